This is an optimization exercise on Yosys and OpenROAD, whose aim is small area, not a production implementation.
Only simulation tests tie the RTL to the original design; equivalence was not proved.
Runs are listed by start time; runs that overlapped did not see each other's results, and the first one shown may already differ from the original design.
Not every run is shown, and edits may drop behaviour that the tests do not exercise.
Power is estimated from default activity; no workload was simulated.

==> flow/design.v <==
`default_nettype none
module uart_down_counter(
        input clk,
        input rst,
        input effective,
        output ready
);
localparam bauds_per_clock = 104;
reg [$clog2(bauds_per_clock)-1:0] downcounter;
always @(posedge clk) begin
        if (rst) begin
                downcounter <= 0;
        end else if (effective) begin
                downcounter <= bauds_per_clock - 1;
        end else if (downcounter != 0) begin
                downcounter <= downcounter - 1;
        end
end
assign ready = (downcounter == 0);
endmodule
module uart_put(
        input clk,
        input rst,
        input [7:0] x,
        input effective,
        output uart,
        output ready
);
reg [3:0] state;
reg [7:0] chr;
assign ready = (state == 0);
wire [10:0] choice;
assign choice = {1'b1, chr, 2'b01};
wire counter_finish;
reg transit;
uart_down_counter counter(
        .clk(clk),
        .rst(rst),
        .effective(transit),
        .ready(counter_finish)
);
reg r_uart;
always @(posedge clk) begin
        if (rst) begin
                state <= 0;
                chr <= 0;
                transit <= 0;
                r_uart <= 1;
        end else if (effective & (state == 0)) begin
                state <= 1;
                chr <= x;
                transit <= 1;
                r_uart <= 1;
        end else if ((state != 0) & counter_finish & ~transit) begin
                if(state != 4'd11) begin
                        state <= state + 1;
                        transit <= 1;
                        r_uart <= choice[state];
                end else begin
                        state <= 0;
                        r_uart <= 1;
                end
        end else begin
                transit <= 0;
        end
end
assign uart = r_uart;
endmodule
module ffmul(
        input clk,
        input rst,
        input [63:0] x,
        input [63:0] y,
        input [63:0] pol,
        input effective,
        output [63:0] result,
        output ready
);
reg [63:0] rx;
reg [63:0] ry;
reg [63:0] rpol;
assign ready = (rx == 0);
reg [63:0] rresult;
assign result = rresult;
always @(posedge clk) begin
        if (rst) begin
                rx <= 0;
                ry <= 0;
                rpol <= 0;
                rresult <= 0;
        end else if (effective) begin
                rx <= x;
                ry <= y;
                rpol <= pol;
                rresult <= 0;
        end else if (rx != 0) begin
                if (rx[0]) begin
                        rresult <= rresult ^ ry;
                end
                rx <= rx[63:1];
                if (ry[63]) begin
                        ry <= {ry[62:0],1'b0} ^ rpol;
                end else begin
                        ry <= {ry[62:0],1'b0};
                end
        end
end
endmodule
module top(
        input uart,
        input clk_12,
        input rst,
        output uart2
);
reg [7:0] my_memory [0:95];
initial begin
        $readmemb("memory.mem", my_memory);
end
wire [63:0] target1;
wire [63:0] target2;
assign target1 = {my_memory[87],my_memory[86],my_memory[85],my_memory[84],my_memory[83],my_memory[82],my_memory[81],my_memory[80]};
assign target2 = {my_memory[95],my_memory[94],my_memory[93],my_memory[92],my_memory[91],my_memory[90],my_memory[89],my_memory[88]};
wire ready1;
wire [63:0] result1;
wire ready2;
wire [63:0] result2;
wire ready3;
wire [63:0] result3;
localparam bauds_per_clock = 104;
reg [31:0] state;
wire downcounter_start;
reg [$clog2(bauds_per_clock)-1:0] downcounter;
reg [3:0] bitn;
always @(posedge clk_12) begin
        if (rst) begin
                bitn <= 0;
                state <= 32'd0;
        end else begin
                case (state)
                        32'd0: begin
                                if (uart == 0) begin
                                        state <= 32'd1;
                                end
                        end
                        32'd1: begin
                                if (downcounter == 0) begin
                                        state <= 32'd2;
                                        bitn <= 7;
                                end
                        end
                        32'd2: begin
                                if (downcounter == 0) begin
                                        if (bitn == 0) begin
                                                state <= 32'd3;
                                        end else begin
                                                bitn <= bitn - 1;
                                        end
                                end
                        end
                        32'd3: begin
                                if (downcounter == 0) begin
                                        state <= 32'd0;
                                end
                        end
                endcase
        end
end
assign downcounter_start =      (state == 32'd0 && uart == 0) ? 1 : 
                                (state == 32'd1 && downcounter == 0) ? 1 :
                                (state == 32'd2 && downcounter == 0) ? 1 : 0;
always @(posedge clk_12) begin
        if (rst) begin
                downcounter <= 0;
        end else begin
                if (downcounter_start) begin
                        downcounter <= bauds_per_clock - 1;
                end else begin
                        if (downcounter != 0) begin
                                downcounter <= downcounter - 1;
                        end
                end
        end
end
wire sample_bit = (state == 32'd2 && downcounter == bauds_per_clock / 2);
reg [7:0] cur_byte;
always @(posedge clk_12) begin
        if (sample_bit) begin
                cur_byte[7-bitn] <= uart;
        end
end
wire byte_strobe = (state == 32'd3 && downcounter == bauds_per_clock / 2);
reg unlock_flag;
reg locked;
reg [3:0] char_counter;
reg [127:0] char_buf;
integer i;
always @(posedge clk_12) begin
        if (rst) begin
                char_counter <= 0;
                locked <= 0;
                char_buf <= 0;
        end else begin
                if (byte_strobe & ~locked) begin
                        if(char_counter == 4'd15) begin
                                locked <= 1;
                        end
                        char_counter <= char_counter + 1;
                        char_buf[char_counter*8 +: 8] <= cur_byte ^ 8'd42;
                end else if (locked & unlock_flag) begin
                        locked <= 0;
                end
        end
end
reg [3:0] stage;
always @(posedge clk_12) begin
        if (rst) begin
                stage <= 0;
        end else if (stage == 0) begin
                if (locked) begin
                        stage <= 1;
                end
        end else if (stage == 1) begin
                stage <= 2;
        end else if (stage == 2) begin
                if(ready1 & ready2)
                        stage <= 3;
        end else if (stage == 3) begin
                stage <= 4;
        end else if (stage == 4) begin
                if(ready1 & ready2 & ready3) begin
                        stage <= 5;
                end
        end else if (stage == 5) begin
                if((result1 == target1)
                &  (result2 == target2)) begin
                        stage <= 6;
                end else begin
                        stage <= 7;
                end
        end else if ((stage == 6)|(stage == 7)) begin
                stage <= 8;
        end else if (stage == 8) begin
                if(unlock_flag)
                        stage <= 0;
        end
end
reg [7:0] start_off;
reg [7:0] end_off;
reg sending;
reg [7:0] chr;
reg send_signal;
wire send_finish;
reg [63:0] enc_key;
reg enc_key_gen;
reg align_bound;
always @(posedge clk_12) begin
        if (rst) begin
                start_off <= 0;
                end_off <= 0;
                sending <= 0;
                chr <= 0;
                send_signal <= 0;
                unlock_flag <= 0;
                align_bound <= 0;
        end else if (~sending&((stage == 6)|(stage == 7))) begin
                sending <= 1;
                send_signal <= 0;
                if (stage == 6) begin
                        start_off <= 0;
                        end_off <= 8'h40;
                end else if (stage == 7) begin
                        start_off <= 8'h40;
                        end_off <= 8'h50;
                end
                align_bound <= 0;
        end else if (sending & send_finish) begin
                if (start_off == end_off) begin
                        send_signal <= 0;
                        sending <= 0;
                        unlock_flag <= 1;
                        start_off <= 0;
                        end_off <= 0;
                        chr <= 0;
                        align_bound <= 0;
                end else if (send_signal == 0) begin
                        send_signal <= 1;
                        chr <= enc_key[(start_off&7)*8 +: 8]^my_memory[start_off];
                        start_off <= start_off + 1;
                        if ((start_off&7) == 7) begin
                                align_bound <= 1;
                        end else begin
                                align_bound <= 0;
                        end
                end else begin
                        align_bound <= 0;
                end
        end else if (unlock_flag) begin
                unlock_flag <= 0;
        end else begin
                send_signal <= 0;
        end
end
reg last_ready3;
always @(posedge clk_12) begin
        if (rst) begin
                enc_key <= 0;
                enc_key_gen <= 0;
        end else if(stage == 1) begin
                enc_key_gen <= 1;
                enc_key <= char_buf[127:64]+char_buf[63:0];
        end else if(stage == 7) begin
                enc_key <= 64'hc456a1adda0b49cf;
        end else if(align_bound) begin
                enc_key_gen <= 1;
        end else begin
                enc_key_gen <= 0;
                if (ready3 & ~last_ready3) begin
                        enc_key <= result3;
                end
        end
        last_ready3 <= ready3;
end
ffmul ff1(
        .clk(clk_12),
        .rst(rst),
        .x((char_buf[63:0]&{64{stage==1}})|
                (result2&{64{stage==3}})),
        .y(64'h12345678deadc32f),
        .pol(64'h30410c084000aa3),
        .effective((stage==1)|(stage==3)),
        .result(result1),
        .ready(ready1)
);
ffmul ff2(
        .clk(clk_12),
        .rst(rst),
        .x((char_buf[127:64]&{64{stage==1}})|
                (result1&{64{stage==3}})),
        .y(64'h113355770044baef),
        .pol(64'h283),
        .effective((stage==1)|(stage==3)),
        .result(result2),
        .ready(ready2)
);
ffmul ff3(
        .clk(clk_12),
        .rst(rst),
        .x(enc_key),
        .y(64'hceba1234deaf2019),
        .pol(64'h80000000001005),
        .effective(enc_key_gen),
        .result(result3),
        .ready(ready3)
);
uart_put putter(
        .clk(clk_12),
        .rst(rst),
        .x(chr),
        .effective(send_signal),
        .uart(uart2),
        .ready(send_finish)
);
endmodule
==> flow/memory.mem <==
00101001
01101101
01111101
11111010
11010110
11100011
10110000
10100000
01110111
11010111
01011000
11101110
00101110
01000001
01011110
11010100
01101101
10101010
00110010
00011010
01111000
11101111
01010101
00110011
00101000
11110100
10100101
11010010
11101010
01000110
10100100
10000010
01000011
10001111
00001000
10111011
00010000
00100100
00010101
10001000
10110100
00110010
01101011
00010000
10100100
00111000
00110101
11000101
11000110
00010110
00010011
11110101
00111001
00101000
00101111
00101001
00001010
11111010
11110010
00111100
10001000
01101111
00101101
10011000
10011011
00111011
01110010
11111010
11001100
11000110
00110111
10101101
11101000
01011100
01100100
01111001
10010011
10011011
00000111
00101110
01001110
01011000
00000110
10000001
10011110
11101100
01011011
11001011
11111011
11011001
00010101
10111000
01110011
00101000
10111010
00100110
==> flow/run.sh <==
#!/bin/bash
# synth_recipe.tcl (not shown) runs the flow's synth.tcl, then flattens the netlist and writes it again
# the make line also repeats each setting of config.mk as NAME=value (left out here)
make -C /OpenROAD-flow-scripts/flow DESIGN_CONFIG=/design/flow/config.mk WORK_HOME=/design/flow/orfs CLKGATE_MAP_FILE= SYNTH_SCRIPT=/design/flow/synth_recipe.tcl finish
==> flow/config.mk <==
export PLATFORM = sky130hd
export DESIGN_NAME = top
export DESIGN_NICKNAME = top
export VERILOG_FILES = /design/flow/design.v
export SDC_FILE = /design/flow/constraint.sdc
export NUM_CORES = 4
export LEC_CHECK = 0
export CAP_MARGIN = 20
export CORE_MARGIN = 2
export CORE_UTILIZATION = 40
export SLEW_MARGIN = 20
==> flow/constraint.sdc <==
create_clock -name core_clock -period 10.0 [get_ports {clk_12}]
set_input_delay 2.0000 -clock core_clock [delete_from_list [all_inputs] [get_ports {clk_12}]]
set_output_delay 2.0000 -clock core_clock [all_outputs]
set_load 0.01 [all_outputs]
==> reports/qor.txt, run 1 <==
crit-path max FO - 129
PD cells - 207 nW/µm²
via count - 31841
Distinct cells, synth - 90
met2 Use GR - 34.8%
Mean Syn Cell Area - 8.76 µm²
CP required - 10500 ps
final net count - 4435
Residual DRC - 0
Slew HR - 17.6%
Area Overhead vs Synth - 9.66%
top-count cell post-synth - nor2_1
row cnt - 115
Clock Skew - 28.7 ps
fmax - 212 MHz
Design Area, Final - 43500 µm²
Synth async-reset ratio - 0%
post-synth top area share - 42.6%
vias in the first global route - 29314
CTS tree - yes
CP Launch Type - primary input
max-slew violations - 0
clk latency of the worst-skew pair - 670 ps
max reg flops - 128
total I/O pin count - 4
Core Region - 98400 µm²
Die Width - 319 µm
crit path time final - 4720 ps
die area - 102000 µm²
Root Driver - clkbuf_16
unrepaired setup endpoints after global routing - no
placed instance area - 40400 µm²
global-route usage over all layers - 22.3%
Final period util - 47.2%
status - no timing/DRC/antenna violations
H-tree depth - 3
CTS buffer count - 92
1st-iter DRT viols - 2691
Initial Utilization - 40.3%
Worst Hold Class - flip-flop to flip-flop
most common cell type on the critical path - o21ai_0
Top reg by flops - char_buf
main flop type after synthesis - dfxtp_1
Seq/Total Area, Yosys - 43.2%
M1 GR Usage - 31.9%
Post-Syn Nets - 4629
final core utilization - 44.2%
gr ovfl total - 0
synthesized flop and latch total - 853
top cells by count, synth - 862 x nor2_1, 845 x dfxtp_1, 417 x mux2i_1, 388 x nand2_1, 265 x a21oi_1
antenna-violating nets left - 0
yosys warns - 4
Fillers - 9744
Worst EP arrival - 5220 ps
IO Port Bufs - 3
CP max stage cell - mux2_2
Mapped Cells - 4532
final setup violation count - 0
antenna violations before repair - 0
CP Class - primary input to flip-flop
layout cell share with drive strength beyond 1 - 5.81%
leading area contributor after synthesis - dfxtp_1
die height - 319 µm
post-CTS setup buffers - 0
Pleak - 15.6 nW
Post-CTS Hold Fix Bufs - 0
Placer Congestion - 0.877
first-pass GRT wire length - 180 mm
Post-Syn Area - 39700 µm²
Avg WL per Cell - 20.5 µm
number of synthesized flops with an enable pin - 8
met3 Track Usage GR - 2.50%
GR peak layer - met2
MaxCap Viol Count - 0
CP endpoint kind - flip-flop
Via-to-Cell Ratio - 5.59
crit path cell chain - buf_8 -> nor3_1 -> o21ai_0 -> mux2_2 -> inv_2 -> nor2_2 -> o21ai_0 -> a311oi_1 -> a211oi_1
largest net degree at the start of global routing - 243
crit-path max cell delay - 600 ps
final HPWL from detailed placement - 81.1 mm
main area contributors after synthesis - dfxtp_1 43%, mux2i_1 11%, nor2_1 8.1%
Hold Fails Final Rpt - 0
clock sinks - 853
Fin Setup TNS - 0 ps
Pre-antenna DRT Iters - 6
peak supply drop - 0.148 mV
clk slew on worst S/H paths - 60 ps
CTS resizes - 0
maximum clock path buffer count - 3
Slew @ Worst Pin - 1240 ps
wirelength, routed - 117 mm
==> worst max-delay path, delay by kind of cell <==
kind,cells,cell delay [ps]
AOI/OAI and AO/OA,4,860
muxes,1,600
and+or+nand+nor,2,520
buffers and inverters,2,1090
==> stage by stage <==
step           cells  power [mW]  setup WS (ps)  hold slack [ps]
6_report        5697        9.00           5280              455
5_1_grt         5696        9.37           4990              467
4_1_cts         5696        9.05           5340              453
3_5_place_dp    5531        5.58           4670              445
3_3_place_gp    5531        5.56           4620              437
2_1_floorplan   4532        5.14           5760              432
==> layer usage <==
metal  wire length (µm)  up-vias
met1              55300    15349
met2              52100      793
met5                  0        -
met4               3660        0
met3               5720      182
li1                   -    15517
==> power by group <==
part / switching [mW] / internal (mW)
logic: 1.01 / 0.588
clock network: 1.46 / 2.03
registers: 0.233 / 3.68
==> final timing paths <==
kind / startpoint / endpoint / slack [ps] / depth (start not counted)
worst max-delay path: rst / flip-flop / 5280 / 9
worst min-delay path: putter.chr[4] / putter.chr[4] / 460 / 2
worst min register to register: putter.chr[4] / putter.chr[4] / 460 / 2
worst max register to register: start_off[2] / flip-flop / 5500 / 13
==> cells by family after synthesis <==
group                    share of synthesized area, %
AND/OR/NAND/NOR                                  17.9
buffers and inverters                            3.77
AO/OA/AOI/OAI                                    14.1
adder cells (fa/ha/maj)                          2.98
multiplexers                                     11.8
XOR/XNOR                                         6.31
flip-flops                                       43.2
==> area by class of cell <==
type | instances | area, µm² | share of cell area (%)
multi-input cells | 3296 | 21100 | 48.5
flip-flops and latches | 853 | 17200 | 39.4
repair buffers | 40 | 342 | 0.785
clock buffers | 132 | 2640 | 6.07
clock inverters | 33 | 450 | 1.03
diodes | 1 | 2.50 | 0.00575
inverters | 55 | 206 | 0.474
well taps | 1287 | 1610 | 3.70
==> layout by cell type (no fill, tap or decap), types with 11 or more instances in the layout <==
cell type,netlist,final
nand2b_1,12,12
a21o_1,42,42
a221oi_1,22,22
mux4_2,17,17
clkbuf_16,0,92
inv_1,52,52
buf_4,2,34
o21ai_0,96,96
nor2_1,862,861
ha_1,93,93
nor2b_1,33,33
xor2_1,221,221
and3_1,15,15
a311oi_1,15,15
nor4b_1,11,11
dfxtp_1,845,840
nor4_1,72,69
o221ai_1,13,13
nand3_1,44,44
a31oi_1,17,17
o211ai_1,15,15
nor3_1,72,71
a211oi_1,207,207
nand4_1,48,48
mux2i_1,417,417
clkbuf_8,0,19
a22oi_1,36,36
nand2_1,388,383
xnor2_1,65,65
a21oi_1,265,264
clkbuf_1,248,21
and2_1,11,11
o21bai_1,14,14
==> inputs of run 2 (changes only) <==
==> flow/design.v (replaced) <==
`default_nettype none
module top(
        input uart,
        input clk_12,
        input rst,
        output uart2
);
localparam [127:0] RXCHARS = 128'h148425168ea60d941b5f0a9c8751cb73;
localparam [511:0] FLAG = 512'h7133355f337630315f5f5f34616563643534653539643830666237363864393463346165653662356665617b67616c660a7d5f63693930315f316169376e3375;
localparam [127:0] TRY = 128'h0a2e2e7a6c70206e6961676120797254;
reg [6:0] cnt;           
reg [3:0] bitn;
reg [5:0] idx;
reg ok;                  
reg tx;                  
wire tick = (cnt == 7'd0);
wire idle = ~tx & (bitn == 4'd1);
wire start = idle & ~uart;
wire wrap = tick & (bitn == 4'd0) & (idx[3:0] == 4'd0);
wire to_tx = ~tx & wrap;
wire done = tx & wrap & (ok ? (idx[5:4] == 2'b01) : (idx[5:4] == 2'b10));
wire [7:0] rxchr = RXCHARS[idx[3:0]*8 +: 8];
wire [7:0] txchr = ok ? FLAG[idx*8 +: 8] : TRY[idx[3:0]*8 +: 8];
always @(posedge clk_12) begin
        if (start)
                cnt <= 7'd51;
        else if (tick)
                cnt <= tx ? 7'd104 : 7'd103;
        else
                cnt <= cnt - 7'd1;
end
always @(posedge clk_12) begin
        if (rst | done) begin
                bitn <= 4'd1;
                idx <= 6'd0;
                ok <= 1'b1;
                tx <= 1'b0;
        end else begin
                if (start | (tx & tick & (bitn == 4'd0)))
                        bitn <= 4'd7;
                else if (tick & ~idle) begin
                        bitn <= bitn + 4'd1;
                        if (bitn == 4'd15)
                                idx <= idx + 6'd1;
                end
                if (to_tx)
                        tx <= 1'b1;
                if (~tx & tick & bitn[3] & (uart != rxchr[bitn[2:0]]))
                        ok <= 1'b0;
        end
end
assign uart2 = ~tx | (bitn[3] ? txchr[bitn[2:0]] : (bitn != 4'd7));
endmodule
removed: flow/memory.mem
==> reports/qor.txt, run 2 <==
status - no timing/DRC/antenna violations
Placer Congestion - 0.910 (+3.8%)
CP Class - flip-flop to output pin
crit-path max cell delay - 730 ps (+130 ps)
fin worst setup slack - 4400 ps (-881 ps)
max-slew violations - 0 (unchanged)
reg2reg start - idx[1]
clk slew on worst S/H paths - 70 ps (about the same)
DP Cell Count - 334 (-94%)
Post-Syn Nets - 301 (-93%)
CP required - 8000 ps (-2500 ps)
hold path cells - 1 (-1)
Final period util - 56.0% (+8.8 points)
Mean Syn Cell Area - 7.47 µm² (-15%)
hold endpoint - cnt[6]
fmax - 179 MHz (-16%)
Distinct cells, synth - 61 (-32%)
MaxCap Viol Count - 0 (unchanged)
Seq/Total Area, Yosys - 17.9% (-25 points)
row cnt - 26 (-77%)
HP Start - cnt[6]
CTS tree - yes
largest net degree at the start of global routing - 58 (-76%)
gr ovfl total - 0 (unchanged)
final setup violation count - 0 (unchanged)
total I/O pin count - 4 (unchanged)
IO Port Bufs - 3 (unchanged)
most frequent cells in the layout - 28 x nor2_1, 21 x nand2_1, 19 x o21ai_0, 19 x dfxtp_1, 16 x a21oi_1
CP endpoint kind - output pin
Fillers - 533 (-95%)
peak supply drop - 0.0619 mV (-58%)
number of synthesized flops with an enable pin - 0 (-8)
die height - 76.9 µm (-76%)
Post-Syn Area - 2130 µm² (-95%)
Design Area, Final - 2160 µm² (-95%)
final HPWL from detailed placement - 3.72 mm (-95%)
post-CTS setup buffers - 0 (unchanged)
non-filler cells, final - 338 (-94%)
maximum clock path buffer count - 2 (-1)
Slew @ Worst Pin - 676 ps (-560 ps)
main area contributors after synthesis - dfxtp_1 18%, ha_1 7.6%, nor2_1 4.9%
H-tree depth - 1 (-2)
synthesized flop and latch total - 19 (-98%)
Ant. Diodes - 0 (-1)
crit path time final - 5600 ps (+881 ps)
Synth async-reset ratio - 0% (unchanged)
leading area contributor after synthesis - dfxtp_1
Seq. cell area - 380 µm² (-98%)
CTS buffer count - 3 (-97%)
Worst Hold Class - flip-flop to flip-flop
Reg2Reg Depth - 8 (-5)
commonest non-fill, non-tap cell in the layout - nor2_1
layout cell share with drive strength beyond 1 - 7.46% (+1.7 points)
die area - 5920 µm² (-94%)
top cells by count, synth - 28 x nor2_1, 21 x nand2_1, 19 x dfxtp_1, 19 x o21ai_0, 16 x a21oi_1
antenna violations before repair - 0 (unchanged)
Pleak - 0.715 nW (-95%)
Root Driver - clkbuf_8
post-synth top area share - 17.9% (-25 points)
max reg flops - 7 (-95%)
Core Region - 5110 µm² (-95%)
worst reg-to-reg setup slack - 7030 ps (+1530 ps)
crit path cell chain - inv_1 -> ha_1 -> nand2_1 -> o21ai_0 -> o211ai_1 -> a311o_1 -> a2111oi_0 -> o311ai_1 -> clkdlybuf4s50_1
Worst EP arrival - 3600 ps (-1620 ps)
wirelength, routed - 5.39 mm (-95%)
Via-to-Cell Ratio - 6.04 (+8.0%)
antenna-violating nets left - 0 (unchanged)
Fin Setup TNS - 0 ps (unchanged)
first-pass GRT wire length - 9.14 mm (-95%)
Largest regs - cnt: 7 flops, idx: 6 flops, bitn: 4 flops
main flop type after synthesis - dfxtp_1
CP Launch Type - flip-flop
global-route usage over all layers - 18.8% (-3.5 points)
unrepaired setup endpoints after global routing - no
crit-path max FO - 18 (-86%)
yosys warns - 1 (-3)
Place WS - 4730 ps (+61.4 ps)
vias in the first global route - 1867 (-94%)
Mapped Cells - 285 (-94%)
placed instance area - 2120 µm² (-95%)
Avg WL per Cell - 15.9 µm (-22%)
Slew HR - 54.9% (+37 points)
Die Width - 76.9 µm (-76%)
Pre-antenna DRT Iters - 4 (-2)
CP max stage cell - dfxtp_1
Area Overhead vs Synth - 1.71%
clk latency of the worst-skew pair - 250 ps (-420 ps)
reg-to-reg endpoint - ok
Initial Utilization - 41.7% (+1.3 points)
PD cells - 87.5 nW/µm² (-58%)
Residual DRC - 0 (unchanged)
Clock Skew - 2.62 ps (-26.0 ps)
Top reg by flops - cnt
Post-CTS Hold Fix Bufs - 0 (unchanged)
final net count - 285 (-94%)
1st-iter DRT viols - 132 (-95%)
CTS resizes - 0 (unchanged)
clock sinks - 19 (-98%)
top-count cell post-synth - nor2_1
Multi-input gate area - 1560 µm² (-93%)
via count - 2040 (-94%)
Hold Fails Final Rpt - 0 (unchanged)
==> run 2: cell type report <==
| cell class | instances | share of cell area, % |
|---|---|---|
| Clock buffer | 4 | 2.08 |
| Inverter | 12 | 2.20 |
| Multi-Input combinational cell | 228 | 72.0 |
| Sequential cell | 19 | 17.6 |
| Tap cell | 70 | 4.05 |
| Timing Repair Buffer | 5 | 2.08 |
==> run 2: worst max-delay path by stage <==
stage	startpoint	endpoint	slack (ps)
floorplan	idx[1]	uart2	5570
CTS	idx[1]	uart2	4450
global placement	idx[1]	uart2	4850
global route	idx[1]	uart2	4150
finish	idx[1]	uart2	4400
detailed placement	idx[1]	uart2	4730
==> run 2: stage by stage <==
step                util, %  power, mW  hold slack (ps)
global route           42.4      0.202              520
CTS                    42.4      0.192              502
finish                 42.4      0.189              500
floorplan                 -      0.131              459
detailed placement     41.5      0.139              488
global placement       41.5      0.138              483
==> run 2: power by group <==
part	leakage (nW)	internal (mW)	total (mW)	switching (mW)
logic	0.537	0.0206	0.0384	0.0177
clock network	0.0228	0.0283	0.0526	0.0243
registers	0.155	0.0858	0.0984	0.0127
==> run 2: cells by family (layout without fill, tap and decap cells) <==
group / count (synthesis) / in the layout / synth area share (%)
compound gates: 80 / 80 / 25.2
xor+xnor: 12 / 12 / 4.94
fa+ha+maj: 13 / 13 / 7.64
buf+inv: 38 / 21 / 8.88
flops: 19 / 19 / 17.9
mux: 9 / 9 / 6.35
simple gates: 114 / 114 / 29.1
==> run 2: worst max-delay path, delay by kind of cell (launching register included) <==
kind,cells,cell delay [ps]
adder cells (fa/ha/maj),1,480
AO/OA/AOI/OAI,5,1290
buffers and inverters,2,700
AND/OR/NAND/NOR,1,140
flip-flops,1,730
==> run 2: metal layers <==
metal	vias up	global-route usage, %	part of all wire, %
met5	-	0	0
met4	0	6.36	2.1
met3	10	3.53	7.5
met2	84	29.7	47
met1	939	25.7	44
li1	1007	-	-
==> inputs of run 3 (changes only) <==
==> flow/flow/run.sh (new file) <==
#!/bin/bash
# Own layout flow: the standard layout, except that synthesis maps the logic with an
# area-oriented ABC script (flow/abc_area.script) and without the adder extraction step.
# Registers come out of the same Yosys passes as the standard synthesis, so they keep
# their names and cell types.
set -euo pipefail
W=$(pwd)
# ORFS's synth.tcl, with the ABC script replaced by ours
sed -e "/^source .*synth_preamble.tcl/a set abc_args [lreplace \$abc_args 1 1 {$W/flow/abc_area.script}]" \
  "$FLOW_HOME/scripts/synth.tcl" > "$W/my_synth_core.tcl"
grep -q lreplace "$W/my_synth_core.tcl"
# synth_recipe.tcl, sourcing that copy
sed -e "s#^source .*synth.tcl#source {$W/my_synth_core.tcl}#" "$W/synth_recipe.tcl" > "$W/my_synth.tcl"
grep -q my_synth_core "$W/my_synth.tcl"
# standard.sh, using that synthesis script and no adder map
sed -E "s#'?SYNTH_SCRIPT=[^ ']*'?#SYNTH_SCRIPT=$W/my_synth.tcl ADDER_MAP_FILE=#" "$W/standard.sh" > "$W/my_standard.sh"
grep -q my_synth.tcl "$W/my_standard.sh"
bash "$W/my_standard.sh" synth > "$W/synth.log" 2>&1
bash "$W/my_standard.sh" finish > "$W/layout.log" 2>&1
test -f "$W/out/final.def"
==> flow/flow/abc_area.script (new file) <==
strash
balance; rewrite; refactor; balance; rewrite; rewrite -z; balance; refactor -z; rewrite -z; balance
balance; rewrite; refactor; balance; rewrite; rewrite -z; balance; refactor -z; rewrite -z; balance
dch -f
map -a
topo
==> flow/standard.sh (new file) <==
#!/bin/bash
# synth_recipe.tcl (not shown) runs the flow's synth.tcl, then flattens the netlist and writes it again
# the make line also repeats each setting of config.mk as NAME=value (left out here)
make -C /OpenROAD-flow-scripts/flow DESIGN_CONFIG=/design/flow/config.mk WORK_HOME=/design/flow/orfs CLKGATE_MAP_FILE= SYNTH_SCRIPT=/design/flow/synth_recipe.tcl "${@:-finish}"
removed: flow/run.sh
==> reports/qor.txt, run 3 <==
status - no timing/DRC/antenna violations
row cnt - 22 (-15%)
leading area contributor after synthesis - dfxtp_1
top cells by count, synth - 53 x nor2_1, 41 x clkinv_1, 29 x a21oi_1, 28 x o21ai_0, 27 x nand2_1
largest net degree at the start of global routing - 22 (-62%)
Pre-antenna DRT Iters - 5 (+1)
final hold slack - 466 ps (-33.3 ps)
layout cell share with drive strength beyond 1 - 1.89% (-5.6 points)
Via-to-Cell Ratio - 6.06 (+0.47%)
Mean Syn Cell Area - 5.97 µm² (-20%)
Ant. Diodes - 0 (unchanged)
CP endpoint kind - output pin
Placer Congestion - 1.02 (+12%)
placed instance area - 1630 µm² (-23%)
crit-path max FO - 21 (+3)
global-route usage over all layers - 25.5% (+6.7 points)
crit path time final - 5980 ps (+373 ps)
Reg2Reg Depth - 17 (+9)
CP Class - flip-flop to output pin
hold endpoint - cnt[6]
unrepaired setup endpoints after global routing - no
Core Region - 3690 µm² (-28%)
Avg WL per Cell - 16.4 µm (+2.6%)
Slew HR - 55.9% (+1.1 points)
total power draw - 0.163 mW (-14%)
Distinct cells, synth - 27 (-56%)
CP max stage cell - dfxtp_1
Synth async-reset ratio - 0% (unchanged)
final setup violation count - 0 (unchanged)
H-tree depth - 1 (unchanged)
Post-CTS Hold Fix Bufs - 0 (unchanged)
non-filler cells, final - 313 (-7.4%)
crit-path max cell delay - 730 ps (about the same)
wirelength, routed - 5.12 mm (-5.0%)
Place WS - 4480 ps (-250 ps)
part of the power in registers - 55.5% (+3.5 points)
hold path cells - 2 (+1)
first-pass GRT wire length - 8.63 mm (-5.6%)
clk latency of the worst-skew pair - 250 ps (about the same)
fmax - 167 MHz (-6.2%)
maximum clock path buffer count - 2 (unchanged)
HP Start - cnt[6]
MaxCap Viol Count - 0 (unchanged)
CP Launch Type - flip-flop
antenna violations before repair - 0 (unchanged)
max-slew violations - 0 (unchanged)
commonest non-fill, non-tap cell in the layout - nor2_1
Fin Setup TNS - 0 ps (unchanged)
Seq/Total Area, Yosys - 24.7% (+6.8 points)
Pleak - 0.527 nW (-26%)
peak supply drop - 0.116 mV (+87%)
P_sw - 0.0414 mW (-24%)
Largest regs - cnt: 7 flops, idx: 6 flops, bitn: 4 flops
die area - 4370 µm² (-26%)
Worst EP arrival - 3980 ps (+380 ps)
worst reg-to-reg setup slack - 6730 ps (-300 ps)
P_int - 0.122 mW (-9.4%)
most frequent cells in the layout - 53 x nor2_1, 41 x clkinv_1, 29 x a21oi_1, 28 x o21ai_0, 27 x nand2_1
PD cells - 97.4 nW/µm² (+11%)
crit path cell chain - clkinv_1 -> nor2_1 -> o22ai_1 -> a21oi_1 -> o21ai_0 -> a21oi_1 -> o21ai_0 -> a221o_2 -> o211ai_1 -> clkdlybuf4s50_1
DP Cell Count - 309 (-7.5%)
post-synth top area share - 24.7% (+6.8 points)
clk slew on worst S/H paths - 70 ps (about the same)
via count - 1898 (-7.0%)
CP required - 8000 ps (about the same)
switch share - 25.3% (-3.6 points)
final HPWL from detailed placement - 3.98 mm (+7.0%)
clock share of power - 31.5% (+3.7 points)
yosys warns - 1 (unchanged)
reg-to-reg endpoint - idx[5]
die height - 66.1 µm (-14%)
main flop type after synthesis - dfxtp_1
reg2reg start - cnt[1]
Slew @ Worst Pin - 658 ps (-17.4 ps)
vias in the first global route - 1832 (-1.9%)
max reg flops - 7 (unchanged)
final net count - 269 (-5.6%)
number of synthesized flops with an enable pin - 0 (unchanged)
synthesized flop and latch total - 19 (unchanged)
final core utilization - 45.5% (+3.1 points)
Post-Syn Nets - 261 (-13%)
IO Port Bufs - 3 (unchanged)
top-count cell post-synth - nor2_1
main area contributors after synthesis - dfxtp_1 25%, nor2_1 13%, clkinv_1 10%
Post-Syn Area - 1540 µm² (-28%)
Initial Utilization - 41.8% (+0.12 points)
fin worst setup slack - 4020 ps (-373 ps)
post-CTS setup buffers - 0 (unchanged)
CTS buffer count - 3 (unchanged)
Root Driver - clkbuf_8
Area Overhead vs Synth - 8.77%
gr ovfl total - 0 (unchanged)
combinational power share - 12.9% (-7.4 points)
Mapped Cells - 258 (-9.5%)
Worst Hold Class - flip-flop to flip-flop
1st-iter DRT viols - 278 (+110%)
total I/O pin count - 4 (unchanged)
Final period util - 59.8% (+3.7 points)
CTS resizes - 0 (unchanged)
Hold Fails Final Rpt - 0 (unchanged)
Design Area, Final - 1680 µm² (-23%)
antenna-violating nets left - 0 (unchanged)
clock sinks - 19 (unchanged)
CTS tree - yes
Residual DRC - 0 (unchanged)
Die Width - 66.1 µm (-14%)
Clock Skew - 4.23 ps (+1.62 ps)
Top reg by flops - cnt
-- run 3: layout make-up --
class | count | area [µm²]
fill | 422 | 2010
multi-input combinational | 198 | 1010
sequential | 19 | 380
inverter | 41 | 154
tap | 48 | 60.1
clock buffer | 4 | 45.0
timing repair buffer | 3 | 30.0
-- run 3: logic make-up (layout without fill, tap and decap cells) --
| kind of cell | Yosys count | after routing | synth area share (%) |
|---|---|---|---|
| buf+inv | 41 | 48 | 9.98 |
| compound gates | 93 | 93 | 37.2 |
| simple gates | 103 | 103 | 27.0 |
| xor+xnor | 2 | 2 | 1.14 |
| flops | 19 | 19 | 24.7 |
-- run 3: how the worst max path moves through the flow --
| stage | end | startpoint |
|---|---|---|
| CTS | uart2 | idx[3] |
| detailed placement | uart2 | idx[3] |
| global route | uart2 | idx[3] |
| finish | uart2 | idx[3] |
| global placement | uart2 | idx[3] |
| floorplan | uart2 | idx[3] |
-- run 3: layer usage --
layer | GRT usage [%] | vias to the layer above | share of wire, %
li1 | - | 935 | -
met1 | 31.2 | 846 | 41
met2 | 43.0 | 91 | 48
met3 | 4.09 | 26 | 6.9
met4 | 12.8 | 0 | 4.8
met5 | 0 | - | 0
-- run 3: worst max-delay path, delay by kind of cell, from the launching register on --
kind	cells	cell delay, ps
buffers and inverters	2	1220
DFF	1	730
and+or+nand+nor	1	500
AOI/OAI and AO/OA	7	1280
-- run 3: power by group through the flow --
stage,Combinational [mW],Clock (mW),Sequential (mW)
6_report,0.0211,0.0515,0.0907
3_5_place_dp,0.0211,0,0.0924
4_1_cts,0.0215,0.0530,0.0907
5_1_grt,0.0251,0.0560,0.0917
2_1_floorplan,0.0171,0,0.0908
3_3_place_gp,0.0211,0,0.0921
==> inputs of run 4 (changes only) <==
==> flow/design.v (replaced) <==
`default_nettype none
module top(
        input uart,
        input clk_12,
        input rst,
        output uart2
);
localparam [127:0] RXCHARS = 128'h148425168ea60d941b5f0a9c8751cb73;
localparam [511:0] FLAG = 512'h7133355f337630315f5f5f34616563643534653539643830666237363864393463346165653662356665617b67616c660a7d5f63693930315f316169376e3375;
localparam [127:0] TRY = 128'h0a2e2e7a6c70206e6961676120797254;
localparam [6:0] CNT_START = 7'd37;    
localparam [6:0] CNT_BIT = 7'd107;      
reg [6:0] cnt;
reg [3:0] bitn;
reg [5:0] idx;
reg ok;                  
reg tx;                  
wire tick = (cnt == 7'd0);
wire idle = ~tx & (bitn == 4'd1);
wire wrap = tick & (bitn == 4'd0) & (idx[3:0] == 4'd0);
wire to_tx = ~tx & wrap;
wire done = tx & wrap & (ok ? (idx[5:4] == 2'b01) : (idx[5:4] == 2'b10));
wire [7:0] rxchr = RXCHARS[idx[3:0]*8 +: 8];
wire [7:0] txchr = ok ? FLAG[idx*8 +: 8] : TRY[idx[3:0]*8 +: 8];
wire tab = tx ? txchr[bitn[2:0]] : rxchr[bitn[2:0]];    
always @(posedge clk_12) begin
        if (idle)
                cnt <= CNT_START;
        else if (tick)
                cnt <= CNT_BIT;
        else
                cnt <= {cnt[5:0], ~(cnt[6] ^ cnt[5])};
end
always @(posedge clk_12) begin
        if (rst | done) begin
                bitn <= 4'd1;
                idx <= 6'd0;
                ok <= 1'b1;
                tx <= 1'b0;
        end else begin
                if ((idle & ~uart) | (tx & tick & (bitn == 4'd0)))
                        bitn <= 4'd7;
                else if (tick) begin     
                        bitn <= bitn + 4'd1;
                        if (bitn == 4'd15)
                                idx <= idx + 6'd1;
                end
                if (to_tx)
                        tx <= 1'b1;
                if (~tx & tick & bitn[3] & (uart != tab))
                        ok <= 1'b0;
        end
end
assign uart2 = ~tx | (bitn[3] ? tab : (bitn != 4'd7));
endmodule
==> flow/flow/run.sh (replaced) <==
#!/bin/bash
# Own layout flow: the standard layout (standard.sh), except that
#  - synthesis maps the logic with an area-oriented ABC script (flow/abc_area.script) and
#    without the adder extraction step; registers come out of the same Yosys passes as
#    the standard synthesis, so they keep their names and cell types;
#  - the port buffers are the smallest buffer, sky130_fd_sc_hd__buf_1;
#  - clock tree synthesis uses sky130_fd_sc_hd__clkbuf_4 and adds no dummy loads.
# Each step's full output goes to a log file here (synth.log, layout.log) and ORFS's own
# logs under orfs/logs.
set -euo pipefail
W=$(pwd)
# ORFS's synth.tcl, with the ABC script replaced by ours
sed -e "/^source .*synth_preamble.tcl/a set abc_args [lreplace \$abc_args 1 1 {$W/flow/abc_area.script}]" \
  "$FLOW_HOME/scripts/synth.tcl" > "$W/my_synth_core.tcl"
grep -q lreplace "$W/my_synth_core.tcl"
# synth_recipe.tcl, sourcing that copy
sed -e "s#^source .*synth.tcl#source {$W/my_synth_core.tcl}#" "$W/synth_recipe.tcl" > "$W/my_synth.tcl"
grep -q my_synth_core "$W/my_synth.tcl"
# standard.sh with that synthesis script, no adder map and buf_1 port buffers
sed -E "s#'?SYNTH_SCRIPT=[^ ']*'?#SYNTH_SCRIPT=$W/my_synth.tcl ADDER_MAP_FILE= \"BUFFER_PORTS_ARGS=-buffer_cell sky130_fd_sc_hd__buf_1\" \"CTS_ARGS=-sink_clustering_enable -repair_clock_nets -buf_list sky130_fd_sc_hd__clkbuf_4 -dont_use_dummy_load\"#" \
  "$W/standard.sh" > "$W/my_standard.sh"
grep -q my_synth.tcl "$W/my_standard.sh"
bash "$W/my_standard.sh" synth > "$W/synth.log" 2>&1
bash "$W/my_standard.sh" finish > "$W/layout.log" 2>&1
test -f "$W/out/final.def"
==> flow/flow/abc_area.script (replaced) <==
strash
&get -n
&deepsyn -S 5 -J 1000
&put
dch -f
amap
topo
--- a/flow/config.mk
+++ b/flow/config.mk
@@ -8,4 +8,5 @@
 export CAP_MARGIN = 20
 export CORE_MARGIN = 2
 export CORE_UTILIZATION = 40
+export GPL_TIMING_DRIVEN = 0
 export SLEW_MARGIN = 20
==> reports/qor.txt, run 4 <==
Fin Setup TNS - 0 ps (unchanged)
Pre-antenna DRT Iters - 6 (+1)
main area contributors after synthesis - dfxtp_1 28%, nor2_1 15%, nor3_1 7.0%
Pleak - 0.479 nW (-9.0%)
PD cells - 100 nW/µm² (+2.8%)
part of the power in registers - 61.2% (+5.7 points)
Mean Syn Cell Area - 6.34 µm² (+6.2%)
Post-CTS Hold Fix Bufs - 0 (unchanged)
first-pass GRT wire length - 6.88 mm (-20%)
Worst EP arrival - 4700 ps (+720 ps)
maximum clock path buffer count - 2 (unchanged)
peak supply drop - 0.0925 mV (-20%)
CP max stage cell - dfxtp_1
max-slew violations - 0 (unchanged)
CTS buffer count - 3 (unchanged)
status - no timing/DRC/antenna violations
delay-heaviest family, CP - simple AND/OR/NAND/NOR gates
Slew @ Worst Pin - 527 ps (-131 ps)
number of synthesized flops with an enable pin - 0 (unchanged)
Mapped Cells - 214 (-17%)
MaxCap Viol Count - 0 (unchanged)
Crit. Startpoint - tx
crit path cell chain - clkinv_1 -> nor2_1 -> clkinv_1 -> nor3_1 -> a31oi_1 -> o21ai_0 -> clkinv_1 -> a31oi_1 -> o221ai_1 -> a31oi_1 -> a31oi_1 -> nor3_1 -> nor2_1 -> nor2_1 -> nor2b_1 -> or4_1 -> buf_1
Hold Fails Final Rpt - 0 (unchanged)
most frequent cells in the layout - 56 x nor2_1, 25 x clkinv_1, 19 x nor3_1, 19 x dfxtp_1, 18 x nand2_1
gr ovfl total - 0 (unchanged)
switch share - 27.1% (+1.7 points)
fmax - 149 MHz (-11%)
Via-to-Cell Ratio - 6.14 (+1.3%)
crit path time final - 6700 ps (+720 ps)
antenna violations before repair - 0 (unchanged)
clk slew on worst S/H paths - 100 ps (+30 ps)
main flop type after synthesis - dfxtp_1
Area Overhead vs Synth - 6.73%
P_int - 0.106 mW (-13%)
CP Launch Type - flip-flop
Post-Syn Nets - 217 (-17%)
layout cell share with drive strength beyond 1 - 1.36% (-0.52 points)
CP endpoint kind - output pin
row cnt - 21 (-4.5%)
CP bufs+invs - 4 (+2)
clock share of power - 24.8% (-6.7 points)
Placer Congestion - 0.988 (-3.1%)
clk latency of the worst-skew pair - 290 ps (+40 ps)
total I/O pin count - 4 (unchanged)
synthesized flop and latch total - 19 (unchanged)
unrepaired setup endpoints after global routing - no
IO Port Bufs - 3 (unchanged)
P_sw - 0.0393 mW (-5.1%)
Largest regs - cnt: 7 flops, idx: 6 flops, bitn: 4 flops
CP required - 8000 ps (about the same)
Core Region - 3280 µm² (-11%)
largest net degree at the start of global routing - 15 (-32%)
clock sinks - 19 (unchanged)
Synth async-reset ratio - 0% (unchanged)
top-count cell post-synth - nor2_1
1st-iter DRT viols - 240 (-14%)
most common cell type on the critical path - a31oi_1
final hold slack - 468 ps (+1.51 ps)
combinational power share - 13.9% (+1.0 points)
CTS resizes - 0 (unchanged)
Root Driver - clkbuf_4
Die Width - 62.3 µm (-5.8%)
crit-path max cell delay - 550 ps (-180 ps)
top cells by count, synth - 56 x nor2_1, 25 x clkinv_1, 19 x dfxtp_1, 19 x nor3_1, 18 x nand2_1
post-CTS setup buffers - 0 (unchanged)
Slew HR - 64.8% (+8.9 points)
wirelength, routed - 4.09 mm (-20%)
leading area contributor after synthesis - dfxtp_1
Distinct cells, synth - 27 (unchanged)
non-filler cells, final - 266 (-15%)
yosys warns - 1 (unchanged)
reg2reg start - tx
Seq/Total Area, Yosys - 28.0% (+3.3 points)
post-synth top area share - 28.0% (+3.3 points)
Avg WL per Cell - 15.4 µm (-5.9%)
final HPWL from detailed placement - 3.13 mm (-21%)
Ant. Diodes - 0 (unchanged)
crit-path max FO - 10 (-52%)
final core utilization - 44.1% (-1.3 points)
Top reg by flops - cnt
Initial Utilization - 41.3% (-0.46 points)
final setup violation count - 0 (unchanged)
Clock Skew - 0.539 ps (-3.70 ps)
die height - 62.3 µm (-5.8%)
commonest non-fill, non-tap cell in the layout - nor2_1
Residual DRC - 0 (unchanged)
die area - 3880 µm² (-11%)
via count - 1634 (-14%)
H-tree depth - 1 (unchanged)
Final period util - 67.0% (+7.2 points)
CTS tree - yes
Worst Hold Class - flip-flop to flip-flop
vias in the first global route - 1558 (-15%)
DP Cell Count - 263 (-15%)
CP Class - flip-flop to output pin
max reg flops - 7 (unchanged)
final net count - 225 (-16%)
Fillers - 347 (-18%)
Post-Syn Area - 1360 µm² (-12%)
global-route usage over all layers - 21.8% (-3.8 points)
HP Start - cnt[1]
antenna-violating nets left - 0 (unchanged)
-- run 4: final timing paths --
check,endpoint,slack (ps),cells after the start
worst min-delay path,cnt[2],470,1
worst min register to register,cnt[2],470,1
worst max register to register,ok,5440,19
worst max-delay path,uart2,3300,17
-- run 4: routing by layer --
layer | vias up | global-route usage [%] | wire length [µm]
met5 | - | 0 | 0
met1 | 721 | 28.5 | 1770
met2 | 104 | 34.4 | 1850
li1 | 796 | - | -
met3 | 13 | 1.81 | 343
met4 | 0 | 14.4 | 128
-- run 4: metrics by stage --
| stage | cell area (µm²) | power [mW] | setup WS, ps |
|---|---|---|---|
| after floorplan | 1360 | 0.105 | 4700 |
| after global placement | 1430 | 0.110 | 3690 |
| after detailed placement | 1430 | 0.111 | 3780 |
| after CTS | 1450 | 0.147 | 3430 |
| after global routing | 1450 | 0.155 | 2810 |
| final | 1450 | 0.145 | 3300 |
-- run 4: area by class of cell --
| type | count | area [µm²] | share of cell area, % |
|---|---|---|---|
| clock buffer | 3 | 22.5 | 1.55 |
| inverter | 25 | 93.8 | 6.48 |
| tap | 46 | 57.6 | 3.97 |
| multi-input combinational | 170 | 883 | 61.0 |
| sequential | 19 | 380 | 26.3 |
| timing repair buffer | 3 | 11.3 | 0.777 |
-- run 4: power groups by stage --
stage | Combinational (mW) | Sequential (mW) | Clock [mW]
5_1_grt | 0.0240 | 0.0900 | 0.0406
6_report | 0.0202 | 0.0889 | 0.0360
2_1_floorplan | 0.0158 | 0.0892 | 0
3_3_place_gp | 0.0198 | 0.0905 | 0
4_1_cts | 0.0202 | 0.0889 | 0.0376
3_5_place_dp | 0.0201 | 0.0905 | 0
-- run 4: cell families after synthesis --
logic type	share of synthesized area [%]
compound gates	30.7
flops	28.0
simple gates	34.4
buf+inv	6.91
==> inputs of run 5 (changes only) <==
--- a/flow/flow/run.sh
+++ b/flow/flow/run.sh
@@ -4,7 +4,7 @@
 #    without the adder extraction step; registers come out of the same Yosys passes as
 #    the standard synthesis, so they keep their names and cell types;
 #  - the port buffers are the smallest buffer, sky130_fd_sc_hd__buf_1;
-#  - clock tree synthesis uses sky130_fd_sc_hd__clkbuf_4 and adds no dummy loads.
+#  - clock tree synthesis uses sky130_fd_sc_hd__clkbuf_8 and adds no dummy loads.
 # Each step's full output goes to a log file here (synth.log, layout.log) and ORFS's own
 # logs under orfs/logs.
 set -euo pipefail
@@ -17,7 +17,7 @@
 sed -e "s#^source .*synth.tcl#source {$W/my_synth_core.tcl}#" "$W/synth_recipe.tcl" > "$W/my_synth.tcl"
 grep -q my_synth_core "$W/my_synth.tcl"
 # standard.sh with that synthesis script, no adder map and buf_1 port buffers
-sed -E "s#'?SYNTH_SCRIPT=[^ ']*'?#SYNTH_SCRIPT=$W/my_synth.tcl ADDER_MAP_FILE= \"BUFFER_PORTS_ARGS=-buffer_cell sky130_fd_sc_hd__buf_1\" \"CTS_ARGS=-sink_clustering_enable -repair_clock_nets -buf_list sky130_fd_sc_hd__clkbuf_4 -dont_use_dummy_load\"#" \
+sed -E "s#'?SYNTH_SCRIPT=[^ ']*'?#SYNTH_SCRIPT=$W/my_synth.tcl ADDER_MAP_FILE= \"BUFFER_PORTS_ARGS=-buffer_cell sky130_fd_sc_hd__buf_1\" \"CTS_ARGS=-sink_clustering_enable -repair_clock_nets -buf_list sky130_fd_sc_hd__clkbuf_8 -dont_use_dummy_load\"#" \
   "$W/standard.sh" > "$W/my_standard.sh"
 grep -q my_synth.tcl "$W/my_standard.sh"
 bash "$W/my_standard.sh" synth > "$W/synth.log" 2>&1
==> reports/qor.txt, run 5 <==
PD cells - 109 nW/µm² (+8.5%)
Avg WL per Cell - 15.4 µm (about the same)
final setup violation count - 0 (unchanged)
layout cell share with drive strength beyond 1 - 1.36% (unchanged)
most frequent cells in the layout - 56 x nor2_1, 25 x clkinv_1, 19 x nor3_1, 19 x dfxtp_1, 18 x nand2_1
Synth async-reset ratio - 0% (unchanged)
fin worst setup slack - 3360 ps (+58.6 ps)
antenna violations before repair - 0 (unchanged)
Placer Congestion - 0.988 (unchanged)
first-pass GRT wire length - 6.89 mm (+0.20%)
Core Region - 3280 µm² (unchanged)
crit-path max FO - 10 (unchanged)
Pre-antenna DRT Iters - 5 (-1)
1st-iter DRT viols - 220 (-8.3%)
mux cell area share after synthesis - 0% (unchanged)
top-count cell post-synth - nor2_1
Die Width - 62.3 µm (unchanged)
CTS tree - yes
Worst EP arrival - 4640 ps (-60 ps)
Clock Skew - 3.01 ps (+2.47 ps)
Synth Area in Simple Gates - 34.4% (unchanged)
top cells by count, synth - 56 x nor2_1, 25 x clkinv_1, 19 x dfxtp_1, 19 x nor3_1, 18 x nand2_1
number of synthesized flops with an enable pin - 0 (unchanged)
Ant. Diodes - 0 (unchanged)
vias in the first global route - 1561 (+0.19%)
CTS buffer count - 3 (unchanged)
compound-gate portion of the synthesized area - 30.7% (unchanged)
largest family of logic cells by synthesized area - simple AND/OR/NAND/NOR gates
Fin Setup TNS - 0 ps (unchanged)
worst reg-to-reg setup slack - 5460 ps (+20 ps)
main area contributors after synthesis - dfxtp_1 28%, nor2_1 15%, nor3_1 7.0%
Initial Utilization - 41.3% (unchanged)
Top reg by flops - cnt
largest net degree at the start of global routing - 15 (unchanged)
via count - 1621 (-0.80%)
die area - 3880 µm² (unchanged)
synthesized flop and latch total - 19 (unchanged)
CP required - 8000 ps (about the same)
post-synth top area share - 28.0% (unchanged)
status - no timing/DRC/antenna violations
Largest regs - cnt: 7 flops, idx: 6 flops, bitn: 4 flops
final HPWL from detailed placement - 3.13 mm (unchanged)
max reg flops - 7 (unchanged)
die height - 62.3 µm (unchanged)
peak supply drop - 0.0996 mV (+7.6%)
max-slew violations - 0 (unchanged)
fmax - 151 MHz (+0.88%)
adder-cell area share of the yosys netlist - 0% (unchanged)
Distinct cells, synth - 27 (unchanged)
Worst Hold Class - flip-flop to flip-flop
total I/O pin count - 4 (unchanged)
H-tree depth - 1 (unchanged)
clk slew on worst S/H paths - 70 ps (-30 ps)
CP Class - flip-flop to output pin
Post-Syn Area - 1360 µm² (unchanged)
Area Overhead vs Synth - 8.11%
Mapped Cells - 214 (unchanged)
post-synthesis xor/xnor area fraction - 0% (unchanged)
crit path time final - 6640 ps (-58.6 ps)
Place WS - 3780 ps (unchanged)
CP Launch Type - flip-flop
clock sinks - 19 (unchanged)
IO Port Bufs - 3 (unchanged)
Post-Syn Nets - 217 (unchanged)
Mean Syn Cell Area - 6.34 µm² (unchanged)
post-CTS setup buffers - 0 (unchanged)
global-route usage over all layers - 21.9% (+0.12 points)
antenna-violating nets left - 0 (unchanged)
yosys warns - 1 (unchanged)
Via-to-Cell Ratio - 6.09 (-0.80%)
Residual DRC - 0 (unchanged)
commonest non-fill, non-tap cell in the layout - nor2_1
gr ovfl total - 0 (unchanged)
Post-CTS Hold Fix Bufs - 0 (unchanged)
Pleak - 0.487 nW (+1.6%)
Root Driver - clkbuf_8
Slew HR - 65.7% (+0.92 points)
Seq/Total Area, Yosys - 28.0% (unchanged)
CTS resizes - 0 (unchanged)
total power draw - 0.160 mW (+9.9%)
clk latency of the worst-skew pair - 260 ps (-30 ps)
leading area contributor after synthesis - dfxtp_1
CP endpoint kind - output pin
Hold Fails Final Rpt - 0 (unchanged)
Slew @ Worst Pin - 513 ps (-13.8 ps)
wirelength, routed - 4.09 mm (about the same)
row cnt - 21 (unchanged)
unrepaired setup endpoints after global routing - no
final net count - 225 (unchanged)
main flop type after synthesis - dfxtp_1
Final period util - 66.4% (-0.59 points)
maximum clock path buffer count - 2 (unchanged)
MaxCap Viol Count - 0 (unchanged)
## run 5: cell types whose count changed in the layout (fill, tap and decap cells not counted)
cell | before | now
clkbuf_4 | 3 | 0
clkbuf_8 | 0 | 3
## run 5: path summary, 6_finish.rpt
path | start | endpoint | cells after the start
setup / recovery | tx | uart2 | 17
hold / removal | cnt[1] | cnt[2] | 1
setup reg to reg | tx | ok | 19
hold reg to reg | cnt[1] | cnt[2] | 1
## run 5: layout make-up
cell class | instances | area [µm²]
clock buffers | 3 | 41.3
fillers | 344 | 1820
inverters | 25 | 93.8
multi-input cells | 170 | 883
flip-flops and latches | 19 | 380
well taps | 46 | 57.6
repair buffers | 3 | 11.3
## run 5: worst max-delay path, stage by stage, from the launching register on
cell and delay [ps]:
dfxtp_1 540, clkinv_1 280, nor2_1 370, clkinv_1 310, nor3_1 490, a31oi_1 240
o21ai_0 330, clkinv_1 100, a31oi_1 180, o221ai_1 160, a31oi_1 290, a31oi_1 140
nor3_1 200, nor2_1 70, nor2_1 90, nor2b_1 70, or4_1 400, buf_1 140
## run 5: where the power goes
part | total, mW | switching [mW] | internal [mW]
Combinational | 0.0202 | 0.0120 | 0.00819
Sequential | 0.0890 | 0.00525 | 0.0837
Clock | 0.0504 | 0.0236 | 0.0268
Total | 0.160 | 0.0409 | 0.119
## run 5: kinds of logic after synthesis
group	count (synthesis)
AND/OR/NAND/NOR	109
buffers and inverters	25
AO/OA/AOI/OAI	61
flip-flops	19
## run 5: layer usage
layer	global-route usage, %	vias to the layer above	wire length [µm]
met1	28.5	709	1820
met4	14.4	0	170
met5	0	-	0
li1	-	799	-
met3	2.36	20	298
met2	34.4	93	1800
## run 5: per-stage QoR
step / cell area, µm² / hold WS (ps) / utilization, % / instances
after global placement: 1430 / 440 / 43.4 / 263
final: 1470 / 460 / 44.7 / 266
after CTS: 1470 / 461 / 44.7 / 266
after floorplan: 1360 / 417 / - / 214
after global routing: 1470 / 473 / 44.7 / 266
after detailed placement: 1430 / 442 / 43.4 / 263
==> inputs of run 6 (changes only) <==
==> flow/flow/run.sh (replaced) <==
#!/bin/bash
# Own layout flow: the standard layout (standard.sh), except that
#  - synthesis maps the logic with an area-oriented ABC script and without the adder
#    extraction step. The script restructures the logic with ABC's &deepsyn, whose result
#    depends on its random seed: the flow tries seeds 1..8 on the logic Yosys hands to ABC
#    and synthesises with the one whose mapping is smallest. Registers come out of the
#    same Yosys passes as the standard synthesis, so they keep their names and cell types;
#  - the port buffers are the smallest buffer, sky130_fd_sc_hd__buf_1;
#  - clock tree synthesis uses sky130_fd_sc_hd__clkbuf_4 and adds no dummy loads.
# Each step's full output goes to a log file here (synth_probe.log, seed_N.log, synth.log,
# layout.log) and ORFS's own logs under orfs/logs.
set -euo pipefail
W=$(pwd)
LIB="$FLOW_HOME/platforms/sky130hd/lib/sky130_fd_sc_hd__tt_025C_1v80.lib"
DONT=$(grep -oE 'sky130_fd_sc_hd__(probe|lpflow)[a-z0-9_]+' "$FLOW_HOME/platforms/sky130hd/config.mk" | sort -u | sed 's/^/-X /' | tr '\n' ' ')
MAP="dch -f; amap; topo"
YABC="$FLOW_HOME/../tools/install/yosys/bin/yosys-abc"
[ -x "$YABC" ] || YABC=$(command -v yosys-abc)

# synthesis with ABC script $1: ORFS's synth.tcl with the ABC script replaced, sourced by
# a copy of synth_recipe.tcl, run by a copy of standard.sh without the adder map
synth_with() {
  sed -e "/^source .*synth_preamble.tcl/a set abc_args [lreplace \$abc_args 1 1 {$1}]" \
    "$FLOW_HOME/scripts/synth.tcl" > "$W/my_synth_core.tcl"
  grep -q lreplace "$W/my_synth_core.tcl"
  sed -e "s#^source .*synth.tcl#source {$W/my_synth_core.tcl}#" "$W/synth_recipe.tcl" > "$W/my_synth.tcl"
  grep -q my_synth_core "$W/my_synth.tcl"
  sed -E "s#'?SYNTH_SCRIPT=[^ ']*'?#SYNTH_SCRIPT=$W/my_synth.tcl ADDER_MAP_FILE= \"BUFFER_PORTS_ARGS=-buffer_cell sky130_fd_sc_hd__buf_1\" \"CTS_ARGS=-sink_clustering_enable -repair_clock_nets -buf_list sky130_fd_sc_hd__clkbuf_4 -dont_use_dummy_load\"#" \
    "$W/standard.sh" > "$W/my_standard.sh"
  grep -q my_synth.tcl "$W/my_standard.sh"
}

# 1. a first synthesis that saves the logic ABC is given
printf 'write_blif %s\nstrash\n%s\n' "$W/abc_in.blif" "$MAP" > "$W/abc_probe.script"
synth_with "$W/abc_probe.script"
bash "$W/my_standard.sh" synth > "$W/synth_probe.log" 2>&1
test -s "$W/abc_in.blif"

# 2. &deepsyn with seeds 1..8, NUM_CORES at a time; keep the smallest mapping
seed_area() {
  "$YABC" -c "read_lib -w $DONT $LIB; read $W/abc_in.blif; strash; &get -n; &deepsyn -S $1 -J 1000; &put; $MAP; print_stats" \
    > "$W/seed_$1.log" 2>&1 || true
}
N=${NUM_CORES:-4}
for S in 1 2 3 4 5 6 7 8; do
  seed_area $S &
  while [ "$(jobs -rp | wc -l)" -ge "$N" ]; do sleep 2; done
done
wait
BEST=1; BESTA=1e30
for S in 1 2 3 4 5 6 7 8; do
  A=$(grep -oE 'area *= *[0-9.]+' "$W/seed_$S.log" | tail -1 | grep -oE '[0-9.]+$' || true)
  echo "seed $S area ${A:-none}" >> "$W/seeds.txt"
  if [ -n "$A" ] && awk "BEGIN{exit !($A < $BESTA)}"; then BEST=$S; BESTA=$A; fi
done
echo "best seed $BEST area $BESTA" >> "$W/seeds.txt"

# 3. the synthesis for the layout, with the best seed, then the rest of the layout
printf 'strash\n&get -n\n&deepsyn -S %s -J 1000\n&put\n%s\n' "$BEST" "$MAP" > "$W/abc_area.script"
synth_with "$W/abc_area.script"
bash "$W/my_standard.sh" clean_synth > "$W/clean_synth.log" 2>&1
bash "$W/my_standard.sh" synth > "$W/synth.log" 2>&1
bash "$W/my_standard.sh" finish > "$W/layout.log" 2>&1
test -f "$W/out/final.def"
removed: flow/flow/abc_area.script
==> reports/qor.txt, run 6 <==
status - no timing/DRC/antenna violations
most frequent cells in the layout - 56 x nor2_1, 25 x clkinv_1, 19 x nor3_1, 19 x dfxtp_1, 18 x nand2_1
leading area contributor after synthesis - dfxtp_1
crit-path max FO - 10 (unchanged)
post-CTS setup buffers - 0 (unchanged)
CTS resizes - 0 (unchanged)
Multi-input gate area - 883 µm² (unchanged)
post-synthesis xor/xnor area fraction - 0% (unchanged)
CP endpoint kind - output pin
synthesized flop and latch total - 19 (unchanged)
final net count - 225 (unchanged)
Area Overhead vs Synth - 6.73%
Slew @ Worst Pin - 527 ps (+13.8 ps)
number of synthesized flops with an enable pin - 0 (unchanged)
vias in the first global route - 1558 (-0.19%)
Seq. cell area - 380 µm² (unchanged)
Largest regs - cnt: 7 flops, idx: 6 flops, bitn: 4 flops
clk latency of the worst-skew pair - 290 ps (+30 ps)
Via-to-Cell Ratio - 6.14 (+0.80%)
layout cell share with drive strength beyond 1 - 1.36% (unchanged)
Avg WL per Cell - 15.4 µm (about the same)
Seq/Total Area, Yosys - 28.0% (unchanged)
antenna-violating nets left - 0 (unchanged)
clk slew on worst S/H paths - 100 ps (+30 ps)
Ant. Diodes - 0 (unchanged)
main flop type after synthesis - dfxtp_1
Mapped Cells - 214 (unchanged)
top-count cell post-synth - nor2_1
CTS buffer count - 3 (unchanged)
Slew HR - 64.8% (-0.92 points)
die area - 3880 µm² (unchanged)
largest family of logic cells by synthesized area - simple AND/OR/NAND/NOR gates
H-tree depth - 1 (unchanged)
CP Launch Type - flip-flop
crit path time final - 6700 ps (+58.6 ps)
CP required - 8000 ps (about the same)
final setup violation count - 0 (unchanged)
Post-CTS Hold Fix Bufs - 0 (unchanged)
PD cells - 100 nW/µm² (-7.9%)
Post-Syn Area - 1360 µm² (unchanged)
worst reg-to-reg setup slack - 5440 ps (-20 ps)
Placer Congestion - 0.988 (unchanged)
CTS tree - yes
Final period util - 67.0% (+0.59 points)
max-slew violations - 0 (unchanged)
MaxCap Viol Count - 0 (unchanged)
HP Start - cnt[1]
largest net degree at the start of global routing - 15 (unchanged)
Pleak - 0.479 nW (-1.6%)
fmax - 149 MHz (-0.88%)
reg2reg start - tx
first-pass GRT wire length - 6.88 mm (-0.20%)
Top reg by flops - cnt
Post-Syn Nets - 217 (unchanged)
Residual DRC - 0 (unchanged)
Synth Area in Simple Gates - 34.4% (unchanged)
Clock Skew - 0.539 ps (-2.47 ps)
Root Driver - clkbuf_4
hold endpoint - cnt[2]
compound-gate portion of the synthesized area - 30.7% (unchanged)
fin worst setup slack - 3300 ps (-58.6 ps)
die height - 62.3 µm (unchanged)
final HPWL from detailed placement - 3.13 mm (unchanged)
Core Region - 3280 µm² (unchanged)
Die Width - 62.3 µm (unchanged)
total I/O pin count - 4 (unchanged)
antenna violations before repair - 0 (unchanged)
maximum clock path buffer count - 2 (unchanged)
clock sinks - 19 (unchanged)
Fin Setup TNS - 0 ps (unchanged)
via count - 1634 (+0.80%)
Initial Utilization - 41.3% (unchanged)
Fillers - 347 (+0.87%)
total power draw - 0.145 mW (-9.0%)
wirelength, routed - 4.09 mm (about the same)
yosys warns - 1 (unchanged)
post-synth top area share - 28.0% (unchanged)
Worst EP arrival - 4700 ps (+60 ps)
peak supply drop - 0.0925 mV (-7.0%)
Synth async-reset ratio - 0% (unchanged)
mux cell area share after synthesis - 0% (unchanged)
Mean Syn Cell Area - 6.34 µm² (unchanged)
Hold Fails Final Rpt - 0 (unchanged)
CP Class - flip-flop to output pin
IO Port Bufs - 3 (unchanged)
Pre-antenna DRT Iters - 6 (+1)
adder-cell area share of the yosys netlist - 0% (unchanged)
final core utilization - 44.1% (-0.57 points)
unrepaired setup endpoints after global routing - no
Distinct cells, synth - 27 (unchanged)
hold path cells - 1 (unchanged)
commonest non-fill, non-tap cell in the layout - nor2_1
Worst Hold Class - flip-flop to flip-flop
Reg2Reg Depth - 19 (unchanged)
max reg flops - 7 (unchanged)
row cnt - 21 (unchanged)
main area contributors after synthesis - dfxtp_1 28%, nor2_1 15%, nor3_1 7.0%
Place WS - 3780 ps (unchanged)
gr ovfl total - 0 (unchanged)
global-route usage over all layers - 21.8% (-0.12 points)
top cells by count, synth - 56 x nor2_1, 25 x clkinv_1, 19 x dfxtp_1, 19 x nor3_1, 18 x nand2_1
1st-iter DRT viols - 240 (+9.1%)
reg-to-reg endpoint - ok
-- run 6: cell counts after synthesis --
Identical to the previous run, type by type.
-- run 6: report_power, final --
group	total (mW)	switching (mW)	internal [mW]
registers	0.0889	0.00526	0.0837
logic	0.0202	0.0121	0.00819
clock network	0.0360	0.0220	0.0140
total	0.145	0.0393	0.106
-- run 6: worst max-delay path by stage --
stage	startpoint	to	cells past startpoint	slack, ps
after global placement	tx	uart2	18	3690
after global routing	tx	uart2	18	2810
final	tx	uart2	17	3300
after detailed placement	tx	uart2	18	3780
after floorplan	tx	uart2	14	4700
after CTS	tx	uart2	18	3430
-- run 6: stage by stage --
stage	cell area, µm²	hold slack [ps]	cells
floorplan	1360	417	214
global placement	1430	440	263
detailed placement	1430	442	263
CTS	1450	469	266
global route	1450	478	266
finish	1450	468	266
-- run 6: area by class of cell --
cell class                 instances  share of cell area [%]
timing repair buffer               3                   0.777
tap                               46                    3.97
inverter                          25                    6.48
sequential                        19                    26.3
multi-input combinational        170                    61.0
clock buffer                       3                    1.55
-- run 6: cells by family (layout without fill, tap and decap cells) --
| group | after synthesis | count (layout) |
|---|---|---|
| buffers and inverters | 25 | 31 |
| DFF | 19 | 19 |
| and+or+nand+nor | 109 | 109 |
| AOI/OAI and AO/OA | 61 | 61 |
-- run 6: worst max-delay path: stages (launching register included) --
cell and delay (ps):
dfxtp_1 550, clkinv_1 280, nor2_1 360, clkinv_1 320, nor3_1 500, a31oi_1 240, o21ai_0 320, clkinv_1 100
a31oi_1 180, o221ai_1 160, a31oi_1 290, a31oi_1 140, nor3_1 200, nor2_1 70, nor2_1 90, nor2b_1 70
or4_1 400, buf_1 140
-- run 6: layer usage --
| metal | track usage, % | up-vias | routed length (µm) |
|---|---|---|---|
| li1 | - | 796 | - |
| met4 | 14.4 | 0 | 128 |
| met5 | 0 | - | 0 |
| met1 | 28.5 | 721 | 1770 |
| met2 | 34.4 | 104 | 1850 |
| met3 | 1.81 | 13 | 343 |
==> inputs of run 7 (changes only) <==
--- a/flow/flow/run.sh
+++ b/flow/flow/run.sh
@@ -2,8 +2,9 @@
 # Own layout flow: the standard layout (standard.sh), except that
 #  - synthesis maps the logic with an area-oriented ABC script and without the adder
 #    extraction step. The script restructures the logic with ABC's &deepsyn, whose result
-#    depends on its random seed: the flow tries seeds 1..8 on the logic Yosys hands to ABC
-#    and synthesises with the one whose mapping is smallest. Registers come out of the
+#    depends on its random seed, and the cell mapping after it on the mapping commands: the
+#    flow tries seeds 1..12, each with four mapping command lists, on the logic Yosys hands
+#    to ABC, and synthesises with the pair whose mapping is smallest. Registers come out of the
 #    same Yosys passes as the standard synthesis, so they keep their names and cell types;
 #  - the port buffers are the smallest buffer, sky130_fd_sc_hd__buf_1;
 #  - clock tree synthesis uses sky130_fd_sc_hd__clkbuf_4 and adds no dummy loads.
@@ -36,27 +37,35 @@
 bash "$W/my_standard.sh" synth > "$W/synth_probe.log" 2>&1
 test -s "$W/abc_in.blif"
 
-# 2. &deepsyn with seeds 1..8, NUM_CORES at a time; keep the smallest mapping
+# 2. &deepsyn with seeds 1..12, NUM_CORES at a time, each mapped four ways; keep the smallest
+TAILS=("dch -f; amap" "dch; amap" "amap" "&get -n; &dch -f; &nf -R 1000; &put")
 seed_area() {
-  "$YABC" -c "read_lib -w $DONT $LIB; read $W/abc_in.blif; strash; &get -n; &deepsyn -S $1 -J 1000; &put; $MAP; print_stats" \
+  "$YABC" -c "read_lib -w $DONT $LIB; read $W/abc_in.blif; strash; &get -n; &deepsyn -S $1 -J 1000; &put; write_blif $W/seed_$1.blif" \
     > "$W/seed_$1.log" 2>&1 || true
+  for T in 0 1 2 3; do
+    "$YABC" -c "read_lib -w $DONT $LIB; read $W/seed_$1.blif; strash; ${TAILS[$T]}; topo; print_stats" \
+      > "$W/seed_$1_map_$T.log" 2>&1 || true
+  done
 }
 N=${NUM_CORES:-4}
-for S in 1 2 3 4 5 6 7 8; do
+SEEDS="1 2 3 4 5 6 7 8 9 10 11 12"
+for S in $SEEDS; do
   seed_area $S &
   while [ "$(jobs -rp | wc -l)" -ge "$N" ]; do sleep 2; done
 done
 wait
-BEST=1; BESTA=1e30
-for S in 1 2 3 4 5 6 7 8; do
-  A=$(grep -oE 'area *= *[0-9.]+' "$W/seed_$S.log" | tail -1 | grep -oE '[0-9.]+$' || true)
-  echo "seed $S area ${A:-none}" >> "$W/seeds.txt"
-  if [ -n "$A" ] && awk "BEGIN{exit !($A < $BESTA)}"; then BEST=$S; BESTA=$A; fi
+BEST=1; BESTT=0; BESTA=1e30
+for S in $SEEDS; do
+  for T in 0 1 2 3; do
+    A=$(grep -oE 'area *= *[0-9.]+' "$W/seed_${S}_map_$T.log" 2>/dev/null | tail -1 | grep -oE '[0-9.]+$' || true)
+    echo "seed $S mapping $T area ${A:-none}" >> "$W/seeds.txt"
+    if [ -n "$A" ] && awk "BEGIN{exit !($A < $BESTA)}"; then BEST=$S; BESTT=$T; BESTA=$A; fi
+  done
 done
-echo "best seed $BEST area $BESTA" >> "$W/seeds.txt"
+echo "best seed $BEST mapping $BESTT area $BESTA" >> "$W/seeds.txt"
 
-# 3. the synthesis for the layout, with the best seed, then the rest of the layout
-printf 'strash\n&get -n\n&deepsyn -S %s -J 1000\n&put\n%s\n' "$BEST" "$MAP" > "$W/abc_area.script"
+# 3. the synthesis for the layout, with the best seed and mapping, then the rest of the layout
+printf 'strash\n&get -n\n&deepsyn -S %s -J 1000\n&put\nstrash\n%s\ntopo\n' "$BEST" "${TAILS[$BESTT]}" > "$W/abc_area.script"
 synth_with "$W/abc_area.script"
 bash "$W/my_standard.sh" clean_synth > "$W/clean_synth.log" 2>&1
 bash "$W/my_standard.sh" synth > "$W/synth.log" 2>&1
==> reports/qor.txt, run 7 <==
main area contributors after synthesis - dfxtp_1 28%, nor2_1 15%, nor3_1 7.8%
Residual DRC - 0 (unchanged)
Worst Hold Class - flip-flop to flip-flop
Top reg by flops - cnt
top sig layer - met4
switch share - 26.8% (-0.29 points)
largest net degree at the start of global routing - 14 (-1)
Mean Syn Cell Area - 6.35 µm² (+0.11%)
Root Driver - clkbuf_4
most common cell type on the critical path - clkinv_1
CP max stage cell - dfxtp_1
Pre-antenna DRT Iters - 5 (-1)
IO Port Bufs - 3 (unchanged)
crit-path max FO - 11 (+1)
P_sw - 0.0387 mW (-1.5%)
post-synthesis xor/xnor area fraction - 0% (unchanged)
Distinct cells, synth - 27 (unchanged)
Hold Fails Final Rpt - 0 (unchanged)
total power draw - 0.145 mW (-0.46%)
Synth Area in Simple Gates - 33.0% (-1.4 points)
via count - 1655 (+1.3%)
Largest regs - cnt: 7 flops, idx: 6 flops, bitn: 4 flops
1st-iter DRT viols - 210 (-13%)
worst reg-to-reg setup slack - 5380 ps (-60 ps)
vias in the first global route - 1421 (-8.8%)
CP Launch Type - flip-flop
Worst EP arrival - 4830 ps (+130 ps)
Placer Congestion - 0.944 (-4.5%)
Ant. Diodes - 0 (unchanged)
placed instance area - 1420 µm² (-0.79%)
Mapped Cells - 212 (-0.93%)
maximum clock path buffer count - 2 (unchanged)
antenna violations before repair - 0 (unchanged)
crit-path max cell delay - 590 ps (+40 ps)
delay-heaviest family, CP - compound AO/OA/AOI/OAI gates
mux cell area share after synthesis - 0% (unchanged)
die height - 62.0 µm (-0.39%)
number of synthesized flops with an enable pin - 0 (unchanged)
Slew @ Worst Pin - 513 ps (-13.9 ps)
post-synth top area share - 28.3% (+0.23 points)
Post-Syn Area - 1350 µm² (-0.83%)
MaxCap Viol Count - 0 (unchanged)
largest family of logic cells by synthesized area - simple AND/OR/NAND/NOR gates
CP endpoint kind - output pin
main flop type after synthesis - dfxtp_1
met3 wire length - 274 µm (-20%)
H-tree depth - 1 (unchanged)
final core utilization - 43.8% (-0.34 points)
Area Overhead vs Synth - 6.78% (about the same)
post-CTS setup buffers - 0 (unchanged)
CP required - 8000 ps (about the same)
CTS buffer count - 3 (unchanged)
die area - 3850 µm² (-0.77%)
global-route usage over all layers - 21.9% (+0.17 points)
PD cells - 101 nW/µm² (+0.32%)
Synth async-reset ratio - 0% (unchanged)
part of the power in registers - 61.3% (about the same)
Final period util - 68.3% (+1.3 points)
Fin Setup TNS - 0 ps (unchanged)
status - no timing/DRC/antenna violations
Core Region - 3280 µm² (unchanged)
clk latency of the worst-skew pair - 300 ps (about the same)
crit path cell chain - clkinv_1 -> nor2_1 -> clkinv_1 -> nor3_1 -> a31oi_1 -> o21ai_0 -> clkinv_1 -> a31oi_1 -> o221ai_1 -> a31oi_1 -> a32oi_1 -> o221ai_1 -> a32oi_1 -> o21ai_0 -> nor2b_1 -> clkinv_1 -> o211ai_1 -> buf_1
layout cell share with drive strength beyond 1 - 1.38% (+0.013 points)
antenna-violating nets left - 0 (unchanged)
gr ovfl total - 0 (unchanged)
final setup violation count - 0 (unchanged)
Clock Skew - 24.4 ps (+23.9 ps)
P_int - 0.106 mW (about the same)
final HPWL from detailed placement - 3.04 mm (-2.8%)
final net count - 223 (-0.89%)
wirelength, routed - 3.93 mm (-3.9%)
CP bufs+invs - 5 (+1)
total I/O pin count - 4 (unchanged)
met1 wire length - 1.76 mm (-0.62%)
Post-Syn Nets - 215 (-0.92%)
crit path time final - 6830 ps (+133 ps)
clock share of power - 24.7% (about the same)
clk slew on worst S/H paths - 110 ps (about the same)
CP Class - flip-flop to output pin
peak supply drop - 0.0877 mV (-5.2%)
Slew HR - 65.5% (+0.71 points)
CTS tree - yes
Design Area, Final - 1440 µm² (-0.78%)
clock sinks - 19 (unchanged)
leading area contributor after synthesis - dfxtp_1
adder-cell area share of the yosys netlist - 0% (unchanged)
Fillers - 358 (+3.2%)
max-slew violations - 0 (unchanged)
top-count cell post-synth - nor2_1
unrepaired setup endpoints after global routing - no
Initial Utilization - 41.0% (-0.34 points)
first-pass GRT wire length - 6.32 mm (-8.1%)
fmax - 146 MHz (-2.0%)
Post-CTS Hold Fix Bufs - 0 (unchanged)
CTS resizes - 0 (unchanged)
max reg flops - 7 (unchanged)
combinational power share - 14.0% (about the same)
row cnt - 21 (unchanged)
yosys warns - 1 (unchanged)
Via-to-Cell Ratio - 6.27 (+2.1%)
synthesized flop and latch total - 19 (unchanged)
Avg WL per Cell - 14.9 µm (-3.1%)
metal2 WL - 1.76 mm (-4.8%)
compound-gate portion of the synthesized area - 31.5% (+0.81 points)
Seq/Total Area, Yosys - 28.3% (+0.23 points)
final hold slack - 436 ps (-31.7 ps)
most frequent cells in the layout - 55 x nor2_1, 26 x clkinv_1, 21 x nor3_1, 19 x dfxtp_1, 18 x nand2_1
Die Width - 62.0 µm (-0.39%)
Pleak - 0.456 nW (-4.8%)
top cells by count, synth - 55 x nor2_1, 26 x clkinv_1, 21 x nor3_1, 19 x dfxtp_1, 18 x nand2_1
commonest non-fill, non-tap cell in the layout - nor2_1
-- run 7: cell types whose count changed in the layout (fill, tap and decap cells not counted), moves of 2 or more --
cell and change:
a21oi_1 -2, a31oi_1 +2, nand3_1 -3, nor3_1 +2
o211ai_1 +2
-- run 7: logic make-up after synthesis --
family                 count (synthesis)
and+or+nand+nor                      105
DFF                                   19
AOI/OAI and AO/OA                     62
buffers and inverters                 26
-- run 7: final timing paths --
path          start     end  cells after the start
max              tx   uart2                     18
max reg2reg      tx      ok                     18
min reg2reg  cnt[4]  cnt[5]                      1
min          cnt[4]  cnt[5]                      1
-- run 7: area by class of cell --
cell class / count / area, µm² / area share [%]
Inverter: 26 / 97.6 / 6.79
Tap cell: 46 / 57.6 / 4.00
Clock buffer: 3 / 22.5 / 1.57
Multi-Input combinational cell: 167 / 868 / 60.4
Timing Repair Buffer: 3 / 11.3 / 0.783
Sequential cell: 19 / 380 / 26.5
-- run 7: per-layer routing --
metal / global-route usage (%) / vias to the layer above
met1: 29.0 / 737
met4: 11.6 / 0
met5: 0 / -
met2: 34.2 / 107
met3: 3.52 / 21
li1: - / 790
-- run 7: power groups by stage --
stage | sequential [mW] | clock [mW] | combinational [mW]
3_3_place_gp | 0.0905 | 0 | 0.0203
2_1_floorplan | 0.0891 | 0 | 0.0160
5_1_grt | 0.0896 | 0.0410 | 0.0231
6_report | 0.0886 | 0.0356 | 0.0203
4_1_cts | 0.0886 | 0.0377 | 0.0203
3_5_place_dp | 0.0904 | 0 | 0.0202
-- run 7: stage by stage --
step / setup slack, ps / std cells
2_1_floorplan: 4790 / 212
3_3_place_gp: 3560 / 261
3_5_place_dp: 3740 / 261
4_1_cts: 3410 / 264
5_1_grt: 2730 / 264
6_report: 3170 / 264
-- run 7: worst register-to-register path: stages (launching register included) --
cell and delay [ps]:
dfxtp_1 590, clkinv_1 310, nor2_1 410, clkinv_1 310, nor3_1 470, a31oi_1 260
o21ai_0 350, clkinv_1 110, a31oi_1 180, o221ai_1 160, a31oi_1 280, a32oi_1 110
o221ai_1 170, a32oi_1 80, o21ai_0 150, nor2b_1 240, o2111ai_1 130, a21oi_1 120
o21ai_0 80

separate check: timing with driven ports:
The results above use ideal ports. As a check the final layouts listed here were re-extracted and re-timed, cells and wires unchanged. Step 1 sets driving cells, clkbuf_16 on the clock port and buf_2 on the other inputs (assumed; they add their load-dependent delay and slew). Step 2 adds t to the input delays and takes it off the output delays; t is the mean of the earliest and latest rising clock arrival at the registers after step 1. Input paths then give back, and output paths get back, about the clock's delay inside the block. Three values: no drivers, after step 1, after step 2; two values: the first two.
| run | t (ns) | setup WS [ns] | hold WS [ns] |
|---|---|---|---|
| run 1 | 0.723 | 5.279 / 5.296 / 4.573 | 0.455 / 0.455 / 0.455 |
| run 2 | 0.277 | 4.398 / 4.373 / 4.649 | 0.500 / 0.500 / 0.500 |
| run 3 | 0.271 | 4.025 / 4.001 / 4.272 | 0.466 / 0.466 / 0.466 |
| run 4 | 0.315 | 3.304 / 3.283 / 3.598 | 0.468 / 0.468 / 0.468 |
| run 5 | 0.278 | 3.363 / 3.339 / 3.617 | 0.460 / 0.460 / 0.460 |
| run 6 | 0.315 | 3.304 / 3.283 / 3.598 | 0.468 / 0.468 / 0.468 |
| run 7 | 0.310 | 3.171 / 3.152 / 3.462 | 0.436 / 0.436 / 0.436 |
After both steps every run listed still meets setup and hold. The setup slack of run 1, which loses most, moves by +0.017 ns with the drivers and by -0.706 ns with both steps.
